This is an optimization exercise on Yosys and OpenROAD, whose aim is small area, not a production implementation. RTL that was checked went through simulation tests only; none was proved equivalent to the original. The runs stand in the order in which they began. Some may have run side by side, so a run need not build on the results above it, and the first need not be the original design. The series may have gaps, and a smaller design here may also do less where the tests do not look. For runs 2 to 5, only the layout was checked, not whether the RTL still works. No activity file was given, so power comes from the tool's default toggle rates.

`design/flow/config.mk`:
```
export PLATFORM = sky130hd
export DESIGN_NAME = mac_interface
export DESIGN_NICKNAME = mac_interface
export VERILOG_FILES = /design/flow/design.v
export SDC_FILE = /design/flow/constraint.sdc
export NUM_CORES = 4
export LEC_CHECK = 0
export CAP_MARGIN = 20
export CORE_MARGIN = 2
export CORE_UTILIZATION = 40
export SLEW_MARGIN = 20
```
`design/flow/constraint.sdc`:
```
create_clock -name core_clock -period 10.0 [get_ports {clk}]
set_input_delay 2.0000 -clock core_clock [delete_from_list [all_inputs] [get_ports {clk}]]
set_output_delay 2.0000 -clock core_clock [all_outputs]
set_load 0.01 [all_outputs]
```
`design/flow/design.v`:
```
module mac_interface (
    input wire clk,
    input wire reset,
    input wire [7:0] addr,            
    input wire [31:0] data_in,        
    input wire write_enable,          
    output reg [31:0] data_out,       
    output wire IRQ_MAC               
);
    reg [31:0] MAC_INA;
    reg [31:0] MAC_INB;
    reg [7:0] MAC_CTRL;
    wire [39:0] MAC_ACC;
    wire [15:0] MAC_OUT;
    mac mac_instance (
        .clk(clk),
        .reset(reset),
        .MAC_INA(MAC_INA),
        .MAC_INB(MAC_INB),
        .MAC_CTRL(MAC_CTRL),
        .MAC_OUT(MAC_OUT),
        .MAC_ACC(MAC_ACC),
        .IRQ_MAC(IRQ_MAC)           
    );
    always @(posedge clk) begin
        if (reset) begin
            MAC_INA <= 32'd0;
            MAC_INB <= 32'd0;
            MAC_CTRL <= 8'd0;
            data_out <= 32'd0;
        end else begin
            if (write_enable) begin
                case (addr)
                    8'h24: MAC_INA <= data_in;            
                    8'h25: MAC_INB <= data_in;            
                    8'h29: MAC_CTRL <= data_in[7:0];      
                    default: ;                            
                endcase
            end else begin
                case (addr)
                    8'h26: data_out <= MAC_ACC[31:0];            
                    8'h27: data_out <= {24'd0, MAC_ACC[39:32]};  
                    8'h28: data_out <= {16'd0, MAC_OUT};         
                    default: data_out <= 32'd0;                  
                endcase
            end
        end
    end
endmodule
module mac (
    input wire clk,                    
    input wire reset,                  
    input wire [31:0] MAC_INA,         
    input wire [31:0] MAC_INB,         
    input wire [7:0] MAC_CTRL,         
    output wire [39:0] MAC_ACC,         
    output reg [15:0] MAC_OUT,         
    output reg IRQ_MAC                 
);
    wire MAC_ON = MAC_CTRL[7];                      
    wire [2:0] MAC_SHIFTER = MAC_CTRL[6:4];         
    wire [1:0] MAC_INPUT_MODE = MAC_CTRL[3:2];      
    wire MAC_START = MAC_CTRL[1];                   
    wire MAC_I_MSK = MAC_CTRL[0];
    wire [4:0] bit_counter;
    reg [15:0] A;
    reg [15:0] B;
    reg [1:0] state;                 
    wire mac_start_latch;             
    wire mac_done;                    
    product mac_product (
        .clk(clk),
        .reset(reset),
        .A(A),
        .B(B),
        .MAC_START(MAC_START),
        .MAC_ACC(MAC_ACC),
        .mac_start_latch(mac_start_latch),
        .bit_counter(bit_counter),
        .mac_done(mac_done)           
    );
    always @(*) begin
        case (MAC_INPUT_MODE)
            2'b00: begin
                A = MAC_INA[15:0];
                B = MAC_INA[31:16];
            end
            2'b01: begin
                A = MAC_INA[15:0];
                B = MAC_INB[15:0];
            end
            2'b10: begin
                A = MAC_INA[31:16];
                B = MAC_INB[31:16];
            end
            2'b11: begin
                if (state == 2'b00) begin
                    A = MAC_INA[15:0];
                    B = MAC_INB[15:0];
                end else begin
                    A = MAC_INA[31:16];
                    B = MAC_INB[31:16];
                end
            end
            default: begin
                A = 16'd0;
                B = 16'd0;
            end
        endcase
    end
    always @(posedge clk) begin
        if (reset) begin
            MAC_OUT <= 16'd0;
            IRQ_MAC <= 1'b0;
            state <= 2'b00;
        end else if (MAC_ON) begin
            if (MAC_START && !mac_start_latch) begin
                if (MAC_INPUT_MODE == 2'b11) begin
                    if (state == 2'b00) begin
                      if (bit_counter == 16)   begin
                      state <= 2'b01;                
                      end
                    end else if (state == 2'b01) begin
                      if (bit_counter == 16)   begin
                         state <= 2'b00;                
                      end               
                    end
                end else begin
                end
           end  
            case (MAC_SHIFTER)
                3'b000: MAC_OUT <= MAC_ACC[31:16];
                3'b001: MAC_OUT <= MAC_ACC[30:15];
                3'b010: MAC_OUT <= MAC_ACC[29:14];
                3'b011: MAC_OUT <= MAC_ACC[28:13];
                3'b100: MAC_OUT <= MAC_ACC[27:12];
                3'b101: MAC_OUT <= MAC_ACC[26:11];
                3'b110: MAC_OUT <= MAC_ACC[25:10];
                3'b111: MAC_OUT <= MAC_ACC[24:9];
                default: MAC_OUT <= MAC_ACC[31:16];
            endcase
            if (MAC_I_MSK && mac_done) begin
                IRQ_MAC <= 1'b1;
            end else begin
                IRQ_MAC <= 1'b0;
            end
        end else begin
            MAC_OUT <= 16'd0;
            IRQ_MAC <= 1'b0;
        end
    end
endmodule
module product(
    input wire clk,                   
    input wire reset,                 
    input wire [15:0] A,              
    input wire [15:0] B,              
    input wire MAC_START,             
    output reg [39:0] MAC_ACC,        
    output reg mac_start_latch,       
    output reg mac_done, 
    output reg [4:0] bit_counter  
);
    reg [31:0] product;               
    always @(posedge clk) begin
        if (reset) begin
            MAC_ACC <= 40'd0;         
            product <= 32'd0;         
            mac_start_latch <= 1'b0;  
            mac_done <= 1'b0;         
            bit_counter <= 5'd0;      
        end else begin
            if (MAC_START && !mac_start_latch) begin
                mac_start_latch <= 1'b1;  
                mac_done <= 1'b0;        
                product <= 32'd0;        
                bit_counter <= 5'd0;     
            end
            if (mac_start_latch && !mac_done) begin
              if (bit_counter < 16) begin
                    if (B[bit_counter]) begin
                        product <= product + ({16'd0, A} << bit_counter);
                    end
                    bit_counter <= bit_counter + 1;  
                end else begin
                    MAC_ACC <= MAC_ACC + {8'd0, product};  
                    mac_done <= 1'b1;        
                    product <= 32'd0;
                end
            end
            if (!MAC_START) begin
                mac_start_latch <= 1'b0;
            end
        end
    end
endmodule
```
`design/flow/run.sh`:
```
#!/bin/bash
# synth_recipe.tcl (not shown) runs the flow's synth.tcl, then flattens the netlist and writes it again
# the make line also repeats each setting of config.mk as NAME=value (left out here)
make -C /OpenROAD-flow-scripts/flow DESIGN_CONFIG=/design/flow/config.mk WORK_HOME=/design/flow/orfs CLKGATE_MAP_FILE= SYNTH_SCRIPT=/design/flow/synth_recipe.tcl finish
```
==> results of run 1 <==
[worst max path at each step]
stage,to,slack [ns],depth (start not counted)
2_1_floorplan,mac_instance.mac_product.product[31],5.76,19
3_3_place_gp,mac_instance.mac_product.product[31],5.07,17
3_5_place_dp,mac_instance.mac_product.product[31],4.91,17
4_1_cts,mac_instance.mac_product.product[31],4.90,17
5_1_grt,mac_instance.mac_product.product[31],4.28,17
6_report,mac_instance.mac_product.product[31],4.82,17
[worst max-delay path, cell delays in order, from the launching register on]
cell	delay [ns]
dfxtp_1	0.33
nand2b_1	0.30
nand2_1	0.43
mux4_2	0.60
mux2i_1	0.21
mux2i_1	0.13
mux2i_1	0.24
nor2_1	0.08
ha_1	0.39
nand3_1	0.18
nor4_1	0.43
o311ai_1	0.22
a31oi_1	0.30
o21ai_1	0.18
o41ai_2	0.50
a311oi_2	0.18
mux2i_1	0.21
mux2i_1	0.19
[placed cells by master, fill, tap and decap left out, types with 9 or more instances in the layout]
| cell type | synthesis | routed |
|---|---|---|
| nand2_1 | 280 | 280 |
| a21oi_1 | 237 | 237 |
| dfxtp_1 | 201 | 201 |
| nor2_1 | 168 | 167 |
| o21ai_0 | 81 | 81 |
| clkdlybuf4s50_1 | 0 | 73 |
| ha_1 | 65 | 65 |
| mux2i_1 | 63 | 63 |
| nand3_1 | 41 | 41 |
| a21o_1 | 35 | 35 |
| xnor2_1 | 26 | 26 |
| inv_1 | 25 | 25 |
| nor3_1 | 26 | 25 |
| clkbuf_16 | 0 | 23 |
| xor2_1 | 21 | 21 |
| and3_1 | 19 | 19 |
| a22o_1 | 19 | 19 |
| mux4_1 | 16 | 16 |
| a22oi_1 | 16 | 16 |
| buf_4 | 3 | 16 |
| o21ai_1 | 15 | 15 |
| o211ai_1 | 13 | 13 |
| a211oi_1 | 13 | 13 |
| nor4_1 | 12 | 12 |
| nor2b_1 | 12 | 12 |
| and2_1 | 11 | 11 |
| mux2_2 | 11 | 11 |
| nand4_1 | 11 | 11 |
| or3_1 | 10 | 10 |
| a31oi_1 | 10 | 10 |
| o22ai_1 | 9 | 9 |
| o31ai_1 | 9 | 9 |
[final cells by class]
class / count / area [µm²] / share of cell area
Multi-Input combinational cell: 1363 / 8640 / 0.577
Sequential cell: 201 / 4020 / 0.269
Timing Repair Buffer: 91 / 876 / 0.0585
Clock buffer: 34 / 667 / 0.0446
Tap cell: 442 / 553 / 0.0369
Inverter: 28 / 113 / 0.00752
Clock inverter: 8 / 96.3 / 0.00644
[flip-flops by register name, summed over array words and instances (netlist names)]
signal / count
mac_instance.mac_product.MAC_ACC: 40
MAC_INA: 32
MAC_INB: 32
data_out: 32
mac_instance.mac_product.product: 32
mac_instance.MAC_OUT: 16
MAC_CTRL: 8
mac_instance.mac_product.bit_counter: 5
mac_instance.IRQ_MAC: 1
mac_instance.mac_product.mac_done: 1
mac_instance.mac_product.mac_start_latch: 1
mac_instance.state: 1
[per-layer routing]
metal / up-vias / part of all wire / global-route usage
met5: - / 0 / 0
met3: 70 / 0.053 / 0.0280
met1: 5989 / 0.45 / 0.313
li1: 6180 / - / -
met4: 0 / 0.034 / 0.0787
met2: 375 / 0.46 / 0.385
[through the flow]
step                      worst slack [ns]  hold WS, ns  utilization
after floorplan                       5.76        0.433            -
after global placement                5.07        0.442        0.436
after detailed placement              4.91        0.447        0.436
after CTS                             4.90        0.455        0.459
after global routing                  4.28        0.472        0.460
final                                 4.82        0.453        0.460
[logic make-up after synthesis]
kind of cell               Yosys count  share of synthesized area
adders and majority gates           67                     0.0644
buffers and inverters              145                     0.0456
xor gates and xnor gates            47                     0.0311
muxes                               97                      0.101
AOI/OAI and AO/OA                  522                      0.243
DFF                                201                      0.304
and+or+nand+nor                    630                      0.211
[report_power, final]
group / leakage, µW / switching, µW / internal (µW) / total [µW]
sequential: 0.00162 / 3.89 / 803 / 807
combinational: 0.00387 / 40.0 / 27.3 / 67.3
clock: 0.000375 / 344 / 513 / 857
==> metrics.csv, run 1 <==
metric,value,unit
Max clock buf depth,3,
CP Max Fanout,11,
clock tree sinks,201,
CTS tree,done,
CP startpoint kind,flip-flop,
drt first pass iters,6,
Filler cells,3341,
cell area after synthesis,13200,µm²
Port Buf Inserts,75,
drt total wl,40400,µm
DR vias/cell,5.82,
Congestion Overflow GR,0,
reg2reg setup slack,4.82,ns
Skew-Pair Late Insertion Delay,0.52,ns
RSZ-0062 raised after global routing,false,
drt initial violations,1073,
Die Ht,186,µm
layout cells sized above 1,0.0586,
Most used DFF post-synth,dfxtp_1,
hold_buf cts,0,
placed instance area,14200,µm²
DIE AREA,34600,µm²
YS warnings,3,
post-synth top area cell,dfxtp_1,
"Seq/Total Area, Yosys",0.304,
"Slew Viols, Final",0,
Setup CP Type,flip-flop to flip-flop,
Initial Utilization,0.407,
initial antenna violation count,0,
vias in the first global route,11700,
# nets final,1818,
VDD IR max,132,µV
reg-to-reg endpoint,mac_instance.mac_product.product[31],
gr usage total,0.232,
"count leader, synth",nand2_1,
HP Class,flip-flop to flip-flop,
outcome,"complete, no violations",
Netlist cell types,85,
fin crit share,0.518,
PD cells,116,nW/µm²
clock root cell,clkbuf_16,
Fin. Hold Viols,0,
Pwr Total,1730,µW
post-route ant nets,0,
Hold Crit Depth,2,
row count,66,
worst r2r src,mac_instance.state[0],
count of final setup violators,0,
maximum number of pins on one net before global-route repair,94,
post-CTS sizing,0,
Num CTS Buffers,23,
Reg2Reg Depth,17,
final instance area,15000,µm²
wire per inst,18.6,µm
core area,32500,µm²
DIE WIDTH,186,µm
Area Overhead vs Synth,13.0,%
asr flop ratio synth,0,
LEAKAGE,0.00586,µW
"top cells by area, synth","dfxtp_1, a21oi_1, nand2_1, ha_1, mux2i_1",
skew final,0.00844,ns
Worst EP arrival,5.63,ns
DRC,0,
first-pass GRT wire length,63700,µm
Post-CTS Setup Bufs,0,
worst hold start,MAC_INB[19],
Crit. End Element,flip-flop,
Inst Count DP,2124,
setup TNS,0,ns
worst-margin pin slew,1.15,ns
Post-synth top cells,"nand2_1, a21oi_1, dfxtp_1, nor2_1, clkbuf_1",
CP Launch Point,mac_instance.state[0],
routability cong.,0.928,
Syn Nets,1819,
Required @ worst endpoint,10.45,ns
via count,12600,
Post-synth EDFFs,0,
Synth top area share,0.304,
H-tree depth,1,
Syn Area/Cell,7.75,µm²
Ports,76,
max_cap viols,0,
final worst path period need,5.18,ns
fin cells,2167,
Hold EP,MAC_INB[19],
Achievable Freq,193,MHz
synthesized flop and latch total,201,
Slew HR,0.226,
Clock transition at path regs,0.06,ns
gate count of the mapped netlist,1709,
Final HPWL DP,29400,µm
Inserted Diodes,0,
==> run 2: changes to the inputs <==
==> design/flow/design.v (replaced) <==
module mac_interface (
    input wire clk,
    input wire reset,
    input wire [7:0] addr,
    input wire [31:0] data_in,
    input wire write_enable,
    output reg [31:0] data_out,
    output reg IRQ_MAC
);
    reg [31:0] MAC_INA;
    reg [31:0] MAC_INB;
    reg        ina_set;      
    reg        inb_set;      
    reg [7:0]  MAC_CTRL;
    reg [39:0] MAC_ACC;
    reg [15:0] MAC_OUT;
    reg        armed;        
    reg        done;
    reg [3:0]  cnt;          
    reg        cnt4;         
    reg        phase;        
    reg [15:0] pu;           
    reg [15:0] pl;           
    wire       on    = MAC_CTRL[7];
    wire [2:0] shift = MAC_CTRL[6:4];
    wire [1:0] mode  = MAC_CTRL[3:2];
    wire       start_bit = MAC_CTRL[1];
    wire       msk   = MAC_CTRL[0];
    wire start  = start_bit & ~armed;
    wire active = armed & ~done;
    wire step   = active & ~cnt4;
    wire comp   = active & cnt4;
    wire a_hi = (mode == 2'b10) | ((mode == 2'b11) & phase);
    wire b_hi = (mode == 2'b10) | ((mode == 2'b11) & phase);
    wire b_ina = (mode == 2'b00);
    wire [15:0] B = b_ina ? MAC_INA[31:16] : (b_hi ? MAC_INB[31:16] : MAC_INB[15:0]);
    wire b = B[cnt] & ina_set & (b_ina | inb_set);
    wire sel_hi = ~cnt4 & b & a_hi;
    wire sel_lo = ~cnt4 & b & ~a_hi;
    wire [15:0] y = ({16{sel_hi}} & MAC_INA[31:16]) |
                    ({16{sel_lo}} & MAC_INA[15:0]) |
                    ({16{cnt4}} & MAC_ACC[31:16]);
    wire [16:0] c;
    wire [16:0] s;
    assign c[0] = 1'b0;
    wire [8:0] hc;
    wire [7:0] hs;
    assign hc[0] = c[16];
    genvar i;
    generate
        for (i = 0; i < 16; i = i + 1) begin : add
            assign s[i] = pu[i] ^ y[i] ^ c[i];
            assign c[i+1] = (pu[i] & y[i]) | (c[i] & (pu[i] ^ y[i]));
        end
        for (i = 0; i < 8; i = i + 1) begin : inc
            assign hs[i] = MAC_ACC[32+i] ^ hc[i];
            assign hc[i+1] = MAC_ACC[32+i] & hc[i];
        end
    endgenerate
    assign s[16] = c[16];
    always @(posedge clk) begin
        if (reset) begin
            ina_set <= 1'b0;
            inb_set <= 1'b0;
            MAC_CTRL <= 8'd0;
            data_out <= 32'd0;
        end else if (write_enable) begin
            case (addr)
                8'h24: ina_set <= 1'b1;
                8'h25: inb_set <= 1'b1;
                8'h29: MAC_CTRL <= data_in[7:0];
                default: ;
            endcase
        end else begin
            case (addr)
                8'h26: data_out <= MAC_ACC[31:0];
                8'h27: data_out <= {24'd0, MAC_ACC[39:32]};
                8'h28: data_out <= {16'd0, MAC_OUT};
                default: data_out <= 32'd0;
            endcase
        end
    end
    always @(posedge clk) begin
        if (write_enable && addr == 8'h24) MAC_INA <= data_in;
        if (write_enable && addr == 8'h25) MAC_INB <= data_in;
    end
    always @(posedge clk) begin
        if (reset) begin
            armed <= 1'b0;
            done <= 1'b0;
            cnt4 <= 1'b0;
            phase <= 1'b0;
            MAC_ACC <= 40'd0;
            MAC_OUT <= 16'd0;
            IRQ_MAC <= 1'b0;
        end else begin
            armed <= start_bit;
            if (start) begin
                done <= 1'b0;
                cnt4 <= 1'b0;
                if (on && mode == 2'b11 && cnt4) phase <= ~phase;
            end
            if (step && cnt == 4'd15) cnt4 <= 1'b1;
            if (comp) begin
                done <= 1'b1;
                MAC_ACC <= {hs, s[15:0], pl};
            end
            MAC_OUT <= on ? (MAC_ACC[31:9] >> (3'd7 - shift)) : 16'd0;
            IRQ_MAC <= on & msk & done;
        end
    end
    always @(posedge clk) begin
        cnt <= start ? 4'd0 : cnt + 4'd1;
        pu <= start ? MAC_ACC[15:0] : s[16:1];
        pl <= {s[0], pl[15:1]};
    end
endmodule
--- a/design/flow/config.mk
+++ b/design/flow/config.mk
@@ -5,7 +5,9 @@
 export SDC_FILE = /design/flow/constraint.sdc
 export NUM_CORES = 4
 export LEC_CHECK = 0
+export ABC_CLOCK_PERIOD_IN_PS = 10000
 export CAP_MARGIN = 20
 export CORE_MARGIN = 2
-export CORE_UTILIZATION = 40
+export CORE_UTILIZATION = 65
+export CTS_BUF_LIST = sky130_fd_sc_hd__clkbuf_4 sky130_fd_sc_hd__clkbuf_8
 export SLEW_MARGIN = 20
==> metrics.csv, run 2 <==
metric,value,unit,change
Reg2Reg Depth,36,,was 17
vias in the first global route,6171,,was 11700
CP startpoint kind,flip-flop,,unchanged
setup ws final,0.421,ns,was 4.82 ns
wire per inst,20.5,µm,was 18.6 µm
Clock transition at path regs,0.06,ns,about the same
Required @ worst endpoint,10.41,ns,was 10.45 ns
HP Class,flip-flop to flip-flop,,unchanged
routability cong.,0.950,,was 0.928
worst-margin pin slew,1.02,ns,was 1.15 ns
Seq pwr share,0.511,,was 0.466
Achievable Freq,104,MHz,was 193 MHz
"top cells by area, synth","dfxtp_1, edfxtp_1, mux2i_1, mux4_2, a21oi_1",,"was dfxtp_1, a21oi_1, nand2_1, ha_1, mux2i_1"
slowest CP cell,dfxtp_1,,was mux4_2
Crit. End Element,flip-flop,,unchanged
fin cells,1042,,was 2167
Area Overhead vs Synth,17.3,%,was 13.0%
post-route ant nets,0,,unchanged
maximum number of pins on one net before global-route repair,88,,was 94
asr flop ratio synth,0,,unchanged
WHS,0.347,ns,was 0.453 ns
Netlist cell types,52,,was 85
core area,13100,µm²,was 32500 µm²
hold_buf cts,0,,unchanged
fin crit share,0.958,,was 0.518
Post-synth EDFFs,64,,was 0
post-synth top area cell,dfxtp_1,,unchanged
most frequent cells in the layout,"dfxtp_1, nand2_1, nor2_1",,"was nand2_1, a21oi_1, dfxtp_1"
count of final setup violators,0,,unchanged
Fin. Hold Viols,0,,unchanged
CTS tree,done,,unchanged
synthesized flop and latch total,203,,was 201
initial antenna violation count,0,,unchanged
outcome,"complete, no violations",,unchanged
Crit path buffers/inverters,5,,was 0
NetSw,385,µW,was 388 µW
setup TNS,0,ns,unchanged
Setup CP Type,flip-flop to flip-flop,,unchanged
Final HPWL DP,14700,µm,was 29400 µm
Initial Utilization,0.658,,was 0.407
first-pass GRT wire length,33700,µm,was 63700 µm
drt initial violations,834,,was 1073
crit-path leading delay family,adder cells,,was multiplexers
max_cap viols,0,,unchanged
Inst Count DP,987,,was 2124
# nets final,911,,was 1818
gate count of the mapped netlist,780,,was 1709
H-tree depth,1,,unchanged
Slew HR,0.320,,was 0.226
clock root cell,clkbuf_8,,was clkbuf_16
DRC,0,,unchanged
Largest Register,MAC_ACC,,was mac_instance.mac_product.MAC_ACC
cell mode on critical path,fa_1,,was mux2i_1
DIE WIDTH,119,µm,was 186 µm
Inserted Diodes,0,,unchanged
row count,42,,was 66
gr usage total,0.305,,was 0.232
DIE AREA,14200,µm²,was 34600 µm²
VDD IR max,155,µV,was 132 µV
post-CTS sizing,0,,unchanged
"commonest non-fill, non-tap cell in the layout",dfxtp_1,,was nand2_1
Port Buf Inserts,75,,unchanged
"Slew Viols, Final",0,,unchanged
DR vias/cell,6.19,,was 5.82
final worst path period need,9.58,ns,was 5.18 ns
Max clock buf depth,3,,unchanged
skew final,0.0159,ns,was 0.00844 ns
CP Max Fanout,9,,was 11
CP max stage delay,0.61,ns,was 0.60 ns
worst r2r src,cnt[0],,was mac_instance.state[0]
Congestion Overflow GR,0,,unchanged
Hold EP,pl[12],,was MAC_INB[19]
reg-to-reg endpoint,MAC_ACC[39],,was mac_instance.mac_product.product[31]
LEAKAGE,0.00339,µW,was 0.00586 µW
Ports,76,,unchanged
Post-synth top cells,"dfxtp_1, nand2_1, nor2_1, a21oi_1, edfxtp_1",,"was nand2_1, a21oi_1, dfxtp_1, nor2_1, clkbuf_1"
worst hold start,pl[13],,was MAC_INB[19]
"count leader, synth",dfxtp_1,,was nand2_1
Synth top area share,0.322,,was 0.304
RSZ-0062 raised after global routing,false,,unchanged
via count,6454,,was 12600
Hold Crit Depth,0,,was 2
Clk pwr share,0.424,,was 0.495
Post-CTS Setup Bufs,0,,unchanged
clock tree sinks,203,,was 201
YS warnings,1,,was 3
drt total wl,21400,µm,was 40400 µm
layout cells sized above 1,0.118,,was 0.0586
Syn Nets,847,,was 1819
Most used DFF post-synth,dfxtp_1,,unchanged
Num CTS Buffers,31,,was 23
Net Sw Frac,0.223,,was 0.224
reg2reg setup slack,0.42,ns,was 4.82 ns
Skew-Pair Late Insertion Delay,0.56,ns,was 0.52 ns
"Seq/Total Area, Yosys",0.544,,was 0.304
max FFs per register,40,,unchanged
Worst EP arrival,9.99,ns,was 5.63 ns
Logic pwr share,0.065,,was 0.039
drt first pass iters,6,,unchanged
PD cells,170,nW/µm²,was 116 nW/µm²
cell internal pwr,1340,µW,about the same
cell area after synthesis,8650,µm²,was 13200 µm²
Placement Setup Slack,0.478,ns,was 4.91 ns
Die Ht,119,µm,was 186 µm
Syn Area/Cell,11.1,µm²,was 7.75 µm²
Finished Core Util,0.772,,was 0.460
[run 2: power by group through the flow]
stage / clock network, µW / logic (µW) / registers [µW]
6_report: 731 / 111 / 881
5_1_grt: 776 / 117 / 882
4_1_cts: 741 / 109 / 880
3_5_place_dp: 0 / 108 / 898
3_3_place_gp: 0 / 103 / 898
2_1_floorplan: 0 / 78.8 / 884
[run 2: cell families (layout without fill, tap and decap cells)]
logic type / after synthesis / count (layout) / share of synthesized area
AO/OA/AOI/OAI: 159 / 159 / 0.124
XOR/XNOR: 3 / 3 / 0.00304
adder cells (fa/ha/maj): 24 / 24 / 0.0478
buffers and inverters: 83 / 169 / 0.0423
flip-flops: 203 / 203 / 0.544
multiplexers: 71 / 71 / 0.109
AND/OR/NAND/NOR: 237 / 237 / 0.130
[run 2: layout make-up]
cell class | instances | area (µm²)
timing repair buffer | 90 | 858
clock inverter | 3 | 42.5
fill | 859 | 2990
tap | 176 | 220
sequential | 203 | 4710
inverter | 24 | 90.1
clock buffer | 52 | 641
multi-input combinational | 494 | 3590
[run 2: per-layer routing]
metal	vias up	wire [µm]	track usage
li1	2936	-	-
met1	3124	9200	0.452
met2	365	9860	0.476
met3	29	2000	0.0546
met4	0	348	0.0676
met5	-	0	0
[run 2: worst max path at each step]
stage	cells past startpoint	startpoint	slack, ns	end
global route	36	cnt[0]	0.02	MAC_ACC[39]
floorplan	38	cnt[0]	1.19	MAC_ACC[39]
detailed placement	36	cnt[0]	0.48	MAC_ACC[39]
finish	36	cnt[0]	0.42	MAC_ACC[39]
CTS	36	cnt[0]	0.42	MAC_ACC[39]
global placement	36	cnt[0]	0.77	MAC_ACC[39]
[run 2: through the flow]
| stage | instance area (µm²) | power [µW] |
|---|---|---|
| final | 10100 | 1720 |
| after global routing | 10100 | 1780 |
| after CTS | 10100 | 1730 |
| after detailed placement | 9460 | 1010 |
| after global placement | 9460 | 1000 |
| after floorplan | 8650 | 963 |
==> run 3: changes to the inputs <==
==> design/flow/config.mk (replaced) <==
export PLATFORM = sky130hd
export DESIGN_NAME = mac_interface
export DESIGN_NICKNAME = mac_interface
export VERILOG_FILES = /design/flow/design.v
export SDC_FILE = /design/flow/constraint.sdc
export NUM_CORES = 4
export LEC_CHECK = 0
export CAP_MARGIN = 20
export CORE_MARGIN = 2
export CORE_UTILIZATION = 40
export SLEW_MARGIN = 20
==> metrics.csv, run 3 <==
metric,value,unit,change
cell area after synthesis,8650,µm²,unchanged
crit-path leading delay family,adder cells,,unchanged
Setup crit end,MAC_ACC[39],,unchanged
Die Ht,151,µm,was 119 µm
Congestion Overflow GR,0,,unchanged
Area Overhead vs Synth,19.1,%,was 17.3%
initial antenna violation count,0,,unchanged
first-pass GRT wire length,33300,µm,was 33700 µm
DIE WIDTH,151,µm,was 119 µm
H-tree depth,1,,unchanged
# nets final,903,,was 911
asr flop ratio synth,0,,unchanged
Fin. Hold Viols,0,,unchanged
row count,53,,was 42
max FFs per register,40,,unchanged
drt initial violations,427,,was 834
CTS tree,done,,unchanged
DIE AREA,22800,µm²,was 14200 µm²
Port Buf Inserts,75,,unchanged
CP startpoint kind,flip-flop,,unchanged
Crit path buffers/inverters,5,,unchanged
hold_buf cts,0,,unchanged
RSZ-0062 raised after global routing,false,,unchanged
WHS,0.342,ns,was 0.347 ns
post-synth top area cell,dfxtp_1,,unchanged
"count leader, synth",dfxtp_1,,unchanged
uppermost routed layer,met4,,unchanged
routability cong.,0.861,,was 0.950
DR vias/cell,5.40,,was 6.19
Crit. End Element,flip-flop,,unchanged
Post-CTS Setup Bufs,0,,unchanged
largest family of logic cells by synthesized area,simple AND/OR/NAND/NOR gates,,unchanged
CP Launch Point,cnt[0],,unchanged
Post-synth top cells,"dfxtp_1, nand2_1, nor2_1, a21oi_1, edfxtp_1",,unchanged
slowest CP cell,dfxtp_1,,unchanged
Slew HR,0.275,,was 0.320
Post-synth EDFFs,64,,unchanged
clock root cell,clkbuf_16,,was clkbuf_8
worst-margin pin slew,1.09,ns,was 1.02 ns
Initial Utilization,0.410,,was 0.658
Ports,76,,unchanged
wire per inst,18.9,µm,was 20.5 µm
wl on met1,10100,µm,was 9200 µm
Simple-Gate Fraction of Synth Area,0.130,,unchanged
Synth Area in Compound Gates,0.124,,unchanged
gr usage total,0.189,,was 0.305
post-route ant nets,0,,unchanged
"commonest non-fill, non-tap cell in the layout",dfxtp_1,,unchanged
Syn Nets,847,,unchanged
reg2reg setup slack,0.63,ns,was 0.42 ns
max_cap viols,0,,unchanged
metal2 WL,9400,µm,was 9860 µm
"Slew Viols, Final",0,,unchanged
Required @ worst endpoint,10.38,ns,was 10.41 ns
via count,6084,,was 6454
drt total wl,21200,µm,was 21400 µm
Syn Area/Cell,11.1,µm²,unchanged
HP Class,flip-flop to flip-flop,,unchanged
maximum number of pins on one net before global-route repair,55,,was 88
"top cells by area, synth","dfxtp_1, edfxtp_1, mux2i_1, mux4_2, a21oi_1",,unchanged
core area,21100,µm²,was 13100 µm²
Final HPWL DP,14700,µm,about the same
Skew-Pair Late Insertion Delay,0.51,ns,was 0.56 ns
final instance area,10300,µm²,was 10100 µm²
fin crit share,0.937,,was 0.958
YS warnings,1,,unchanged
cell count along the critical path,35,,was 36
metal3 WL,1220,µm,was 2000 µm
drt first pass iters,7,,was 6
DRC,0,,unchanged
Netlist cell types,52,,unchanged
vias in the first global route,5958,,was 6171
gate count of the mapped netlist,780,,unchanged
CP max stage delay,0.57,ns,was 0.61 ns
layout cells sized above 1,0.0940,,was 0.118
outcome,"complete, no violations",,unchanged
Largest Register,MAC_ACC,,unchanged
synthesized flop and latch total,203,,unchanged
final worst path period need,9.37,ns,was 9.58 ns
reg-to-reg endpoint,MAC_ACC[39],,unchanged
Reg2Reg Depth,35,,was 36
Synth top area share,0.322,,unchanged
mux cell area share after synthesis,0.109,,unchanged
LEAKAGE,0.00338,µW,was 0.00339 µW
Filler cells,1951,,was 859
setup TNS,0,ns,unchanged
Num CTS Buffers,23,,was 31
Synth Area in XOR/XNOR,0.00304,,unchanged
area of the multi-input gates,3590,µm²,about the same
cell mode on critical path,fa_1,,unchanged
Most used DFF post-synth,dfxtp_1,,unchanged
sequential cell area,4700,µm²,was 4710 µm²
count of final setup violators,0,,unchanged
worst r2r src,cnt[0],,unchanged
clock tree sinks,203,,unchanged
Clock transition at path regs,0.06,ns,about the same
Max clock buf depth,3,,unchanged
placed instance area,9590,µm²,was 9460 µm²
adder-cell area share of the yosys netlist,0.0477,,unchanged
skew final,0.0173,ns,was 0.0159 ns
Worst EP arrival,9.75,ns,was 9.99 ns
Achievable Freq,107,MHz,was 104 MHz
Inserted Diodes,0,,unchanged
post-CTS sizing,0,,unchanged
"Seq/Total Area, Yosys",0.544,,unchanged
CP Max Fanout,11,,was 9
Hold Crit Depth,0,,unchanged
most frequent cells in the layout,"dfxtp_1, nand2_1, nor2_1",,unchanged
Setup CP Type,flip-flop to flip-flop,,unchanged
VDD IR max,131,µV,was 155 µV
PD cells,172,nW/µm²,was 170 nW/µm²
==> run 3: worst reg2reg max path: cells and delay by family (launching register included) <==
family                     cells  cell delay [ns]
muxes                          2             0.60
buffers and inverters          5             0.54
xor gates and xnor gates       1             0.16
AOI/OAI and AO/OA              2             0.46
DFF                            1             0.57
adders and majority gates     23             6.79
and+or+nand+nor                2             0.11
==> run 3: cell type report <==
| type | instances | area share |
|---|---|---|
| multi-input cells | 494 | 0.349 |
| clock inverters | 5 | 0.00340 |
| repair buffers | 90 | 0.0834 |
| clock buffers | 35 | 0.0653 |
| flip-flops and latches | 203 | 0.457 |
| inverters | 24 | 0.00875 |
| well taps | 275 | 0.0334 |
==> run 3: kinds of logic after synthesis <==
family,Yosys count
flops,203
fa+ha+maj,24
buf+inv,83
mux,71
compound gates,159
xor+xnor,3
simple gates,237
==> run 3: layer usage <==
layer,up-vias,track usage
met5,-,0
met4,0,0.0528
met3,34,0.0304
met2,199,0.296
met1,2929,0.273
li1,2922,-
==> run 3: worst min path at each step <==
stage | to | slack [ns] | startpoint
final | pl[2] | 0.34 | pl[3]
after global placement | pl[3] | 0.33 | pl[4]
after detailed placement | pl[7] | 0.34 | pl[8]
after global routing | pl[7] | 0.35 | pl[8]
after floorplan | pl[0] | 0.33 | pl[1]
after CTS | pl[2] | 0.35 | pl[3]
==> run 3: per-stage QoR <==
stage / utilization / std cells / worst slack, ns / power [µW]
after floorplan: - / 780 / 1.19 / 963
after global placement: 0.455 / 1086 / 0.743 / 1000
after detailed placement: 0.455 / 1086 / 0.582 / 1000
after CTS: 0.488 / 1126 / 0.555 / 1790
after global routing: 0.488 / 1126 / 0.0438 / 1840
final: 0.488 / 1126 / 0.632 / 1770
==> run 3: report_power, final <==
| group | switching [µW] | internal (µW) | total [µW] | leakage (µW) |
|---|---|---|---|---|
| clock network | 324 | 463 | 787 | 0.000353 |
| registers | 19.3 | 861 | 880 | 0.00170 |
| logic | 55.0 | 52.5 | 108 | 0.00134 |
==> run 4: changes to the inputs <==
--- a/design/flow/design.v
+++ b/design/flow/design.v
@@ -13,7 +13,8 @@
     reg        inb_set;      
     reg [7:0]  MAC_CTRL;
     reg [39:0] MAC_ACC;
-    reg [15:0] MAC_OUT;
+    reg [15:0] MAC_OUT;      
+    reg        out_on;       
     reg        armed;        
     reg        done;
     reg [3:0]  cnt;          
@@ -75,12 +76,13 @@
             case (addr)
                 8'h26: data_out <= MAC_ACC[31:0];
                 8'h27: data_out <= {24'd0, MAC_ACC[39:32]};
-                8'h28: data_out <= {16'd0, MAC_OUT};
+                8'h28: data_out <= {16'd0, out_on ? MAC_OUT : 16'd0};
                 default: data_out <= 32'd0;
             endcase
         end
     end
     always @(posedge clk) begin
+        MAC_OUT <= MAC_ACC[31:9] >> (3'd7 - shift);
         if (write_enable && addr == 8'h24) MAC_INA <= data_in;
         if (write_enable && addr == 8'h25) MAC_INB <= data_in;
     end
@@ -91,7 +93,7 @@
             cnt4 <= 1'b0;
             phase <= 1'b0;
             MAC_ACC <= 40'd0;
-            MAC_OUT <= 16'd0;
+            out_on <= 1'b0;
             IRQ_MAC <= 1'b0;
         end else begin
             armed <= start_bit;
@@ -105,7 +107,7 @@
                 done <= 1'b1;
                 MAC_ACC <= {hs, s[15:0], pl};
             end
-            MAC_OUT <= on ? (MAC_ACC[31:9] >> (3'd7 - shift)) : 16'd0;
+            out_on <= on;
             IRQ_MAC <= on & msk & done;
         end
     end
==> design/flow/flow/run.sh (new file) <==
#!/bin/bash
# Own layout flow: the standard ORFS flow (standard.sh) with three changes.
#  1. Synthesis is the standard one except for the ABC script used to map the
#     combinational logic (flow/area.abc, area oriented instead of delay
#     oriented).  Registers, their names and cell types are untouched.
#  2. Port buffers use the smallest buffer cell (sky130_fd_sc_hd__buf_1).
#  3. Clock tree synthesis uses sky130_fd_sc_hd__clkbuf_4 buffers, sinks
#     clustered by 10, and no dummy loads.
# Each tool's output goes to its own log in this folder.
set -euo pipefail
HERE=$(pwd)
FLOWDIR=$HERE/flow
# synthesis script: ORFS synth.tcl with the ABC script replaced
sed "s|^  log_cmd abc {\*}\$abc_args|  set abc_args [lreplace \$abc_args 1 1 $FLOWDIR/area.abc]\n  log_cmd abc {*}\$abc_args|" \
  "$FLOW_HOME/scripts/synth.tcl" > "$HERE/synth_area.tcl"
grep -q "area.abc" "$HERE/synth_area.tcl"
sed "s|source \$::env(SCRIPTS_DIR)/synth.tcl|source $HERE/synth_area.tcl|" \
  "$HERE/synth_recipe.tcl" > "$HERE/synth_recipe_area.tcl"
grep -q "synth_area.tcl" "$HERE/synth_recipe_area.tcl"
sed "s|SYNTH_SCRIPT=[^ ]*synth_recipe.tcl|SYNTH_SCRIPT=$HERE/synth_recipe_area.tcl|" \
  "$HERE/standard.sh" > "$HERE/standard_area.sh"
grep -q "synth_recipe_area.tcl" "$HERE/standard_area.sh"
export BUFFER_PORTS_ARGS="-buffer_cell sky130_fd_sc_hd__buf_1"
export CTS_ARGS="-sink_clustering_enable -repair_clock_nets -dont_use_dummy_load -buf_list sky130_fd_sc_hd__clkbuf_4 -sink_clustering_size 10 -sink_clustering_max_diameter 40"
bash "$HERE/standard_area.sh" > "$HERE/flow_make.log" 2>&1
==> design/flow/flow/area.abc (new file) <==
strash
&get -n
&deepsyn -T 60
&dch -f
&nf -R 1000
&put
==> design/flow/standard.sh (new file) <==
#!/bin/bash
# synth_recipe.tcl (not shown) runs the flow's synth.tcl, then flattens the netlist and writes it again
# the make line also repeats each setting of config.mk as NAME=value (left out here)
make -C /OpenROAD-flow-scripts/flow DESIGN_CONFIG=/design/flow/config.mk WORK_HOME=/design/flow/orfs CLKGATE_MAP_FILE= SYNTH_SCRIPT=/design/flow/synth_recipe.tcl "${@:-finish}"
--- a/design/flow/config.mk
+++ b/design/flow/config.mk
@@ -7,5 +7,5 @@
 export LEC_CHECK = 0
 export CAP_MARGIN = 20
 export CORE_MARGIN = 2
-export CORE_UTILIZATION = 40
+export CORE_UTILIZATION = 65
 export SLEW_MARGIN = 20
removed: design/flow/run.sh
==> metrics.csv, run 4 <==
metric,value,unit,change
outcome,"complete, no violations",,unchanged
Most used DFF post-synth,dfxtp_1,,unchanged
maximum number of pins on one net before global-route repair,40,,was 55
DIE WIDTH,111,µm,was 151 µm
cell area after synthesis,7500,µm²,was 8650 µm²
hold_buf cts,0,,unchanged
Die Ht,111,µm,was 151 µm
Required @ worst endpoint,10.53,ns,was 10.38 ns
Worst EP arrival,10.14,ns,was 9.75 ns
asr flop ratio synth,0,,unchanged
Syn Nets,677,,was 847
post-route ant nets,0,,unchanged
DR vias/cell,6.66,,was 5.40
via count,5805,,was 6084
max FFs per register,40,,unchanged
PD cells,159,nW/µm²,was 172 nW/µm²
CP max stage delay,0.43,ns,was 0.57 ns
Final HPWL DP,13100,µm,was 14700 µm
CTS tree,done,,unchanged
Max clock buf depth,3,,unchanged
Clock transition at path regs,0.10,ns,was 0.06 ns
CP Launch Point,MAC_CTRL[2],,was cnt[0]
"Seq/Total Area, Yosys",0.630,,was 0.544
Syn Area/Cell,12.3,µm²,was 11.1 µm²
Port Buf Inserts,75,,unchanged
worst-margin pin slew,0.962,ns,was 1.09 ns
Slew HR,0.357,,was 0.275
Skew-Pair Late Insertion Delay,0.64,ns,was 0.51 ns
CP Max Fanout,6,,was 11
Initial Utilization,0.662,,was 0.410
Largest Register,MAC_ACC,,unchanged
final worst path period need,9.60,ns,was 9.37 ns
"count leader, synth",dfxtp_1,,unchanged
cell mode on critical path,fa_1,,unchanged
Netlist cell types,36,,was 52
clock tree sinks,204,,was 203
Synth top area share,0.374,,was 0.322
Fin. Hold Viols,0,,unchanged
Achievable Freq,104,MHz,was 107 MHz
routability cong.,0.921,,was 0.861
vias in the first global route,5520,,was 5958
slowest CP cell,fa_1,,was dfxtp_1
worst hold start,pl[11],,was pl[3]
max_cap viols,0,,unchanged
HP Class,flip-flop to flip-flop,,unchanged
first-pass GRT wire length,29200,µm,was 33300 µm
fin crit share,0.960,,was 0.937
VDD IR max,136,µV,was 131 µV
wire per inst,21.3,µm,was 18.9 µm
drt initial violations,656,,was 427
H-tree depth,1,,unchanged
Num CTS Buffers,27,,was 23
YS warnings,1,,unchanged
worst r2r src,MAC_CTRL[2],,was cnt[0]
core area,11300,µm²,was 21100 µm²
gr usage total,0.296,,was 0.189
"commonest non-fill, non-tap cell in the layout",dfxtp_1,,unchanged
drt total wl,18500,µm,was 21200 µm
initial antenna violation count,1,,was 0
row count,39,,was 53
LEAKAGE,0.00297,µW,was 0.00338 µW
synthesized flop and latch total,204,,was 203
WHS,0.342,ns,about the same
DIE AREA,12400,µm²,was 22800 µm²
# nets final,796,,was 903
Finished Core Util,0.741,,was 0.488
Post-synth top cells,"dfxtp_1, edfxtp_1, nand2_1, a222oi_1, nor2_1",,"was dfxtp_1, nand2_1, nor2_1, a21oi_1, edfxtp_1"
Crit. End Element,flip-flop,,unchanged
clock root cell,clkbuf_4,,was clkbuf_16
Ports,76,,unchanged
count of final setup violators,0,,unchanged
most frequent cells in the layout,"dfxtp_1, buf_1, edfxtp_1",,"was dfxtp_1, nand2_1, nor2_1"
"top cells by area, synth","dfxtp_1, edfxtp_1, a222oi_1, a22o_1, fa_1",,"was dfxtp_1, edfxtp_1, mux2i_1, mux4_2, a21oi_1"
Area Overhead vs Synth,11.8,%,was 19.1%
layout cells sized above 1,0.0949,,was 0.0940
CP startpoint kind,flip-flop,,unchanged
post-synth top area cell,dfxtp_1,,unchanged
skew final,0.0731,ns,was 0.0173 ns
Post-synth EDFFs,64,,unchanged
drt first pass iters,6,,was 7
DRC,0,,unchanged
Setup CP Type,flip-flop to flip-flop,,unchanged
"Slew Viols, Final",0,,unchanged
Congestion Overflow GR,0,,unchanged
gate count of the mapped netlist,610,,was 780
-- run 4: cell count changes in the layout (fill, tap and decap cells not counted), sizes merged, moves of 25 or more --
| cell | before | now |
|---|---|---|
| nor2 | 82 | 50 |
| a222oi | 8 | 52 |
| clkdlybuf4s50 | 74 | 0 |
| clkinv | 4 | 30 |
| a22o | 0 | 49 |
| buf | 16 | 90 |
| nand2 | 91 | 58 |
| mux2i | 50 | 1 |
| a21oi | 76 | 30 |
| inv | 25 | 0 |
-- run 4: kinds of logic after synthesis --
family / share of synthesized area
multiplexers: 0.00734
adder cells (fa/ha/maj): 0.0551
flip-flops: 0.630
AO/OA/AOI/OAI: 0.195
buffers and inverters: 0.0150
AND/OR/NAND/NOR: 0.0976
-- run 4: final cells by class --
cell class / instances / area, µm²
Antenna cell: 1 / 2.50
Clock buffer: 27 / 203
Fill cell: 799 / 2940
Inverter: 30 / 113
Multi-Input combinational cell: 376 / 2760
Sequential cell: 204 / 4730
Tap cell: 143 / 179
Timing Repair Buffer: 90 / 402
-- run 4: critical path, delay by kind of cell, from the launching register on --
family | cells | cell delay (ns)
buffers and inverters | 6 | 0.49
DFF | 1 | 0.37
adders and majority gates | 23 | 6.79
AOI/OAI and AO/OA | 5 | 0.75
and+or+nand+nor | 6 | 1.14
-- run 4: metal layers --
layer  up-vias  part of all wire  track usage
met5         -                 0            0
met4         0             0.041        0.132
met3        60             0.075       0.0381
met2       338              0.49        0.480
met1      2797              0.39        0.406
li1       2610                 -            -
-- run 4: path summary, 6_finish.rpt --
kind / end / slack, ns / cells past startpoint
worst max-delay path: MAC_ACC[38] / 0.40 / 40
worst min-delay path: pl[10] / 0.34 / 0
worst max register to register: MAC_ACC[38] / 0.40 / 40
worst min register to register: pl[10] / 0.34 / 0
-- run 4: where the power goes --
part           total (µW)  internal, µW  switching (µW)  leakage [µW]
logic                77.6          33.4            44.2       0.00114
clock network         371           124             247      0.000124
registers             887           864            23.4       0.00171
total                1340          1020             315       0.00297
-- run 4: per-stage QoR --
step	instances	instance area [µm²]	power [µW]	TNS [ns]	worst slack, ns
after detailed placement	842	8090	977	-0.352	-0.175
after global placement	842	8090	973	0	0.159
after global routing	871	8380	1380	-0.0426	-0.0238
after floorplan	610	7500	947	0	0.173
final	871	8380	1340	0	0.396
after CTS	869	8310	1330	0	0.0128
-- run 4: timing repair --
| item | CTS | global route |
|---|---|---|
| resized for setup | 7 | 21 |
| setup buffers | 0 | 1 |
| setup endpoints to repair | 3 | 6 |
| pin swaps | 0 | 5 |
==> run 5: changes to the inputs <==
==> design/flow/flow/area.abc (replaced) <==
strash
&get -n
&deepsyn -T 60
&put
dch
amap
strash
dch
amap
topo
==> metrics.csv, run 5 <==
metric,value,unit,change
Skew-Pair Late Insertion Delay,0.65,ns,was 0.64 ns
"count leader, synth",dfxtp_1,,unchanged
Final HPWL DP,13900,µm,was 13100 µm
PD cells,160,nW/µm²,was 159 nW/µm²
area of the multi-input gates,2520,µm²,was 2760 µm²
Initial Utilization,0.661,,was 0.662
DR vias/cell,6.49,,was 6.66
DIE WIDTH,112,µm,was 111 µm
"Seq/Total Area, Yosys",0.628,,was 0.630
clock root cell,clkbuf_4,,unchanged
YS warnings,1,,unchanged
Post-synth EDFFs,64,,unchanged
Congestion Overflow GR,0,,unchanged
maximum number of pins on one net before global-route repair,40,,unchanged
DIE AREA,12400,µm²,about the same
setup TNS,0,ns,unchanged
Required @ worst endpoint,10.55,ns,was 10.53 ns
worst-margin pin slew,1.02,ns,was 0.962 ns
"Slew Viols, Final",0,,unchanged
Filler cells,822,,was 799
LEAKAGE,0.00263,µW,was 0.00297 µW
Synth top area share,0.373,,was 0.374
Worst EP arrival,10.14,ns,about the same
gate count of the mapped netlist,666,,was 610
most frequent cells in the layout,"dfxtp_1, clkinv_1, o22ai_1",,"was dfxtp_1, buf_1, edfxtp_1"
Area Overhead vs Synth,12.7,%,was 11.8%
skew final,0.0951,ns,was 0.0731 ns
Largest Register,MAC_ACC,,unchanged
wire per inst,20.9,µm,was 21.3 µm
Num CTS Buffers,27,,unchanged
asr flop ratio synth,0,,unchanged
first-pass GRT wire length,30300,µm,was 29200 µm
Setup CP Type,flip-flop to flip-flop,,unchanged
max_cap viols,0,,unchanged
drt first pass iters,7,,was 6
Most used DFF post-synth,dfxtp_1,,unchanged
Ports,76,,unchanged
post-route ant nets,0,,unchanged
crit-path leading delay family,adder cells,,unchanged
outcome,"complete, no violations",,unchanged
Syn Area/Cell,11.3,µm²,was 12.3 µm²
drt initial violations,869,,was 656
Crit. End Element,flip-flop,,unchanged
DRC,0,,unchanged
via count,6050,,was 5805
Max clock buf depth,3,,unchanged
count of final setup violators,0,,unchanged
Inserted Diodes,0,,was 1
H-tree depth,1,,unchanged
Syn Nets,733,,was 677
Post-synth top cells,"dfxtp_1, clkinv_1, o22ai_1, edfxtp_1",,"was dfxtp_1, edfxtp_1, nand2_1, a222oi_1, nor2_1"
cell mode on critical path,fa_2,,was fa_1
sequential cell area,4730,µm²,about the same
final worst path period need,9.59,ns,was 9.60 ns
clock tree sinks,204,,unchanged
Achievable Freq,104,MHz,about the same
cell area after synthesis,7520,µm²,was 7500 µm²
# nets final,858,,was 796
fin crit share,0.959,,was 0.960
placed instance area,8170,µm²,was 8090 µm²
post-synth top area cell,dfxtp_1,,unchanged
final instance area,8480,µm²,was 8380 µm²
max FFs per register,40,,unchanged
Pwr Total,1360,µW,was 1340 µW
Port Buf Inserts,75,,unchanged
VDD IR max,128,µV,was 136 µV
slowest CP cell,fa_1,,unchanged
Slew HR,0.318,,was 0.357
HP Class,flip-flop to flip-flop,,unchanged
drt total wl,19500,µm,was 18500 µm
Crit path buffers/inverters,7,,was 6
CP Max Fanout,5,,was 6
CP startpoint kind,flip-flop,,unchanged
Clock transition at path regs,0.10,ns,about the same
vias in the first global route,5769,,was 5520
synthesized flop and latch total,204,,unchanged
routability cong.,0.969,,was 0.921
"top cells by area, synth","dfxtp_1, edfxtp_1, o22ai_1, clkinv_1, fa_1",,"was dfxtp_1, edfxtp_1, a222oi_1, a22o_1, fa_1"
hold_buf cts,0,,unchanged
core area,11400,µm²,was 11300 µm²
Die Ht,112,µm,was 111 µm
gr usage total,0.310,,was 0.296
CTS tree,done,,unchanged
initial antenna violation count,0,,was 1
Fin. Hold Viols,0,,unchanged
Netlist cell types,31,,was 36
CP max stage delay,0.42,ns,was 0.43 ns
"commonest non-fill, non-tap cell in the layout",dfxtp_1,,unchanged
layout cells sized above 1,0.104,,was 0.0949
row count,39,,unchanged
-- run 5: metrics by stage --
step	std cells	setup WS [ns]	hold WS, ns	utilization
2_1_floorplan	666	0.0543	0.338	-
3_3_place_gp	901	0.0707	0.340	0.718
3_5_place_dp	902	-0.304	0.344	0.719
4_1_cts	929	0.0114	0.331	0.739
5_1_grt	932	-0.00786	0.338	0.746
6_report	932	0.413	0.328	0.746
-- run 5: report_power, final --
part	switching, µW	internal, µW	total (µW)
registers	10.4	862	872
clock network	245	124	369
logic	71.3	43.4	115
total	327	1030	1360
-- run 5: timing repair --
item                                    CTS  global route
gates resized for setup                   8            21
endpoints found under the setup margin    3             5
pin swaps                                 4             8
hold endpoints to repair                  0             0
buffers inserted                          0             3
-- run 5: cell families (layout without fill, tap and decap cells) --
family,after synthesis,in the layout,synth area share
flops,204,204,0.628
compound gates,225,225,0.203
simple gates,104,104,0.0591
buf+inv,109,232,0.0544
fa+ha+maj,24,24,0.0549
-- run 5: path summary, 6_finish.rpt --
check | startpoint | endpoint | slack, ns | depth (start not counted)
worst min-delay path | pl[5] | pl[4] | 0.33 | 0
worst max register to register | MAC_CTRL[2] | MAC_ACC[39] | 0.41 | 44
worst min register to register | pl[5] | pl[4] | 0.33 | 0
worst max-delay path | MAC_CTRL[2] | MAC_ACC[39] | 0.41 | 44
-- run 5: metal layers --
metal,track usage,up-vias,wire [µm]
li1,-,2758,-
met1,0.427,2880,7840
met2,0.509,361,9390
met3,0.0512,51,1610
met4,0.100,0,637
met5,0,-,0
-- run 5: layout make-up --
type	count	area share
clock buffer	27	0.0239
tap	143	0.0211
inverter	109	0.0488
sequential	204	0.557
timing repair buffer	96	0.0518
multi-input combinational	353	0.297
==> run 6: changes to the inputs <==
--- a/design/flow/design.v
+++ b/design/flow/design.v
@@ -12,7 +12,8 @@
     reg        ina_set;      
     reg        inb_set;      
     reg [7:0]  MAC_CTRL;
-    reg [39:0] MAC_ACC;
+    reg [39:0] MAC_ACC;      
+    reg        acc_cy;       
     reg [15:0] MAC_OUT;      
     reg        out_on;       
     reg        armed;        
@@ -46,7 +47,7 @@
     assign c[0] = 1'b0;
     wire [8:0] hc;
     wire [7:0] hs;
-    assign hc[0] = c[16];
+    assign hc[0] = acc_cy;
     genvar i;
     generate
         for (i = 0; i < 16; i = i + 1) begin : add
@@ -75,7 +76,7 @@
         end else begin
             case (addr)
                 8'h26: data_out <= MAC_ACC[31:0];
-                8'h27: data_out <= {24'd0, MAC_ACC[39:32]};
+                8'h27: data_out <= {24'd0, hs};
                 8'h28: data_out <= {16'd0, out_on ? MAC_OUT : 16'd0};
                 default: data_out <= 32'd0;
             endcase
@@ -93,10 +94,13 @@
             cnt4 <= 1'b0;
             phase <= 1'b0;
             MAC_ACC <= 40'd0;
+            acc_cy <= 1'b0;
             out_on <= 1'b0;
             IRQ_MAC <= 1'b0;
         end else begin
             armed <= start_bit;
+            acc_cy <= comp & c[16];
+            MAC_ACC[39:32] <= hs;
             if (start) begin
                 done <= 1'b0;
                 cnt4 <= 1'b0;
@@ -105,7 +109,7 @@
             if (step && cnt == 4'd15) cnt4 <= 1'b1;
             if (comp) begin
                 done <= 1'b1;
-                MAC_ACC <= {hs, s[15:0], pl};
+                MAC_ACC[31:0] <= {s[15:0], pl};
             end
             out_on <= on;
             IRQ_MAC <= on & msk & done;
==> metrics.csv, run 6 <==
metric,value,unit,change
post-route ant nets,0,,unchanged
adder-cell area share of the yosys netlist,0.0554,,was 0.0549
"Seq/Total Area, Yosys",0.637,,was 0.628
Congestion Overflow GR,0,,unchanged
max FFs per register,40,,unchanged
gr usage total,0.293,,was 0.310
fin crit share,0.932,,was 0.959
skew final,0.0731,ns,was 0.0951 ns
"commonest non-fill, non-tap cell in the layout",dfxtp_1,,unchanged
routability cong.,0.932,,was 0.969
CTS tree,done,,unchanged
Fin. Hold Viols,0,,unchanged
Logic pwr share,0.073,,was 0.085
most frequent cells in the layout,"dfxtp_1, o22ai_1, clkinv_1",,"was dfxtp_1, clkinv_1, o22ai_1"
count of final setup violators,0,,unchanged
Netlist cell types,32,,was 31
Largest Register,MAC_ACC,,unchanged
initial antenna violation count,1,,was 0
post-CTS sizing,0,,was 8
sequential cell area,4740,µm²,was 4730 µm²
max_cap viols,0,,unchanged
"count leader, synth",dfxtp_1,,unchanged
RSZ-0062 raised after global routing,false,,
Ports,76,,unchanged
post-synth top area cell,dfxtp_1,,unchanged
"Slew Viols, Final",0,,unchanged
Num CTS Buffers,27,,unchanged
Achievable Freq,107,MHz,was 104 MHz
worst hold start,pl[13],,was pl[5]
Final HPWL DP,13100,µm,was 13900 µm
Slew HR,0.243,,was 0.318
H-tree depth,1,,unchanged
# nets final,840,,was 858
YS warnings,1,,unchanged
DIE WIDTH,111,µm,was 112 µm
CP startpoint kind,flip-flop,,unchanged
row count,39,,unchanged
Crit. End Element,flip-flop,,unchanged
Simple-Gate Fraction of Synth Area,0.0774,,was 0.0591
Initial Utilization,0.658,,was 0.661
CP Max Fanout,16,,was 5
first-pass GRT wire length,28600,µm,was 30300 µm
wire per inst,19.7,µm,was 20.9 µm
slowest CP cell,fa_1,,unchanged
Worst EP arrival,9.74,ns,was 10.14 ns
Net Sw Frac,0.234,,was 0.241
DR vias/cell,6.32,,was 6.49
asr flop ratio synth,0,,unchanged
Most used DFF post-synth,dfxtp_1,,unchanged
setup TNS,0,ns,unchanged
via count,5786,,was 6050
CP Launch Point,MAC_CTRL[2],,unchanged
clock tree sinks,205,,was 204
Post-CTS Setup Bufs,0,,unchanged
worst r2r src,MAC_CTRL[2],,unchanged
maximum number of pins on one net before global-route repair,34,,was 40
Max clock buf depth,3,,unchanged
Seq pwr share,0.655,,was 0.643
Synth Area in Compound Gates,0.189,,was 0.203
NetSw,313,µW,was 327 µW
drt initial violations,526,,was 869
Post-synth EDFFs,64,,unchanged
Clock transition at path regs,0.10,ns,about the same
PD cells,163,nW/µm²,was 160 nW/µm²
Syn Nets,729,,was 733
drt total wl,18000,µm,was 19500 µm
Filler cells,848,,was 822
reg2reg setup slack,0.68,ns,was 0.41 ns
Synth Area in XOR/XNOR,0,,unchanged
Port Buf Inserts,75,,unchanged
HP Class,flip-flop to flip-flop,,unchanged
DRC,0,,unchanged
clock root cell,clkbuf_4,,unchanged
final worst path period need,9.32,ns,was 9.59 ns
Finished Core Util,0.724,,was 0.746
gate count of the mapped netlist,662,,was 666
cell internal pwr,1020,µW,was 1030 µW
DIE AREA,12300,µm²,was 12400 µm²
Skew-Pair Late Insertion Delay,0.62,ns,was 0.65 ns
vias in the first global route,5427,,was 5769
layout cells sized above 1,0.0506,,was 0.104
Required @ worst endpoint,10.42,ns,was 10.55 ns
largest family of logic cells by synthesized area,compound AO/OA/AOI/OAI gates,,unchanged
worst-margin pin slew,1.13,ns,was 1.02 ns
mux cell area share after synthesis,0,,unchanged
VDD IR max,124,µV,was 128 µV
synthesized flop and latch total,205,,was 204
cell mode on critical path,fa_1,,was fa_2
Die Ht,111,µm,was 112 µm
cell area after synthesis,7450,µm²,was 7520 µm²
Clk pwr share,0.272,,about the same
"top cells by area, synth","dfxtp_1, edfxtp_1, o22ai_1, clkinv_1, fa_1",,unchanged
LEAKAGE,0.00261,µW,was 0.00263 µW
drt first pass iters,6,,was 7
area of the multi-input gates,2420,µm²,was 2520 µm²
Post-synth top cells,"dfxtp_1, o22ai_1, clkinv_1, edfxtp_1, o21ai_0",,"was dfxtp_1, clkinv_1, o22ai_1, edfxtp_1"
Area Overhead vs Synth,9.94,%,was 12.7%
core area,11300,µm²,was 11400 µm²
outcome,"complete, no violations",,unchanged
hold_buf cts,0,,unchanged
Setup CP Type,flip-flop to flip-flop,,unchanged
CP max stage delay,0.44,ns,was 0.42 ns
Syn Area/Cell,11.3,µm²,about the same
Synth top area share,0.379,,was 0.373
run 6: changes by cell type in the layout (fill, tap and decap cells not counted), moves of 8 or more:
cell,change
nand3_1,-8
buf_4,-14
nor2_1,+14
o221ai_1,-13
clkinv_1,-24
nand2_1,+27
a221oi_1,-11
o21ai_0,+15
a221o_1,+8
fa_2,-13
o22ai_1,+10
fa_1,+13
a21oi_1,-12
nor3_1,+9
run 6: per-layer routing:
metal,vias up,share of wire,GRT usage
met1,2768,0.42,0.402
li1,2694,-,-
met4,0,0.035,0.112
met2,283,0.47,0.474
met3,41,0.075,0.0492
met5,-,0,0
run 6: path summary, 6_finish.rpt:
check,to,cells past startpoint
worst max-delay path,MAC_ACC[31],35
worst min-delay path,pl[12],0
worst max register to register,MAC_ACC[31],35
worst min register to register,pl[12],0
run 6: final cells by class:
cell class,instances,share of cell area
repair buffers,82,0.0408
well taps,143,0.0218
multi-input cells,375,0.296
clock buffers,27,0.0247
flip-flops and latches,205,0.579
inverters,82,0.0376
diodes,1,0.000305
run 6: through the flow:
stage	instances	hold slack (ns)	worst slack (ns)	total power [µW]	area (µm²)
2_1_floorplan	662	0.331	1.36	956	7450
3_3_place_gp	887	0.334	0.867	987	7980
3_5_place_dp	887	0.339	0.662	988	7980
4_1_cts	914	0.325	0.604	1340	8190
5_1_grt	915	0.328	0.0868	1390	8190
6_report	915	0.330	0.680	1340	8190
run 6: worst max-delay path: cells and delay by family, from the launching register on:
family          cells  cell delay [ns]
flops               1             0.38
fa+ha+maj          16             5.91
compound gates      7             1.02
simple gates        5             1.20
buf+inv             7             0.64
run 6: cell families after synthesis:
kind of cell | after synthesis
AND/OR/NAND/NOR | 139
adder cells (fa/ha/maj) | 24
buffers and inverters | 82
AO/OA/AOI/OAI | 212
flip-flops | 205
run 6: power by group through the flow:
stage | Sequential (µW) | Clock (µW) | Combinational (µW)
after floorplan | 892 | 0 | 64.0
after CTS | 875 | 371 | 95.2
after detailed placement | 894 | 0 | 94.6
final | 875 | 364 | 97.2
after global placement | 894 | 0 | 93.1
after global routing | 876 | 403 | 110
==> run 7: changes to the inputs <==
==> design/flow/config.mk (replaced) <==
export PLATFORM = sky130hd
export DESIGN_NAME = mac_interface
export DESIGN_NICKNAME = mac_interface
export VERILOG_FILES = /design/flow/design.v
export SDC_FILE = /design/flow/constraint.sdc
export NUM_CORES = 4
export LEC_CHECK = 0
export CAP_MARGIN = 0
export CORE_MARGIN = 2
export CORE_UTILIZATION = 75
export SLEW_MARGIN = 0
==> metrics.csv, run 7 <==
metric,value,unit,change
crit-path leading delay family,adder cells,,unchanged
RSZ-0062 raised after global routing,false,,unchanged
"top cells by area, synth","dfxtp_1, edfxtp_1, o22ai_1, clkinv_1, fa_1",,unchanged
max_cap viols,0,,unchanged
Setup CP Type,flip-flop to flip-flop,,unchanged
cell mode on critical path,fa_1,,unchanged
"Slew Viols, Final",0,,unchanged
DRC,0,,unchanged
CP Max Fanout,16,,unchanged
post-CTS sizing,0,,unchanged
vias in the first global route,5948,,was 5427
first-pass GRT wire length,29900,µm,was 28600 µm
Largest Register,MAC_ACC,,unchanged
LEAKAGE,0.00260,µW,was 0.00261 µW
CP Launch Point,MAC_CTRL[2],,unchanged
cell area after synthesis,7450,µm²,unchanged
DIE WIDTH,104,µm,was 111 µm
Finished Core Util,0.838,,was 0.724
fin crit share,0.942,,was 0.932
Post-synth top cells,"dfxtp_1, o22ai_1, clkinv_1, edfxtp_1, o21ai_0",,unchanged
count of final setup violators,0,,unchanged
Fin. Hold Viols,0,,unchanged
Worst EP arrival,9.87,ns,was 9.74 ns
outcome,"complete, no violations",,unchanged
Congestion Overflow GR,0,,unchanged
drt total wl,18800,µm,was 18000 µm
wire per inst,20.8,µm,was 19.7 µm
uppermost routed layer,met4,,unchanged
Skew-Pair Late Insertion Delay,0.60,ns,was 0.62 ns
via count,6038,,was 5786
PD cells,164,nW/µm²,was 163 nW/µm²
"Seq/Total Area, Yosys",0.637,,unchanged
HP Class,flip-flop to flip-flop,,unchanged
Hold Crit Depth,0,,unchanged
setup TNS,0,ns,unchanged
worst r2r src,MAC_CTRL[2],,unchanged
Crit. End Element,flip-flop,,unchanged
max FFs per register,40,,unchanged
hold_buf cts,0,,unchanged
cell count along the critical path,36,,was 35
H-tree depth,1,,unchanged
Initial Utilization,0.766,,was 0.658
Netlist cell types,32,,unchanged
Synth top area share,0.379,,unchanged
Die Ht,104,µm,was 111 µm
Logic pwr share,0.078,,was 0.073
Syn Nets,729,,unchanged
YS warnings,1,,unchanged
post-route ant nets,0,,unchanged
maximum number of pins on one net before global-route repair,34,,unchanged
Post-synth EDFFs,64,,unchanged
DR vias/cell,6.69,,was 6.32
metal3 WL,1820,µm,was 1360 µm
CP max stage delay,0.43,ns,was 0.44 ns
Required @ worst endpoint,10.44,ns,was 10.42 ns
Reg2Reg Depth,36,,was 35
Filler cells,571,,was 848
routability cong.,0.958,,was 0.932
cell internal pwr,1010,µW,was 1020 µW
Slew HR,0.241,,was 0.243
clock root cell,clkbuf_4,,unchanged
metal2 WL,9160,µm,was 8530 µm
# nets final,838,,was 840
Post-CTS Setup Bufs,0,,unchanged
Clk pwr share,0.268,,was 0.272
Area Overhead vs Synth,9.45,%,was 9.94%
initial antenna violation count,0,,was 1
drt first pass iters,10,,was 6
Syn Area/Cell,11.3,µm²,unchanged
CTS tree,done,,unchanged
row count,36,,was 39
final worst path period need,9.42,ns,was 9.32 ns
layout cells sized above 1,0.0455,,was 0.0506
slowest CP cell,fa_1,,unchanged
core area,9730,µm²,was 11300 µm²
gate count of the mapped netlist,662,,unchanged
DIE AREA,10800,µm²,was 12300 µm²
most frequent cells in the layout,"dfxtp_1, o22ai_1, clkinv_1",,unchanged
"count leader, synth",dfxtp_1,,unchanged
CP startpoint kind,flip-flop,,unchanged
skew final,0.0602,ns,was 0.0731 ns
Ports,76,,unchanged
drt initial violations,826,,was 526
synthesized flop and latch total,205,,unchanged
worst-margin pin slew,1.14,ns,was 1.13 ns
NetSw,323,µW,was 313 µW
Inserted Diodes,0,,was 1
Clock transition at path regs,0.10,ns,about the same
Final HPWL DP,13600,µm,was 13100 µm
Num CTS Buffers,25,,was 27
Seq pwr share,0.654,,was 0.655
Max clock buf depth,3,,unchanged
wl on met1,6830,µm,was 7520 µm
Net Sw Frac,0.242,,was 0.234
Crit path buffers/inverters,8,,was 7
clock tree sinks,205,,unchanged
VDD IR max,143,µV,was 124 µV
Most used DFF post-synth,dfxtp_1,,unchanged
"commonest non-fill, non-tap cell in the layout",dfxtp_1,,unchanged
Achievable Freq,106,MHz,was 107 MHz
post-synth top area cell,dfxtp_1,,unchanged
asr flop ratio synth,0,,unchanged
worst hold start,pl[14],,was pl[13]
Port Buf Inserts,75,,unchanged
gr usage total,0.351,,was 0.293
## run 7: cell types whose count changed in the layout (fill, tap and decap cells not counted)
cell	previous run	this run
nor3_2	3	2
clkbuf_4	27	25
and3_1	2	3
and3_2	1	0
diode_2	1	0
nor3_1	14	15
## run 7: metrics by stage
stage / hold WS, ns / setup WS, ns / cell area (µm²) / power, µW / std cells
floorplan: 0.331 / 1.36 / 7450 / 956 / 662
global placement: 0.333 / 1.11 / 7970 / 987 / 877
detailed placement: 0.336 / 0.747 / 7970 / 993 / 877
CTS: 0.357 / 0.734 / 8160 / 1330 / 902
global route: 0.357 / 0.188 / 8160 / 1380 / 902
finish: 0.357 / 0.575 / 8160 / 1340 / 902
## run 7: path summary, 6_finish.rpt
kind / to / slack, ns
max: MAC_ACC[31] / 0.58
min: pl[13] / 0.36
max reg2reg: MAC_ACC[31] / 0.58
min reg2reg: pl[13] / 0.36
## run 7: layer usage
metal  GRT usage  vias up
met1       0.450     2805
met2       0.598      444
li1            -     2700
met5           0        -
met3      0.0535       89
met4       0.159        0
## run 7: power by group through the flow
stage	clock [µW]	combinational, µW	sequential (µW)
floorplan	0	64.0	892
global placement	0	92.9	894
detailed placement	0	99.3	894
CTS	358	100	875
global route	388	111	876
finish	358	104	875
## run 7: kinds of logic after synthesis
logic type	Yosys count	share of synthesized area
compound gates	212	0.189
fa+ha+maj	24	0.0554
buf+inv	82	0.0413
flops	205	0.637
simple gates	139	0.0774
## run 7: final cells by class
cell class	instances	area, µm²	area share
Sequential cell	205	4740	0.582
Clock buffer	25	188	0.0230
Timing Repair Buffer	82	334	0.0410
Inverter	82	308	0.0377
Multi-Input combinational cell	375	2420	0.296
Tap cell	133	166	0.0204
==> run 8: changes to the inputs <==
--- a/design/flow/config.mk
+++ b/design/flow/config.mk
@@ -7,5 +7,5 @@
 export LEC_CHECK = 0
 export CAP_MARGIN = 0
 export CORE_MARGIN = 2
-export CORE_UTILIZATION = 75
+export CORE_UTILIZATION = 70
 export SLEW_MARGIN = 0
==> metrics.csv, run 8 <==
metric,value,unit,change
"count leader, synth",dfxtp_1,,unchanged
clock root cell,clkbuf_4,,unchanged
layout cells sized above 1,0.0480,,was 0.0455
synthesized flop and latch total,205,,unchanged
"Seq/Total Area, Yosys",0.637,,unchanged
Finished Core Util,0.792,,was 0.838
RSZ-0062 raised after global routing,false,,unchanged
cell area after synthesis,7450,µm²,unchanged
PD cells,163,nW/µm²,was 164 nW/µm²
CP max stage delay,0.43,ns,about the same
CTS tree,done,,unchanged
post-synth top area cell,dfxtp_1,,unchanged
skew final,0.0524,ns,was 0.0602 ns
DR vias/cell,6.49,,was 6.69
Achievable Freq,107,MHz,was 106 MHz
"Slew Viols, Final",0,,unchanged
Clock transition at path regs,0.10,ns,about the same
Crit. End Element,flip-flop,,unchanged
"commonest non-fill, non-tap cell in the layout",dfxtp_1,,unchanged
DRC,0,,unchanged
final worst path period need,9.35,ns,was 9.42 ns
worst-margin pin slew,1.09,ns,was 1.14 ns
Final HPWL DP,13100,µm,was 13600 µm
Hold Crit Depth,0,,unchanged
asr flop ratio synth,0,,unchanged
Post-CTS Setup Bufs,0,,unchanged
count of final setup violators,0,,unchanged
Netlist cell types,32,,unchanged
clock tree sinks,205,,unchanged
post-route ant nets,0,,unchanged
Seq pwr share,0.655,,was 0.654
Clk pwr share,0.269,,was 0.268
routability cong.,0.936,,was 0.958
hold_buf cts,0,,unchanged
gate count of the mapped netlist,662,,unchanged
Initial Utilization,0.722,,was 0.766
Filler cells,673,,was 571
Die Ht,107,µm,was 104 µm
drt initial violations,758,,was 826
fin crit share,0.935,,was 0.942
Most used DFF post-synth,dfxtp_1,,unchanged
crit-path leading delay family,adder cells,,unchanged
Worst EP arrival,9.79,ns,was 9.87 ns
CP Max Fanout,16,,unchanged
Fin. Hold Viols,0,,unchanged
HP Class,flip-flop to flip-flop,,unchanged
cell internal pwr,1020,µW,was 1010 µW
Crit path buffers/inverters,8,,unchanged
Port Buf Inserts,75,,unchanged
wire per inst,19.8,µm,was 20.8 µm
DIE AREA,11500,µm²,was 10800 µm²
slowest CP cell,o21ai_0,,was fa_1
Skew-Pair Late Insertion Delay,0.61,ns,was 0.60 ns
post-CTS sizing,0,,unchanged
core area,10300,µm²,was 9730 µm²
Synth top area share,0.379,,unchanged
outcome,"complete, no violations",,unchanged
maximum number of pins on one net before global-route repair,34,,unchanged
VDD IR max,147,µV,was 143 µV
gr usage total,0.319,,was 0.351
cell count along the critical path,36,,unchanged
Area Overhead vs Synth,9.70,%,was 9.45%
max_cap viols,0,,unchanged
Slew HR,0.266,,was 0.241
Congestion Overflow GR,0,,unchanged
via count,5886,,was 6038
Largest Register,MAC_ACC,,unchanged
Post-synth top cells,"dfxtp_1, o22ai_1, clkinv_1, edfxtp_1, o21ai_0",,unchanged
Max clock buf depth,3,,unchanged
Post-synth EDFFs,64,,unchanged
H-tree depth,1,,unchanged
first-pass GRT wire length,27900,µm,was 29900 µm
Num CTS Buffers,26,,was 25
Required @ worst endpoint,10.45,ns,was 10.44 ns
cell mode on critical path,fa_1,,unchanged
setup ws final,0.655,ns,was 0.575 ns
Ports,76,,unchanged
Reg2Reg Depth,36,,unchanged
max FFs per register,40,,unchanged
Setup CP Type,flip-flop to flip-flop,,unchanged
most frequent cells in the layout,"dfxtp_1, o22ai_1, clkinv_1",,unchanged
"top cells by area, synth","dfxtp_1, edfxtp_1, o22ai_1, clkinv_1, fa_1",,unchanged
setup TNS,0,ns,unchanged
Syn Nets,729,,unchanged
DIE WIDTH,107,µm,was 104 µm
NetSw,317,µW,was 323 µW
# nets final,840,,was 838
Logic pwr share,0.076,,was 0.078
initial antenna violation count,0,,unchanged
Net Sw Frac,0.237,,was 0.242
drt total wl,17900,µm,was 18800 µm
CP startpoint kind,flip-flop,,unchanged
Inserted Diodes,0,,unchanged
Placement Setup Slack,0.849,ns,was 0.747 ns
drt first pass iters,8,,was 10
Syn Area/Cell,11.3,µm²,unchanged
row count,37,,was 36
YS warnings,1,,unchanged
vias in the first global route,5540,,was 5948
LEAKAGE,0.00261,µW,was 0.00260 µW
Pwr Total,1340,µW,about the same
## run 8: cell counts after synthesis
Identical to the previous run, type by type.
## run 8: cells by family (layout without fill, tap and decap cells)
family | count (synthesis) | after routing | synth area share
buffers and inverters | 82 | 191 | 0.0413
DFF | 205 | 205 | 0.637
adders and majority gates | 24 | 24 | 0.0554
and+or+nand+nor | 139 | 139 | 0.0774
AOI/OAI and AO/OA | 212 | 212 | 0.189
## run 8: stage by stage
step	hold WS, ns	instances	cell area, µm²
6_report	0.352	907	8180
5_1_grt	0.367	907	8180
4_1_cts	0.350	907	8180
3_5_place_dp	0.337	881	7980
3_3_place_gp	0.334	881	7980
2_1_floorplan	0.331	662	7450
## run 8: worst reg2reg max path, delay by kind of cell, from the launching register on
kind / cells / cell delay, ns
adder cells (fa/ha/maj): 16 / 5.90
AND/OR/NAND/NOR: 5 / 0.96
buffers and inverters: 8 / 0.88
AO/OA/AOI/OAI: 7 / 1.09
flip-flops: 1 / 0.37
## run 8: path summary, 6_finish.rpt
kind                            slack (ns)   startpoint          end
worst max-delay path                  0.65  MAC_CTRL[2]  MAC_ACC[31]
worst min-delay path                  0.35       pl[14]       pl[13]
worst max register to register        0.65  MAC_CTRL[2]  MAC_ACC[31]
worst min register to register        0.35       pl[14]       pl[13]
## run 8: layer usage
layer | part of all wire | vias up | track usage
met5 | 0 | - | 0
met4 | 0.050 | 0 | 0.158
met3 | 0.086 | 75 | 0.0505
met2 | 0.48 | 373 | 0.523
met1 | 0.39 | 2753 | 0.414
li1 | - | 2685 | -
## run 8: cell type report
| cell class | count | area, µm² | share of cell area |
|---|---|---|---|
| Sequential cell | 205 | 4740 | 0.580 |
| Multi-Input combinational cell | 375 | 2420 | 0.296 |
| Timing Repair Buffer | 83 | 342 | 0.0418 |
| Inverter | 82 | 308 | 0.0376 |
| Clock buffer | 26 | 195 | 0.0239 |
| Tap cell | 136 | 170 | 0.0208 |
## run 8: power by group through the flow
stage	sequential, µW	clock [µW]	combinational, µW
after floorplan	892	0	64.0
after global placement	894	0	94.3
after detailed placement	894	0	97.6
after CTS	875	362	98.0
after global routing	877	394	110
final	875	359	102
==> run 9: changes to the inputs <==
--- a/design/flow/flow/run.sh
+++ b/design/flow/flow/run.sh
@@ -6,6 +6,8 @@
 #  2. Port buffers use the smallest buffer cell (sky130_fd_sc_hd__buf_1).
 #  3. Clock tree synthesis uses sky130_fd_sc_hd__clkbuf_4 buffers, sinks
 #     clustered by 10, and no dummy loads.
+#  4. After global routing, cells on paths with positive slack are downsized
+#     (ORFS RECOVER_POWER), which also recovers area.
 # Each tool's output goes to its own log in this folder.
 set -euo pipefail
 HERE=$(pwd)
@@ -21,5 +23,6 @@
   "$HERE/standard.sh" > "$HERE/standard_area.sh"
 grep -q "synth_recipe_area.tcl" "$HERE/standard_area.sh"
 export BUFFER_PORTS_ARGS="-buffer_cell sky130_fd_sc_hd__buf_1"
+export RECOVER_POWER=100
 export CTS_ARGS="-sink_clustering_enable -repair_clock_nets -dont_use_dummy_load -buf_list sky130_fd_sc_hd__clkbuf_4 -sink_clustering_size 10 -sink_clustering_max_diameter 40"
 bash "$HERE/standard_area.sh" > "$HERE/flow_make.log" 2>&1
==> metrics.csv, run 9 <==
metric,value,unit,change
Max clock buf depth,3,,unchanged
maximum number of pins on one net before global-route repair,34,,unchanged
most frequent cells in the layout,"dfxtp_1, o22ai_1, clkinv_1",,unchanged
YS warnings,1,,unchanged
Initial Utilization,0.722,,unchanged
vias in the first global route,5540,,unchanged
Reg2Reg Depth,36,,unchanged
cell count along the critical path,36,,unchanged
NetSw,316,µW,was 317 µW
Skew-Pair Late Insertion Delay,0.61,ns,about the same
Failed Checks,"max-capacitance violations, max-slew violations",,
DIE AREA,11500,µm²,unchanged
Logic pwr share,0.076,,about the same
clock root cell,clkbuf_4,,unchanged
outcome,finished with violations,,"was complete, no violations"
Setup CP Type,flip-flop to flip-flop,,unchanged
drt first pass iters,6,,was 8
drt initial violations,697,,was 758
gr usage total,0.319,,unchanged
LEAKAGE,0.00259,µW,was 0.00261 µW
post-synth top area cell,dfxtp_1,,unchanged
placed instance area,7980,µm²,unchanged
Filler cells,674,,was 673
"commonest non-fill, non-tap cell in the layout",dfxtp_1,,unchanged
Synth top area share,0.379,,unchanged
CP Max Fanout,16,,unchanged
Crit. End Element,flip-flop,,unchanged
CP startpoint kind,flip-flop,,unchanged
DRC,0,,unchanged
WHS,0.356,ns,was 0.352 ns
layout cells sized above 1,0.0402,,was 0.0480
post-route ant nets,0,,unchanged
metal3 WL,1710,µm,was 1540 µm
Fin. Hold Viols,0,,unchanged
routability cong.,0.936,,unchanged
asr flop ratio synth,0,,unchanged
H-tree depth,1,,unchanged
Post-CTS Setup Bufs,0,,unchanged
Crit path buffers/inverters,8,,unchanged
final instance area,8150,µm²,was 8180 µm²
row count,37,,unchanged
synthesized flop and latch total,205,,unchanged
Inserted Diodes,0,,unchanged
cell internal pwr,1020,µW,about the same
Most used DFF post-synth,dfxtp_1,,unchanged
uppermost routed layer,met4,,unchanged
CTS tree,done,,unchanged
hold_buf cts,0,,unchanged
Syn Nets,729,,unchanged
Placement Setup Slack,0.849,ns,unchanged
Slew HR,-0.225,,was 0.266
cell mode on critical path,fa_1,,unchanged
max_cap viols,2,,was 0
first-pass GRT wire length,27900,µm,unchanged
initial antenna violation count,0,,unchanged
Worst EP arrival,9.76,ns,was 9.79 ns
Post-synth EDFFs,64,,unchanged
Netlist cell types,32,,unchanged
wl on met1,6750,µm,was 6900 µm
Seq pwr share,0.656,,was 0.655
setup TNS,0,ns,unchanged
Port Buf Inserts,75,,unchanged
count of final setup violators,0,,unchanged
"top cells by area, synth","dfxtp_1, edfxtp_1, o22ai_1, clkinv_1, fa_1",,unchanged
RSZ-0062 raised after global routing,false,,unchanged
Die Ht,107,µm,unchanged
setup ws final,0.678,ns,was 0.655 ns
Hold Crit Depth,0,,unchanged
"Slew Viols, Final",68,,was 0
"Seq/Total Area, Yosys",0.637,,unchanged
metal2 WL,8560,µm,was 8590 µm
DIE WIDTH,107,µm,unchanged
via count,5921,,was 5886
Achievable Freq,107,MHz,about the same
post-CTS sizing,0,,unchanged
cell area after synthesis,7450,µm²,unchanged
Num CTS Buffers,26,,unchanged
CP max stage delay,0.42,ns,was 0.43 ns
Required @ worst endpoint,10.44,ns,was 10.45 ns
"count leader, synth",dfxtp_1,,unchanged
Final HPWL DP,13100,µm,unchanged
skew final,0.0445,ns,was 0.0524 ns
slowest CP cell,o21ai_0,,unchanged
wire per inst,19.8,µm,unchanged
# nets final,840,,unchanged
Clock transition at path regs,0.10,ns,about the same
gate count of the mapped netlist,662,,unchanged
Clk pwr share,0.268,,was 0.269
core area,10300,µm²,unchanged
fin crit share,0.932,,was 0.935
Congestion Overflow GR,0,,unchanged
Ports,76,,unchanged
Net Sw Frac,0.236,,was 0.237
DR vias/cell,6.53,,was 6.49
worst-margin pin slew,1.84,ns,was 1.09 ns
HP Class,flip-flop to flip-flop,,unchanged
final worst path period need,9.32,ns,was 9.35 ns
Area Overhead vs Synth,9.38,%,was 9.70%
Post-synth top cells,"dfxtp_1, o22ai_1, clkinv_1, edfxtp_1, o21ai_0",,unchanged
Largest Register,MAC_ACC,,unchanged
max FFs per register,40,,unchanged
VDD IR max,147,µV,about the same
crit-path leading delay family,adder cells,,unchanged
clock tree sinks,205,,unchanged
PD cells,164,nW/µm²,was 163 nW/µm²
Syn Area/Cell,11.3,µm²,unchanged
drt total wl,17900,µm,unchanged
[run 9: cell count changes in the layout (fill, tap and decap cells not counted), sizes merged]
cell / previous run / this run
buf: 83 / 77
clkbuf: 26 / 32
[run 9: cell families after synthesis]
family,Yosys count,share of synthesized area
AND/OR/NAND/NOR,139,0.0774
AO/OA/AOI/OAI,212,0.189
buffers and inverters,82,0.0413
adder cells (fa/ha/maj),24,0.0554
flip-flops,205,0.637
[run 9: through the flow]
stage / cells / util / total power [µW]
floorplan: 662 / - / 956
global placement: 881 / 0.773 / 988
detailed placement: 881 / 0.773 / 991
finish: 907 / 0.790 / 1330
CTS: 907 / 0.792 / 1330
global route: 907 / 0.790 / 1380
[run 9: worst paths after layout]
path	start	to	slack [ns]
worst max-delay path	MAC_CTRL[2]	pu[14]	0.68
worst min-delay path	pl[14]	pl[13]	0.36
worst max register to register	MAC_CTRL[2]	pu[14]	0.68
worst min register to register	pl[14]	pl[13]	0.36
[run 9: cell type report]
type	instances	area, µm²	share of cell area
Tap cell	136	170	0.0209
Inverter	82	308	0.0378
Multi-Input combinational cell	375	2410	0.296
Timing Repair Buffer	83	323	0.0396
Sequential cell	205	4740	0.582
Clock buffer	26	195	0.0239
[run 9: per-layer routing]
layer	global-route usage	vias to the layer above
li1	-	2684
met1	0.414	2786
met2	0.523	376
met3	0.0505	75
met4	0.158	0
met5	0	-
[run 9: power groups by stage]
stage | clock (µW) | combinational (µW) | sequential (µW)
after global placement | 0 | 94.3 | 894
after CTS | 362 | 98.0 | 875
after detailed placement | 0 | 97.6 | 894
after global routing | 394 | 110 | 877
after floorplan | 0 | 64.0 | 892
final | 358 | 102 | 875
==> run 10: changes to the inputs <==
--- a/design/flow/design.v
+++ b/design/flow/design.v
@@ -14,7 +14,9 @@
     reg [7:0]  MAC_CTRL;
     reg [39:0] MAC_ACC;      
     reg        acc_cy;       
-    reg [15:0] MAC_OUT;      
+    reg [16:0] out_w;        
+    reg        out_s0;       
+    wire [15:0] MAC_OUT = out_s0 ? out_w[15:0] : out_w[16:1];
     reg        out_on;       
     reg        armed;        
     reg        done;
@@ -83,7 +85,8 @@
         end
     end
     always @(posedge clk) begin
-        MAC_OUT <= MAC_ACC[31:9] >> (3'd7 - shift);
+        out_w <= MAC_ACC[31:9] >> (3'd6 - {shift[2:1], 1'b0});
+        out_s0 <= shift[0];
         if (write_enable && addr == 8'h24) MAC_INA <= data_in;
         if (write_enable && addr == 8'h25) MAC_INB <= data_in;
     end
--- a/design/flow/flow/run.sh
+++ b/design/flow/flow/run.sh
@@ -6,8 +6,6 @@
 #  2. Port buffers use the smallest buffer cell (sky130_fd_sc_hd__buf_1).
 #  3. Clock tree synthesis uses sky130_fd_sc_hd__clkbuf_4 buffers, sinks
 #     clustered by 10, and no dummy loads.
-#  4. After global routing, cells on paths with positive slack are downsized
-#     (ORFS RECOVER_POWER), which also recovers area.
 # Each tool's output goes to its own log in this folder.
 set -euo pipefail
 HERE=$(pwd)
@@ -23,6 +21,5 @@
   "$HERE/standard.sh" > "$HERE/standard_area.sh"
 grep -q "synth_recipe_area.tcl" "$HERE/standard_area.sh"
 export BUFFER_PORTS_ARGS="-buffer_cell sky130_fd_sc_hd__buf_1"
-export RECOVER_POWER=100
 export CTS_ARGS="-sink_clustering_enable -repair_clock_nets -dont_use_dummy_load -buf_list sky130_fd_sc_hd__clkbuf_4 -sink_clustering_size 10 -sink_clustering_max_diameter 40"
 bash "$HERE/standard_area.sh" > "$HERE/flow_make.log" 2>&1
==> metrics.csv, run 10 <==
metric,value,unit,change
routability cong.,0.970,,was 0.936
Syn Nets,697,,was 729
"top cells by area, synth","dfxtp_1, edfxtp_1, o22ai_1, clkinv_1, fa_1",,unchanged
DR vias/cell,6.52,,was 6.53
skew final,0.0585,ns,was 0.0445 ns
worst-margin pin slew,1.24,ns,was 1.84 ns
placed instance area,7930,µm²,was 7980 µm²
adder-cell area share of the yosys netlist,0.0557,,was 0.0554
Finished Core Util,0.790,,about the same
CTS tree,done,,unchanged
slowest CP cell,o41ai_1,,was o21ai_0
reg2reg setup slack,0.74,ns,was 0.68 ns
fin cells,874,,was 907
count of final setup violators,0,,unchanged
max FFs per register,40,,unchanged
uppermost routed layer,met4,,unchanged
NetSw,314,µW,was 316 µW
core area,10300,µm²,about the same
Net Sw Frac,0.234,,was 0.236
Synth Area in XOR/XNOR,0,,unchanged
Filler cells,647,,was 674
post-synth top area cell,dfxtp_1,,unchanged
Most used DFF post-synth,dfxtp_1,,unchanged
CP startpoint kind,flip-flop,,unchanged
gate count of the mapped netlist,630,,was 662
"count leader, synth",dfxtp_1,,unchanged
mux cell area share after synthesis,0,,unchanged
Fin. Hold Viols,0,,unchanged
Synth top area share,0.386,,was 0.379
outcome,"complete, no violations",,was finished with violations
DIE AREA,11400,µm²,was 11500 µm²
final instance area,8120,µm²,was 8150 µm²
Reg2Reg Depth,34,,was 36
largest family of logic cells by synthesized area,compound AO/OA/AOI/OAI gates,,unchanged
RSZ-0062 raised after global routing,false,,unchanged
post-CTS sizing,0,,unchanged
"Slew Viols, Final",0,,was 68
Achievable Freq,108,MHz,was 107 MHz
Num CTS Buffers,26,,unchanged
YS warnings,1,,unchanged
clock root cell,clkbuf_4,,unchanged
Final HPWL DP,13100,µm,about the same
HP Class,flip-flop to flip-flop,,unchanged
PD cells,166,nW/µm²,was 164 nW/µm²
metal3 WL,1400,µm,was 1710 µm
fin crit share,0.926,,was 0.932
hold_buf cts,0,,unchanged
CP max stage delay,0.46,ns,was 0.42 ns
Slew HR,0.172,,was -0.225
# nets final,807,,was 840
Ports,76,,unchanged
Netlist cell types,38,,was 32
final worst path period need,9.26,ns,was 9.32 ns
cell mode on critical path,fa_1,,unchanged
Crit. End Element,flip-flop,,unchanged
"Seq/Total Area, Yosys",0.646,,was 0.637
maximum number of pins on one net before global-route repair,34,,unchanged
first-pass GRT wire length,28400,µm,was 27900 µm
Simple-Gate Fraction of Synth Area,0.0606,,was 0.0774
max_cap viols,0,,was 2
post-route ant nets,0,,unchanged
Setup CP Type,flip-flop to flip-flop,,unchanged
Hold Crit Depth,0,,unchanged
setup TNS,0,ns,unchanged
Worst EP arrival,9.69,ns,was 9.76 ns
drt total wl,17900,µm,about the same
vias in the first global route,5627,,was 5540
layout cells sized above 1,0.0488,,was 0.0402
wire per inst,20.4,µm,was 19.8 µm
wl on met1,6820,µm,was 6750 µm
Synth Area in Compound Gates,0.188,,was 0.189
"commonest non-fill, non-tap cell in the layout",dfxtp_1,,unchanged
synthesized flop and latch total,207,,was 205
Inst Count DP,848,,was 881
Post-CTS Setup Bufs,0,,unchanged
DIE WIDTH,107,µm,about the same
Inserted Diodes,0,,unchanged
DRC,0,,unchanged
metal2 WL,8970,µm,was 8560 µm
clock tree sinks,207,,was 205
asr flop ratio synth,0,,unchanged
initial antenna violation count,0,,unchanged
Required @ worst endpoint,10.42,ns,was 10.44 ns
drt first pass iters,7,,was 6
Clock transition at path regs,0.10,ns,about the same
Syn Area/Cell,11.8,µm²,was 11.3 µm²
Seq pwr share,0.658,,was 0.656
most frequent cells in the layout,"dfxtp_1, clkinv_1, o22ai_1",,"was dfxtp_1, o22ai_1, clkinv_1"
Clk pwr share,0.267,,was 0.268
cell area after synthesis,7410,µm²,was 7450 µm²
Port Buf Inserts,75,,unchanged
Congestion Overflow GR,0,,unchanged
gr usage total,0.321,,was 0.319
Post-synth top cells,"dfxtp_1, clkinv_1, o22ai_1, edfxtp_1, nor2_1",,"was dfxtp_1, o22ai_1, clkinv_1, edfxtp_1, o21ai_0"
via count,5702,,was 5921
Initial Utilization,0.721,,was 0.722
Max clock buf depth,3,,unchanged
row count,37,,unchanged
Skew-Pair Late Insertion Delay,0.61,ns,about the same
H-tree depth,1,,unchanged
Die Ht,107,µm,about the same
Post-synth EDFFs,64,,unchanged
CP Max Fanout,7,,was 16
Logic pwr share,0.075,,was 0.076
Pwr Total,1350,µW,was 1330 µW
cell internal pwr,1030,µW,was 1020 µW
LEAKAGE,0.00259,µW,about the same
drt initial violations,598,,was 697
VDD IR max,115,µV,was 147 µV
Area Overhead vs Synth,9.63,%,was 9.38%
Largest Register,MAC_ACC,,unchanged
-- run 10: cell types whose count changed after synthesis, sizes merged, moves of 4 or more --
cell | before | now
o21ai | 60 | 33
a21oi | 1 | 8
nand2 | 53 | 32
o22ai | 92 | 88
clkinv | 82 | 99
a222oi | 13 | 21
nor2 | 55 | 38
o221ai | 1 | 5
nor3 | 17 | 11
-- run 10: logic make-up (layout without fill, tap and decap cells) --
family          count (synthesis)  after routing
flops                         207            207
compound gates                198            198
simple gates                  102            102
buf+inv                        99            207
fa+ha+maj                      24             24
-- run 10: worst paths after layout --
check / from / to
hold / removal: pl[12] / pl[11]
hold reg to reg: pl[12] / pl[11]
setup reg to reg: MAC_CTRL[2] / MAC_ACC[31]
setup / recovery: MAC_CTRL[2] / MAC_ACC[31]
-- run 10: area by class of cell --
| type | count | area, µm² | share of cell area |
|---|---|---|---|
| multi-input combinational | 324 | 2260 | 0.279 |
| tap | 136 | 170 | 0.0210 |
| inverter | 99 | 372 | 0.0458 |
| clock buffer | 26 | 195 | 0.0240 |
| timing repair buffer | 82 | 334 | 0.0411 |
| sequential | 207 | 4780 | 0.589 |
-- run 10: power by group through the flow --
stage / sequential [µW] / combinational (µW) / clock, µW
final: 885 / 101 / 360
after global routing: 887 / 111 / 394
after CTS: 884 / 98.5 / 366
after detailed placement: 903 / 98.1 / 0
after global placement: 903 / 97.6 / 0
after floorplan: 901 / 67.3 / 0
-- run 10: per-layer routing --
layer,GRT usage,vias to the layer above
li1,-,2590
met1,0.406,2731
met2,0.549,321
met3,0.0565,60
met4,0.135,0
met5,0,-
-- run 10: critical path, delay by kind of cell (launching register included) --
family          cells  cell delay [ns]
simple gates        3             0.75
compound gates      8             1.47
flops               1             0.34
buf+inv             7             0.69
fa+ha+maj          16             5.83
-- run 10: through the flow --
step | hold WS, ns | setup slack, ns
after detailed placement | 0.348 | 0.989
after floorplan | 0.331 | 0.690
after CTS | 0.354 | 0.891
after global placement | 0.343 | 1.06
after global routing | 0.365 | 0.256
final | 0.359 | 0.737
==> run 11: changes to the inputs <==
==> design/flow/flow/area.abc (replaced) <==
strash
&get -n
&deepsyn -T 60
&put
dch
amap -m -F 4 -A 8
topo
==> metrics.csv, run 11 <==
metric,value,unit,change
RSZ-0062 raised after global routing,false,,unchanged
Initial Utilization,0.718,,was 0.721
"commonest non-fill, non-tap cell in the layout",dfxtp_1,,unchanged
CTS tree,done,,unchanged
Netlist cell types,30,,was 38
Achievable Freq,106,MHz,was 108 MHz
asr flop ratio synth,0,,unchanged
final instance area,8100,µm²,was 8120 µm²
vias in the first global route,5486,,was 5627
reg2reg setup slack,0.57,ns,was 0.74 ns
cell area after synthesis,7370,µm²,was 7410 µm²
DR vias/cell,6.43,,was 6.52
Placement Setup Slack,0.611,ns,was 0.989 ns
Setup CP Type,flip-flop to flip-flop,,unchanged
crit-path leading delay family,adder cells,,unchanged
max FFs per register,40,,unchanged
GRT met1 Usage,0.419,,was 0.406
wire per inst,20.7,µm,was 20.4 µm
first-pass GRT wire length,28000,µm,was 28400 µm
Largest Register,MAC_ACC,,unchanged
Synth top area share,0.388,,was 0.386
layer with the highest usage,met2,,unchanged
via count,5575,,was 5702
LEAKAGE,0.00257,µW,was 0.00259 µW
Inserted Diodes,0,,unchanged
setup TNS,0,ns,unchanged
worst-margin pin slew,1.27,ns,was 1.24 ns
routability cong.,0.956,,was 0.970
Area Overhead vs Synth,9.86,%,was 9.63%
area of the multi-input gates,2250,µm²,was 2260 µm²
"Seq/Total Area, Yosys",0.649,,was 0.646
H-tree depth,1,,unchanged
Post-synth EDFFs,64,,unchanged
Congestion Overflow GR,0,,unchanged
slowest CP cell,nor2_1,,was o41ai_1
Die Ht,107,µm,about the same
CP Max Fanout,16,,was 7
# nets final,800,,was 807
gr usage total,0.321,,about the same
sequential cell area,4780,µm²,unchanged
post-CTS sizing,0,,unchanged
clock root cell,clkbuf_4,,unchanged
Crit path buffers/inverters,8,,was 7
cell mode on critical path,fa_1,,unchanged
hold_buf cts,0,,unchanged
placed instance area,7910,µm²,was 7930 µm²
met3 Track Usage GR,0.0541,,was 0.0565
core area,10300,µm²,unchanged
Final HPWL DP,13200,µm,was 13100 µm
fin crit share,0.943,,was 0.926
setup ws final,0.574,ns,was 0.737 ns
Post-synth top cells,"dfxtp_1, clkinv_1, o22ai_1, edfxtp_1, a222oi_1",,"was dfxtp_1, clkinv_1, o22ai_1, edfxtp_1, nor2_1"
Syn Nets,688,,was 697
Clock transition at path regs,0.11,ns,was 0.10 ns
"count leader, synth",dfxtp_1,,unchanged
post-route ant nets,0,,unchanged
Post-CTS Setup Bufs,0,,unchanged
Required @ worst endpoint,10.46,ns,was 10.42 ns
initial antenna violation count,0,,unchanged
drt total wl,18000,µm,was 17900 µm
most frequent cells in the layout,"dfxtp_1, clkinv_1, o22ai_1",,unchanged
Fin. Hold Viols,0,,unchanged
"Slew Viols, Final",0,,unchanged
CP max stage delay,0.44,ns,was 0.46 ns
Slew HR,0.150,,was 0.172
DIE AREA,11400,µm²,about the same
Filler cells,652,,was 647
DIE WIDTH,107,µm,about the same
Syn Area/Cell,11.9,µm²,was 11.8 µm²
Ports,76,,unchanged
maximum number of pins on one net before global-route repair,34,,unchanged
DRC,0,,unchanged
VDD IR max,151,µV,was 115 µV
Crit. End Element,flip-flop,,unchanged
Skew-Pair Late Insertion Delay,0.63,ns,was 0.61 ns
Most used DFF post-synth,dfxtp_1,,unchanged
drt first pass iters,6,,was 7
post-synth top area cell,dfxtp_1,,unchanged
final worst path period need,9.43,ns,was 9.26 ns
GR Util met2,0.538,,was 0.549
CP startpoint kind,flip-flop,,unchanged
Port Buf Inserts,75,,unchanged
clock tree sinks,207,,unchanged
drt initial violations,671,,was 598
outcome,"complete, no violations",,unchanged
gate count of the mapped netlist,621,,was 630
Num CTS Buffers,26,,unchanged
Max clock buf depth,3,,unchanged
Worst EP arrival,9.88,ns,was 9.69 ns
synthesized flop and latch total,207,,unchanged
HP Class,flip-flop to flip-flop,,unchanged
"top cells by area, synth","dfxtp_1, edfxtp_1, o22ai_1, a222oi_1, clkinv_1",,"was dfxtp_1, edfxtp_1, o22ai_1, clkinv_1, fa_1"
count of final setup violators,0,,unchanged
skew final,0.0970,ns,was 0.0585 ns
max_cap viols,0,,unchanged
layout cells sized above 1,0.0520,,was 0.0488
PD cells,167,nW/µm²,was 166 nW/µm²
row count,37,,unchanged
YS warnings,1,,unchanged
## run 11: cell count changes after synthesis, sizes merged, moves of 4 or more
cell and change:
a222oi +15, o211ai +5, nor2b +9, or3 -5, clkinv -4, a221o -6
## run 11: kinds of logic after synthesis
logic type / Yosys count / synth area share
compound gates: 194 / 0.185
buf+inv: 95 / 0.0484
simple gates: 101 / 0.0623
flops: 207 / 0.649
fa+ha+maj: 24 / 0.0560
## run 11: worst paths after layout
path / startpoint / endpoint / cells after the start
worst max-delay path: MAC_CTRL[2] / MAC_ACC[31] / 35
worst min-delay path: pl[14] / pl[13] / 0
worst max register to register: MAC_CTRL[2] / MAC_ACC[31] / 35
worst min register to register: pl[14] / pl[13] / 0
## run 11: report_power, final
group	internal, µW	switching, µW	total [µW]	leakage [µW]
combinational	36.8	66.8	104	0.000724
sequential	874	12.4	886	0.00173
clock	119	242	362	0.000120
## run 11: metal layers
layer  vias up  routed length, µm
met5         -                  0
met4         0                583
met3        55               1260
met2       300               8890
met1      2654               7240
li1       2566                  -
## run 11: layout make-up
type                       count  area share
multi-input combinational    319       0.277
inverter                      95      0.0440
clock buffer                  26      0.0241
sequential                   207       0.591
tap                          136      0.0210
timing repair buffer          84      0.0431
## run 11: per-stage QoR
stage / cells / power (µW) / utilization / hold WS [ns]
global placement: 841 / 1010 / 0.769 / 0.341
global route: 867 / 1400 / 0.788 / 0.353
detailed placement: 841 / 1010 / 0.769 / 0.345
floorplan: 621 / 969 / - / 0.332
finish: 867 / 1350 / 0.788 / 0.344
CTS: 867 / 1350 / 0.788 / 0.345

==> port drivers added, routing unchanged <==
The flow's constraints put no driver on any port. The routed layouts listed below were extracted and timed again, unchanged, in two steps.
Step 1 (the two cells are an assumption about what drives the block):
set clk [get_ports {clk}]
set_driving_cell -lib_cell sky130_fd_sc_hd__clkbuf_16 $clk
set_driving_cell -lib_cell sky130_fd_sc_hd__buf_2 [delete_from_list [all_inputs] $clk]
Step 2, shift: input delay + t, output delay - t, t = (earliest + latest rising clock arrival at the registers) / 2. This alone moves slack from input paths to output paths.
Three values: ideal, step 1, step 2; two values: the first two.
run | t (ns) | setup WS [ns] | cell pins on the clock port's net
run 1 | 0.567 | 4.817 / 4.817 / 4.817 | 1
run 2 | 0.591 | 0.421 / 0.421 / 0.421 | 1
run 3 | 0.540 | 0.632 / 0.632 / 0.632 | 1
run 4 | 0.641 | 0.396 / 0.396 / 0.396 | 1
run 5 | 0.639 | 0.413 / 0.413 / 0.413 | 1
run 6 | 0.619 | 0.680 / 0.680 / 0.680 | 1
run 7 | 0.605 | 0.575 / 0.575 / 0.575 | 1
run 8 | 0.623 | 0.655 / 0.655 / 0.655 | 1
run 9 | 0.621 | 0.678 / 0.678 / 0.678 | 1
run 10 | 0.617 | 0.737 / 0.737 / 0.737 | 1
run 11 | 0.621 | 0.574 / 0.574 / 0.574 | 1
